What follows belongs to an exercise in optimizing a design on an open flow for small area; a production flow would make more cautious choices. RTL that was checked went through simulation tests only; none was proved equivalent to the original. Order is by start time. A run may have started before the one above it ended, and the first run may already hold edits. The series may have gaps, and a smaller design here may also do less where the tests do not look. For runs 3 to 5 and 8, only the layout was checked, not whether the RTL still works. The flow treats the clock pin as an ideal source, which a real chip does not have. Power figures rest on the tool's default switching activity, not on a simulated workload.

===== design/flow/run.sh =====
#!/bin/bash
# synth_recipe.tcl (not shown) runs the flow's synth.tcl, then flattens the netlist and writes it again
# the make line also repeats each setting of config.mk as NAME=value (left out here)
make -C /OpenROAD-flow-scripts/flow DESIGN_CONFIG=/design/flow/config.mk WORK_HOME=/design/flow/orfs CLKGATE_MAP_FILE= SYNTH_SCRIPT=/design/flow/synth_recipe.tcl finish

===== design/flow/config.mk =====
export PLATFORM = sky130hd
export DESIGN_NAME = control_led
export DESIGN_NICKNAME = control_led
export VERILOG_FILES = /design/flow/design.v
export SDC_FILE = /design/flow/constraint.sdc
export NUM_CORES = 4
export LEC_CHECK = 0
export CAP_MARGIN = 20
export CORE_MARGIN = 2
export CORE_UTILIZATION = 40
export SLEW_MARGIN = 20

===== design/flow/constraint.sdc =====
create_clock -name core_clock -period 10.0 [get_ports {pclk}]
set_input_delay 2.0000 -clock core_clock [delete_from_list [all_inputs] [get_ports {pclk}]]
set_output_delay 2.0000 -clock core_clock [all_outputs]
set_load 0.01 [all_outputs]

===== design/flow/design.v =====
module control_led(
  input   pclk,
  input   rst,
  input   button,
  output reg  [7:0] led
);
reg [31:0] press_count, release_count, press_catch, release_catch;
reg start_case; 
reg [1:0] click;
reg [11:0] div;
always @(posedge pclk) begin
  if (rst) div <= 12'd0;
  else     div <= div - 1'b1;
end
wire clk25 = div[11];
reg last_clk_in;
wire count_en;
always @(posedge pclk) begin  
  if (rst) last_clk_in <= 1'b0;
  else last_clk_in <= clk25;
end
assign count_en = ~last_clk_in & clk25;
always @(posedge pclk) begin  
  if (rst) begin
    press_count <= 32'h0000_0000;
    release_count <= 32'h0000_0000;
  end else if (button == 1'b0) begin
    press_count <= press_count + 1'b1;
    release_count <= 32'h0000_0000;
  end else begin
    press_count <= 32'h0000_0000;
    release_count <= release_count + 1'b1;
  end
end
always @(posedge pclk) begin  
  if (rst) begin
    click <= 2'b00;
  end else if(button == 1'b0 && release_catch != 32'h0000_0000) begin
    if(release_catch < 32'd3000) begin
      click <= click + 1'b1;
    end else begin
      click <= 2'b01;
    end
  end else begin
    click <= click;
  end
end
always @(posedge pclk) begin  
	if (rst) begin
		start_case <= 1'b0;
	end else if (button == 1'b1 && press_count != 32'h0000_0000) begin
		start_case <= 1'b1;
	end else if (click == 2'b01) begin
		if (press_catch >= 32'd12000 && press_catch < 32'd30000) begin
			if (start_case == 1'b1) begin
				start_case <= 1'b0;
			end else begin
				start_case <= start_case;
			end
		end else if (press_catch >= 32'd30000) begin
			if (start_case == 1'b1) begin
				start_case <= 1'b0;
			end else begin
				start_case <= start_case;
			end
		end else begin
			start_case <= start_case;
		end
	end else if (click == 2'b10) begin
		if (start_case == 1'b1) begin
			start_case <= 1'b0;
		end else begin
			start_case <= start_case;
		end
	end else begin
		if (start_case == 1'b1) begin
			start_case <= 1'b0;
		end else begin
			start_case <= start_case;
		end
	end
end
always @(posedge pclk) begin  
  if (rst) begin
    press_catch <= 32'h0000_0000;
  end else if (button == 1'b1 && press_count != 32'h0000_0000) begin
    press_catch <= press_count;
  end else begin
    press_catch <= press_catch;
  end
end
always @(posedge pclk) begin  
  if (rst) begin
    release_catch <= 32'h0000_0000;
  end else if (button == 1'b0) begin
    release_catch <= release_count;
  end else begin
    release_catch <= release_catch;
  end
end
always @(posedge pclk) begin  
  if (rst) begin
    led <= 8'h00;
  end else if (click == 2'b01) begin
    if (press_catch < 32'd12000) begin
      led <= 8'hff;
    end else if (press_catch >= 32'd12000 && press_catch < 32'd30000) begin
      if (start_case == 1'b1) begin
        led <= 8'h01;
      end else begin
        if (led == 8'h00) begin
          led <= 8'h01;
        end else begin
          if (count_en == 1'b1) begin
            led <= {led[6:0], 1'b0};
          end else begin
            led <= led;
          end
        end
      end
    end else if (press_catch >= 32'd30000) begin
      if (start_case == 1'b1) begin
        led <= 8'h80;
      end else begin
        if (led == 8'h00) begin
          led <= 8'h80;
        end else begin
          if (count_en == 1'b1) begin
            led <= {1'b0, led[7:1]};
          end else begin
            led <= led;
          end
        end
      end
    end else begin
      led <= led;
    end
  end else if(click == 2'b10) begin
    if (start_case == 1'b1) begin
      led <= 8'h81;
    end else begin
      if (led == 8'h00) begin
        led <= 8'h81;
      end else begin
        if (count_en == 1'b1) begin
          led <= {1'b0, led[7:5], led[2:0], 1'b0};
        end else begin
          led <= led;
        end
      end
    end
  end else begin
    if (start_case == 1'b1) begin
      led <= 8'h18;
    end else begin
      if (led <= 8'h00) begin
        led <= 8'h18;
      end else begin
        if (count_en == 1'b1) begin
          led <= {led[6:4], 1'b0, 1'b0, led[3:1]};
        end else begin
          led <= led;
        end
      end
    end
  end
end
endmodule

==> run_results.csv, run 1 <==
group,metric,value,unit
cts,post_cts_buffers,0,
worst_setup_path,crit_chain,"clkdlybuf4s50_1",
floorplan,initial_core_util,0.413,
floorplan,dieArea,17500,sq um
worst_setup_path,cp_slowest_stage_delay,0.58,ns
pwr,ir_drop,0.000111,V
route,drc,0,
finish,syn2layout_area_growth,14.0,%
cts,htreeDepth,4,
place,gp_congestion,0.802,
timing,hold_violations,0,
cts,cts-buffers-inserted,17,
logic_synthesis,yosys_warnings,1,
status,status,"finished clean",
logic_synthesis,syn_avg_cell_area,8.87,sq um
logic_synthesis,synth.ff_latch_count,152,
logic_synthesis,syn-num-nets,753,
grt,grt_pass1_wl,23.4,mm
route,via_count,5050,
cts,clockRootBuffer,"clkbuf_16",
timing,relSlewSlack,0.430,
min_path,hold_path_class,"reg -> reg",
route,final_antenna_net_count,0,
place,place_hpwl,9.37,mm
timing,finalClockSkew,0.00746,ns
floorplan,pin_count,11,
route,vias_per_cell,5.19,
timing,setup_tns,0,ns
worst_setup_path,startpoint_type,"flop",
timing,finalCriticalPeriod,3.46,ns
logic_synthesis,async_reset_ff_frac,0,
finish,nets,753,
finish,postLayoutCoreUtil,0.470,
pwr,p_leak,2.87,nW
cts,cts_resized,0,
timing,finalSetupViolCount,0,
logic_synthesis,synth-edff-count,0,
cts,cts_sinks,152,
worst_setup_path,critPathKind,"reg -> out",
floorplan,core-area,16000,sq um
worst_setup_path,cpLargestDelayFamily,"buffers and inverters",
grt,grt_usage,0.163,
worst_setup_path,crit_slowest_cell,"clkdlybuf4s50_1",
timing,timing.final.crit_share,0.346,
flow_run,drv_cap,0,
timing,report.final.slew_viol_count,0,
logic_synthesis,ys_types,51,
route,wl,13.5,mm
timing,worstMarginPinSlew,0.849,ns
logic_synthesis,synthCells,744,
floorplan,die_height,132,um
finish,num_antenna_cells,0,
place,io_buffers,10,
floorplan,fp.dieW,132,um
pwr,cellPowerDensity,203,nW/um^2
worst_setup_path,critPathBufInv,1,
pwr,power,1.53,mW
worst_setup_path,cp.arrival,1.46,ns
timing,fmax,289,MHz
cts,tritoncts,"yes",
route,drt_iter0_drc,265,
grt,antenna_found_initial,0,
grt,grt_pass1_vias,4982,
worst_setup_path,end_kind,"output port",
cts,insertion_delay,0.42,ns
grt,grt_max_degree,86,
logic_synthesis,seq_area_frac_synth,0.461,
worst_setup_path,cp.required,8.00,ns
route,drt-pass1-iter-count,4,
cts,path_clk_slew,0.06,ns
worst_setup_path,worstPathMaxFanout,6,
logic_synthesis,syn_area,6600,sq um
route,wire_per_inst,13.9,um
timing,rsz0062_at_grt,"no",
cts,hold_buffers,0,
cts,clock_path_buffers,2,
finish,drive_above_1_share,0.0581,
floorplan,rows,46,
grt,overflow,0,
logic_synthesis,synth_flop_cell,"dfxtp_1",
## through the flow
stage | worst slack [ns] | area [sq um] | cells | hold WS (ns)
floorplan | 6.79 | 6600 | 744 | 0.421
global placement | 6.02 | 6870 | 941 | 0.433
detailed placement | 5.92 | 6870 | 941 | 0.445
CTS | 6.37 | 7520 | 973 | 0.459
global route | 6.48 | 7520 | 973 | 0.473
finish | 6.54 | 7520 | 973 | 0.456
## flip-flops by register name (all words and copies together) (netlist names)
| signal | count |
|---|---|
| release_catch | 32 |
| press_catch | 32 |
| last_clk_in | 1 |
| press_count | 32 |
| div | 12 |
| led | 8 |
| click | 2 |
| release_count | 32 |
| start_case | 1 |
## power breakdown
part	internal, mW	switching (mW)	leakage (nW)
registers	0.629	0.0279	1.23
logic	0.0790	0.0955	1.34
clock network	0.443	0.253	0.301
total	1.15	0.376	2.87
## final timing paths
check / startpoint / end / slack (ns) / depth (start not counted)
worst min register to register: div[0] / div[0] / 0.46 / 1
worst min-delay path: div[0] / div[0] / 0.46 / 1
worst max-delay path: led[3] / led[3] / 6.54 / 1
worst max register to register: press_catch[23] / led[5] / 7.46 / 6
## per-layer routing
layer | vias to the layer above | wire [um] | global-route usage
li1 | 2586 | - | -
met1 | 2391 | 6640 | 0.206
met2 | 60 | 6330 | 0.265
met3 | 13 | 364 | 0.0421
met4 | 0 | 211 | 0.0699
met5 | - | 0 | 0
## logic make-up after synthesis
family	Yosys count	share of synthesized area
compound gates	73	0.0715
xor+xnor	61	0.0809
fa+ha+maj	6	0.0114
buf+inv	46	0.0273
flops	152	0.461
mux	66	0.100
simple gates	340	0.248
## Yosys cell counts, types with 2 or more instances
library cell | instances | area (sq um)
nand2b_1 | 6 | 37.5
a211oi_1 | 5 | 37.5
buf_2 | 5 | 25.0
nand3b_1 | 2 | 15.0
nand4_1 | 14 | 87.6
o31ai_1 | 2 | 15.0
nor3_1 | 15 | 75.1
dfxtp_1 | 152 | 3040
or4_1 | 3 | 22.5
buf_1 | 6 | 22.5
inv_1 | 14 | 52.6
and3_1 | 11 | 68.8
a21o_1 | 3 | 22.5
a31oi_1 | 3 | 18.8
nor2_1 | 162 | 608
and2_1 | 4 | 25.0
or3_1 | 7 | 43.8
nand2_1 | 35 | 131
a32o_1 | 4 | 40.0
nor4_1 | 22 | 138
ha_1 | 6 | 75.1
xor2_1 | 32 | 280
o21ai_0 | 17 | 85.1
and4_1 | 7 | 61.3
a22o_1 | 4 | 35.0
xnor2_1 | 29 | 254
clkbuf_1 | 20 | 75.1
o21a_1 | 5 | 37.5
nand3_1 | 34 | 170
nor2b_1 | 8 | 50.1
nor4b_1 | 2 | 17.5
a21oi_1 | 21 | 105
mux2i_1 | 66 | 661
## area by class of cell
type / instances / area (sq um)
fillers: 1546 / 8480
clock buffers: 17 / 425
repair buffers: 13 / 113
clock inverters: 15 / 228
well taps: 216 / 270
inverters: 14 / 52.6
flip-flops and latches: 152 / 3040
multi-input cells: 546 / 3390
## cells in the final DEF (no fill, tap or decap), types with 4 or more instances in the layout
master and count:
nor2_1 162, dfxtp_1 152, mux2i_1 66, nand2_1 35
nand3_1 34, xor2_1 32, xnor2_1 29, nor4_1 22
a21oi_1 21, clkbuf_16 17, o21ai_0 16, nor3_1 15
inv_1 14, nand4_1 14, and3_1 11, nor2b_1 8
clkdlybuf4s50_1 8, or3_1 7, and4_1 7, ha_1 6
nand2b_1 5, a211oi_1 5, o21a_1 5, clkinvlp_4 5
bufinv_16 5, a22o_1 4, a32o_1 4, and2_1 4
clkinv_4 4
==> inputs of run 2 (changes only) <==
==> design/flow/design.v (replaced) <==
module control_led(
  input   pclk,
  input   rst,
  input   button,
  output reg  [7:0] led
);
reg [11:0] div;
always @(posedge pclk) begin
  if (rst) div <= 12'hffe;
  else     div <= div + 1'b1;
end
wire count_en = &div;
reg        lvl;
reg [14:0] cnt;
wire cnt_sat = cnt[14] & cnt[13] & cnt[12] & cnt[10] & cnt[8] & cnt[5] & cnt[4];
always @(posedge pclk) begin
  if (rst) begin
    lvl <= 1'b1;
    cnt <= 15'd0;
  end else begin
    lvl <= button;
    if (button != lvl) cnt <= 15'd1;
    else if (!cnt_sat)  cnt <= cnt + 1'b1;
  end
end
wire led_zero = (led == 8'h00);
wire just_reset = led_zero & div[1];
wire first_rel  = button & ~lvl;           
wire press_med  = (cnt >= 15'd12000);
wire rel_long   = (cnt >= 15'd3000);
reg [1:0] pcls;
reg [1:0] rcls;
reg [1:0] click;
reg start_case;
always @(posedge pclk) begin
  if (rst) begin
    pcls <= 2'd0;
    rcls <= 2'd0;
    click <= 2'd0;
  end else begin
    if (first_rel) pcls <= cnt_sat ? 2'd2 : press_med ? 2'd1 : 2'd0;
    if (!button) begin
      rcls <= (~lvl | just_reset) ? 2'd0 : rel_long ? 2'd2 : 2'd1;
      if (rcls != 2'd0) click <= rcls[0] ? click + 1'b1 : 2'd1;
    end
  end
end
wire c1short = (click == 2'b01) && (pcls == 2'd0);
always @(posedge pclk) begin
  start_case <= first_rel | (c1short & start_case);
end
wire restart = start_case | led_zero;
always @(posedge pclk) begin
  if (rst) led <= 8'h00;
  else if (click == 2'b01) begin
    if (pcls == 2'd0)       led <= 8'hff;
    else if (pcls == 2'd1) begin
      if (restart)          led <= 8'h01;
      else if (count_en)    led <= {led[6:0], 1'b0};
    end else begin
      if (restart)          led <= 8'h80;
      else if (count_en)    led <= {1'b0, led[7:1]};
    end
  end else if (click == 2'b10) begin
    if (restart)            led <= 8'h81;
    else if (count_en)      led <= {1'b0, led[7:5], led[2:0], 1'b0};
  end else begin
    if (restart)            led <= 8'h18;
    else if (count_en)      led <= {led[6:4], 2'b00, led[3:1]};
  end
end
endmodule
==> run 2 against run 1 <==
Against the previous run:
- still clean
- register-to-register slack better by 0.48 ns
- routed wire length decreased by 70%
- area after synthesis fell by 66%
- clock power down 85%
- non-clock buffer count fell by 2
- count of clock-buffer cells in the layout is 10 lower
- clock skew down 0.0031 ns
- total power decreased by 65%
- largest cell class unchanged
==> run_results.csv, run 2 <==
group,metric,value,unit
place,gp_congestion,0.818,
timing,finalSetupViolCount,0,
logic_synthesis,ys_types,45,
min_path,hold_depth,1,
cts,cts_resized,0,
pwr,power,0.531,mW
min_path,hold_path_class,"reg -> reg",
finish,largest_register,"cnt",
grt,busiest_layer,"met2",
route,wire_per_inst,11.9,um
logic_synthesis,synth_area_leaders,"dfxtp_1 38%, nor2_1 5.8%, xor2_1 5.4%",
timing,finalClockSkew,0.00438,ns
floorplan,core-area,5470,sq um
pwr,cellPowerDensity,215,nW/um^2
cts,hold_buffers,0,
logic_synthesis,syn_area,2260,sq um
flow_run,drv_cap,0,
place,place_hpwl,2.86,mm
route,final_antenna_net_count,0,
cts,tritoncts,"yes",
worst_setup_path,cp.arrival,3.60,ns
timing,finalCriticalPeriod,3.38,ns
timing,fmax,296,MHz
logic_synthesis,yosysMostFrequentCell,"dfxtp_1",
floorplan,dieArea,6280,sq um
cts,clockRootBuffer,"clkbuf_8",
route,drc,0,
timing,worst_hold_slack,0.450,ns
route,wl,4.06,mm
grt,use_met3,0.0352,
logic_synthesis,seq_area_frac_synth,0.380,
logic_synthesis,yosysTopAreaCellShare,0.380,
timing,hold_violations,0,
floorplan,fp.dieW,79.2,um
cts,cts-buffers-inserted,5,
cts,post_cts_buffers,0,
status,status,"finished clean",
timing,relSlewSlack,0.634,
cts,cts_sinks,43,
place,io_buffers,10,
worst_setup_path,startpoint_type,"input port",
pwr,p_leak,0.869,nW
grt,grt_max_degree,30,
finish,num_antenna_cells,0,
route,drt_iter0_drc,75,
floorplan,initial_core_util,0.414,
grt,antenna_found_initial,0,
grt,grt_usage,0.143,
cts,path_clk_slew,0.07,ns
pwr,ir_drop,0.0000803,V
logic_synthesis,synth-edff-count,0,
timing,rsz0062_at_grt,"no",
worst_setup_path,worstPathMaxFanout,14,
route,via_count,1773,
worst_setup_path,critPathKind,"in -> reg",
worst_setup_path,cp.required,10.22,ns
timing,fin_ws,6.62,ns
cts,insertion_delay,0.29,ns
place,place_ws,6.31,ns
worst_setup_path,end_kind,"flop",
logic_synthesis,syn-num-nets,269,
logic_synthesis,yosys_warnings,1,
logic_synthesis,synth.ff_latch_count,43,
grt,grt.met2_usage,0.216,
finish,largest_register_ffs,15,
timing,setup_tns,0,ns
floorplan,die_height,79.2,um
timing,timing.final.crit_share,0.338,
finish,final_cell_mix,"43 x dfxtp_1, 35 x nor2_1, 22 x nand2_1",
worst_setup_path,r2r_cells,6,
logic_synthesis,yosysTopAreaCell,"dfxtp_1",
finish,drive_above_1_share,0.0892,
timing,report.final.slew_viol_count,0,
grt,grt_pass1_wl,7.20,mm
finish,syn2layout_area_growth,9.12,%
logic_synthesis,synthCells,260,
cts,clock_path_buffers,2,
finish,layout_commonest_cell,"dfxtp_1",
grt,overflow,0,
logic_synthesis,synth_top_cells_by_count,"43 x dfxtp_1, 35 x nor2_1, 22 x nand2_1",
grt,grt_use_met1,0.196,
floorplan,rows,27,
finish,nets,277,
logic_synthesis,synth_flop_cell,"dfxtp_1",
route,drt-pass1-iter-count,4,
finish,reg_top3,"cnt: 15 flops, div: 12 flops, led: 8 flops",
grt,grt_pass1_vias,1523,
cts,htreeDepth,2,
logic_synthesis,async_reset_ff_frac,0,
route,vias_per_cell,5.20,
logic_synthesis,syn_avg_cell_area,8.71,sq um
timing,worstMarginPinSlew,0.549,ns
floorplan,pin_count,11,
-- run 2: cell types whose count changed after synthesis, moves of 16 or more --
cell | previous run | this run
nor4_1 | 22 | 1
nor2_1 | 162 | 35
nand3_1 | 34 | 9
mux2i_1 | 66 | 3
clkbuf_1 | 20 | 4
xor2_1 | 32 | 14
dfxtp_1 | 152 | 43
xnor2_1 | 29 | 7
-- run 2: worst max-delay path: stages --
cell             delay [ns]
clkdlybuf4s50_1        0.53
ha_1                   0.36
nand2b_1               0.31
o21bai_1               0.28
a31oi_1                0.13
-- run 2: metrics by stage --
step | util | cell area [sq um] | instances
floorplan | - | 2260 | 260
CTS | 0.451 | 2470 | 341
detailed placement | 0.436 | 2390 | 333
finish | 0.451 | 2470 | 341
global route | 0.451 | 2470 | 341
global placement | 0.436 | 2390 | 333
-- run 2: final timing paths --
path | start | slack (ns) | to
worst min-delay path | div[0] | 0.45 | div[0]
worst max-delay path | button | 6.62 | cnt[5]
worst min register to register | div[0] | 0.45 | div[0]
worst max register to register | click[0] | 7.94 | led[7]
-- run 2: cells by family (layout without fill, tap and decap cells) --
| family | after synthesis | count (layout) | synth area share |
|---|---|---|---|
| compound gates | 54 | 54 | 0.178 |
| flops | 43 | 43 | 0.380 |
| simple gates | 115 | 115 | 0.269 |
| xor+xnor | 21 | 21 | 0.0813 |
| fa+ha+maj | 6 | 6 | 0.0332 |
| buf+inv | 18 | 27 | 0.0453 |
| mux | 3 | 3 | 0.0133 |
-- run 2: layer usage --
metal | routed length [um] | share of wire | vias up
li1 | - | - | 918
met1 | 2040 | 0.50 | 813
met2 | 1830 | 0.45 | 38
met3 | 154 | 0.038 | 4
met4 | 39 | 0.0096 | 0
met5 | 0 | 0 | -
-- run 2: power by group --
part / leakage, nW / switching (mW) / internal (mW)
logic: 0.475 / 0.104 / 0.0943
clock network: 0.0422 / 0.0551 / 0.0490
registers: 0.351 / 0.0329 / 0.196
-- run 2: cell type report --
type | instances | area [sq um]
Sequential cell | 43 | 861
Clock inverter | 1 | 5.00
Inverter | 8 | 30.0
Tap cell | 72 | 90.1
Fill cell | 566 | 3000
Multi-Input combinational cell | 199 | 1300
Clock buffer | 7 | 76.3
Timing Repair Buffer | 11 | 108
==> inputs of run 3 (changes only) <==
==> design/flow/design.v (replaced) <==
module control_led(
  input   pclk,
  input   rst,
  input   button,
  output reg  [7:0] led
);
reg  [11:0] div;
wire div_low0 = ~|div[10:0];
wire count_en = div_low0 & ~div[11];
always @(posedge pclk) begin
  if (rst) div <= 12'h800;
  else     div <= {div[10:0], div[11] ^ div[10] ^ div[9] ^ div[3] ^ div_low0};
end
localparam [14:0] SEED_PRESS = 15'h7c00;
localparam [14:0] SEED_REL   = 15'h6000;
localparam [14:0] HIT_A      = 15'h7da4;   
localparam [14:0] HIT_B      = 15'h6da5;   
reg        lvl;
reg [14:0] run;
reg        flag_a, flag_b;
wire       edge_b = button ^ lvl;
always @(posedge pclk) begin
  lvl <= rst | button;
  if (edge_b) run <= button ? SEED_REL : SEED_PRESS;
  else        run <= {run[13:0], run[14] ^ run[6]};
  flag_a <= ~edge_b & (flag_a | (run == HIT_A));
  flag_b <= ~edge_b & (flag_b | (run == HIT_B));
end
wire led_zero = ~|led;
wire just_reset = led_zero & div[11];
wire first_rel  = button & ~lvl;
reg pc_short, pc_med;
reg rc_nz, rc_long;
reg [1:0] click;
reg start_case;
always @(posedge pclk) begin
  if (rst) begin
    pc_short <= 1'b1;
    rc_nz    <= 1'b0;
    click    <= 2'b00;
  end else begin
    if (first_rel) begin
      pc_short <= ~flag_a;
      pc_med   <= ~flag_b;
    end
    if (!button) begin
      rc_nz   <= lvl & ~just_reset;
      rc_long <= flag_a;
      if (rc_nz) click <= rc_long ? 2'b01 : {click[0], ~click[1]};
    end
  end
  start_case <= first_rel | (c1short & start_case);
end
wire c1      = ~click[1] & click[0];
wire c1short = c1 & pc_short;
wire x = ~click[0] | (c1 & pc_med);
wire y = click[0] & (click[1] | pc_med);
wire restart = start_case | led_zero;
always @(posedge pclk) begin
  if (rst)             led <= 8'h00;
  else if (c1short)    led <= 8'hff;
  else if (restart)    led <= {~x, 2'b00, x & ~y, x & ~y, 2'b00, y};
  else if (count_en)   led <= {x & led[6],
                               x ? led[5] : led[7],
                               x ? led[4] : led[6],
                               x ? (y & led[3]) : led[5],
                               y ? led[2] : (~x & led[4]),
                               y ? led[1] : led[3],
                               y ? led[0] : led[2],
                               ~y & led[1]};
end
endmodule
==> design/flow/flow/run.sh (new file) <==
#!/bin/bash
# Own layout flow: the standard synthesis, its combinational logic
# re-mapped for area with every register kept as the standard synthesis made
# it, then the standard ORFS layout steps (port buffers of the smallest buffer).
set -euo pipefail
W=$(pwd)
R=$W/orfs/results/$FLOW_PLATFORM/control_led/base
LIB=$FLOW_HOME/platforms/$FLOW_PLATFORM/lib/sky130_fd_sc_hd__tt_025C_1v80.lib
YOSYS=$FLOW_HOME/../tools/install/yosys/bin/yosys
[[ -x $YOSYS ]] || YOSYS=yosys

bash standard.sh synth > "$W/flow_1_synth.log" 2>&1
cp "$R/1_2_yosys.v" "$R/1_2_yosys_standard.v"

RS_LIB=$LIB RS_IN=$R/1_2_yosys_standard.v RS_OUT=$R/1_2_yosys.v RS_ABC=$W/flow/abc.scr \
  "$YOSYS" -c flow/resynth.tcl > "$W/flow_2_resynth.log" 2>&1
rm -f "$R/1_synth.odb" "$R/1_synth.sdc"

bash standard.sh "BUFFER_PORTS_ARGS=-buffer_cell sky130_fd_sc_hd__buf_1" finish \
  > "$W/flow_3_layout.log" 2>&1
==> design/flow/flow/abc.scr (new file) <==
strash
ifraig
scorr
dc2
strash
&get -n
&st
&dch -f
&nf -R 1000 -a
&put
==> design/flow/flow/resynth.tcl (new file) <==
# Re-map the combinational logic of the standard synthesis for area, keeping
# every register instance (name, cell type and connections) as it is.
set lib $::env(RS_LIB)
set in  $::env(RS_IN)
set out $::env(RS_OUT)
set scr $::env(RS_ABC)
yosys read_liberty -ignore_miss_func -ignore_miss_dir $lib
yosys read_verilog $in
yosys hierarchy -top control_led
# registers (and anything else with state) stay as cell instances
foreach p {*__df* *__edf* *__sdf* *__sedf* *__dl* *__conb*} { yosys setattr -mod -set keep_hierarchy 1 $p }
yosys flatten
yosys rename -hide w:*.*
yosys opt_clean
yosys abc -script $scr -liberty $lib -dont_use *lpflow* -dont_use *probe*
yosys opt_clean -purge
yosys splitnets
yosys opt_clean -purge
yosys hilomap -singleton -hicell sky130_fd_sc_hd__conb_1 HI -locell sky130_fd_sc_hd__conb_1 LO
yosys select control_led
yosys tee -o $out.stat stat -liberty $lib
yosys write_verilog -noattr -nohex -nodec -selected $out
==> design/flow/standard.sh (new file) <==
#!/bin/bash
# synth_recipe.tcl (not shown) runs the flow's synth.tcl, then flattens the netlist and writes it again
# the make line also repeats each setting of config.mk as NAME=value (left out here)
make -C /OpenROAD-flow-scripts/flow DESIGN_CONFIG=/design/flow/config.mk WORK_HOME=/design/flow/orfs CLKGATE_MAP_FILE= SYNTH_SCRIPT=/design/flow/synth_recipe.tcl "${@:-finish}"
removed: design/flow/run.sh
==> run 3 against run 2 <==
Against the previous run:
- via count decreased by 31%
- synthesized cell count decreased by 35%
- clock skew increased by 0.0046 ns
- largest power group unchanged
- largest cell class is now sequential cells
- die area decreased by 27%
- cell area decreased by 27%
- final cell count decreased by 30%
- register-to-register slack improved by 0.09 ns
- critical endpoint is now led[7]
==> run_results.csv, run 3 <==
group,metric,value,unit
route,drc,0,
grt,antenna_found_initial,0,
place,gp_congestion,0.880,
finish,layout_commonest_cell,"dfxtp_1",
flow_run,drv_cap,0,
route,wl,3.06,mm
worst_setup_path,rr_startpoint,"div[9]",
cts,cts_sinks,45,
place,io_buffers,10,
worst_setup_path,startpoint_type,"input port",
min_path,hold_path.startpoint,"flag_b",
finish,final_cells,238,
logic_synthesis,syn_area,1630,sq um
floorplan,core-area,3940,sq um
finish,nets,190,
route,final_antenna_net_count,0,
worst_setup_path,crit_chain,"buf_1, or2_0, o21ai_0",
logic_synthesis,yosys_warnings,1,
min_path,hold_path_class,"reg -> reg",
finish,seq_area,921,sq um
grt,grt_pass1_vias,1118,
finish,drive_above_1_share,0.0319,
floorplan,rows,23,
timing,finalCriticalPeriod,3.12,ns
route,via_count,1220,
timing,setup_tns,0,ns
finish,multiInputGateArea,683,sq um
finish,largest_register_ffs,15,
finish,num_antenna_cells,0,
worst_setup_path,r2r-end,"led[0]",
cts,hold_buffers,0,
cts,clockRootBuffer,"clkbuf_8",
grt,grt_pass1_wl,5.20,mm
cts,tritoncts,"yes",
cts,cts_resized,0,
logic_synthesis,syn-num-nets,173,
timing,fmax,320,MHz
floorplan,pin_count,11,
finish,reg_top3,"run: 15 flops, div: 12 flops, led: 8 flops",
grt,grt_max_degree,25,
timing,finalSetupViolCount,0,
finish,largest_register,"run",
worst_setup_path,worstPathMaxFanout,24,
min_path,hold_depth,2,
worst_setup_path,cp.arrival,3.26,ns
cts,htreeDepth,2,
route,drt-pass1-iter-count,4,
cts,post_cts_buffers,0,
cts,path_clk_slew,0.08,ns
worst_setup_path,crit_slowest_cell,"buf_1",
floorplan,fp.dieW,67.8,um
cts,clock_path_buffers,2,
route,drt_iter0_drc,74,
status,status,"finished clean",
floorplan,initial_core_util,0.413,
worst_setup_path,cp_slowest_stage_delay,0.73,ns
worst_setup_path,end_kind,"flop",
place,place_hpwl,2.13,mm
route,wire_per_inst,12.9,um
logic_synthesis,syn_avg_cell_area,9.57,sq um
worst_setup_path,critPathLaunch,"rst",
cts,insertion_delay,0.29,ns
worst_setup_path,critPathKind,"in -> reg",
timing,finalClockSkew,0.00898,ns
pwr,p_leak,0.699,nW
timing,report.final.slew_viol_count,0,
timing,worstMarginPinSlew,1.01,ns
finish,nFillCells,362,
cts,cts-buffers-inserted,5,
grt,overflow,0,
min_path,holdPathEnd,"flag_b",
worst_setup_path,cpLargestDelayFamily,"buffers and inverters",
worst_setup_path,regToRegSetupSlack,8.03,ns
worst_setup_path,cp.required,10.14,ns
worst_setup_path,r2r_cells,6,
pwr,cellPowerDensity,231,nW/um^2
floorplan,die_height,67.8,um
timing,relSlewSlack,0.328,
worst_setup_path,critPathBufInv,1,
finish,syn2layout_area_growth,11.2,%
timing,timing.final.crit_share,0.312,
route,vias_per_cell,5.13,
grt,grt_usage,0.154,
logic_synthesis,synthCells,170,
floorplan,dieArea,4590,sq um
timing,hold_violations,0,
place,dp.cells,230,
timing,rsz0062_at_grt,"no",
pwr,ir_drop,0.0000912,V
finish,final_cell_mix,"43 x dfxtp_1, 22 x nor2_1, 13 x nor2b_1",
run 3: final cells by class:
class | count | area share
clock buffer | 5 | 0.0381
clock inverter | 3 | 0.00692
tap | 50 | 0.0346
sequential | 45 | 0.509
multi-input combinational | 119 | 0.378
timing repair buffer | 10 | 0.0208
inverter | 6 | 0.0125
run 3: per-stage QoR:
stage          setup slack [ns]  total power, mW  instance area, sq um   util  hold WS [ns]
3_5_place_dp               6.62            0.315                  1730  0.438         0.442
6_report                   6.88            0.417                  1810  0.459         0.447
4_1_cts                    6.89            0.419                  1810  0.459         0.451
2_1_floorplan              7.00            0.286                  1630      -         0.416
3_3_place_gp               6.70            0.313                  1730  0.438         0.435
5_1_grt                    6.78            0.443                  1810  0.459         0.474
run 3: worst max path at each step:
| stage | depth (start not counted) | slack [ns] | end |
|---|---|---|---|
| floorplan | 4 | 7.00 | flag_b |
| global placement | 5 | 6.70 | led[6] |
| detailed placement | 5 | 6.62 | led[6] |
| CTS | 5 | 6.89 | led[5] |
| global route | 5 | 6.78 | led[5] |
| finish | 3 | 6.88 | led[7] |
run 3: power by group:
group	switching, mW	total [mW]	internal [mW]
Clock	0.0573	0.104	0.0471
Sequential	0.0198	0.220	0.200
Combinational	0.0566	0.0928	0.0362
Total	0.134	0.417	0.283
run 3: layer usage:
layer,routed length (um),vias up,global-route usage
li1,-,621,-
met1,1510,568,0.206
met2,1360,25,0.229
met3,142,6,0.0500
met4,48,0,0.0600
met5,0,-,0
run 3: worst min-delay path, cell delays in order (launching register included):
cell     delay (ns)
dfxtp_1        0.32
nand2_1        0.05
nand2_1        0.04
==> inputs of run 4 (changes only) <==
--- a/design/flow/flow/run.sh
+++ b/design/flow/flow/run.sh
@@ -16,5 +16,5 @@
   "$YOSYS" -c flow/resynth.tcl > "$W/flow_2_resynth.log" 2>&1
 rm -f "$R/1_synth.odb" "$R/1_synth.sdc"
 
-bash standard.sh "BUFFER_PORTS_ARGS=-buffer_cell sky130_fd_sc_hd__buf_1" finish \
+bash standard.sh "BUFFER_PORTS_ARGS=-buffer_cell sky130_fd_sc_hd__buf_1" "CTS_ARGS=-buf_list sky130_fd_sc_hd__clkbuf_8 -root_buf sky130_fd_sc_hd__clkbuf_8 -dont_use_dummy_load -repair_clock_nets" finish \
   > "$W/flow_3_layout.log" 2>&1
==> run 4 against run 3 <==
Against the previous run:
- synthesized cell count did not move
- total power fell by 1.2%
- maximum frequency increased by 0.60%
- setup slack improved by 0.019 ns
- hold slack hardly changed
- clock power fell by 5%
- cell area down 0.69%
- critical path type unchanged
- flip-flop and latch count unchanged
- critical endpoint is now led[5]
==> run_results.csv, run 4 <==
group,metric,value,unit
timing,fmax,322,MHz
finish,syn2layout_area_growth,10.4,%
cts,htreeDepth,2,
finish,largest_register,"run",
timing,relSlewSlack,0.336,
grt,overflow,0,
pwr,p_int,0.281,mW
floorplan,core-area,3940,sq um
route,vias_per_cell,5.22,
cts,path_clk_slew,0.07,ns
logic_synthesis,syn_avg_cell_area,9.57,sq um
finish,layout_commonest_cell,"dfxtp_1",
worst_setup_path,regToRegSetupSlack,7.99,ns
cts,cts_resized,0,
grt,grt_usage,0.155,
grt,grt_pass1_wl,5.22,mm
timing,finalCriticalPeriod,3.10,ns
timing,finalSetupViolCount,0,
timing,worstMarginPinSlew,0.997,ns
cts,hold_buffers,0,
route,wl,3.07,mm
floorplan,rows,23,
worst_setup_path,worstPathMaxFanout,24,
logic_synthesis,syn-num-nets,173,
pwr,p_sw_frac,0.317,
cts,cts-buffers-inserted,5,
place,io_buffers,10,
worst_setup_path,cp.required,10.16,ns
place,dp.cells,230,
pwr,clkPwrFrac,0.240,
worst_setup_path,startpoint_type,"input port",
pwr,p_leak,0.692,nW
pwr,combPwrFrac,0.226,
route,drc,0,
cts,cts_sinks,45,
place,gp_congestion,0.880,
grt,grt_max_degree,25,
timing,setup_tns,0,ns
min_path,hold_path_class,"reg -> reg",
cts,clockRootBuffer,"clkbuf_8",
floorplan,pin_count,11,
cts,clock_path_buffers,2,
route,final_antenna_net_count,0,
finish,nets,190,
floorplan,dieArea,4590,sq um
pwr,ir_drop,0.0000771,V
worst_setup_path,rr_startpoint,"div[9]",
logic_synthesis,syn_area,1630,sq um
worst_setup_path,crit_chain,"buf_1, or3_1, a21oi_1, o21ai_0, nand2_1",
timing,finalClockSkew,0.00960,ns
finish,final_cells,235,
route,wire_per_inst,13.0,um
pwr,cellPowerDensity,229,nW/um^2
route,via_count,1226,
route,drt-pass1-iter-count,4,
timing,report.final.slew_viol_count,0,
timing,rsz0062_at_grt,"no",
pwr,power_frac_seq,0.534,
floorplan,initial_core_util,0.413,
grt,grt_pass1_vias,1126,
pwr,p_switching,0.131,mW
worst_setup_path,cp_slowest_stage_delay,0.72,ns
finish,drive_above_1_share,0.0270,
finish,reg_top3,"run: 15 flops, div: 12 flops, led: 8 flops",
worst_setup_path,critPathLaunch,"rst",
route,drt_iter0_drc,80,
place,place_hpwl,2.13,mm
worst_setup_path,critPathKind,"in -> reg",
logic_synthesis,yosys_warnings,1,
floorplan,fp.dieW,67.8,um
pwr,power,0.412,mW
floorplan,die_height,67.8,um
timing,hold_violations,0,
finish,final_cell_mix,"43 x dfxtp_1, 22 x nor2_1, 13 x nor2b_1",
min_path,hold_path.startpoint,"flag_b",
finish,num_antenna_cells,0,
cts,insertion_delay,0.29,ns
grt,antenna_found_initial,0,
cts,post_cts_buffers,0,
finish,largest_register_ffs,15,
worst_setup_path,end_kind,"flop",
timing,timing.final.crit_share,0.310,
flow_run,drv_cap,0,
timing,worst_hold_slack,0.446,ns
status,status,"finished clean",
worst_setup_path,cp.arrival,3.27,ns
logic_synthesis,synthCells,170,
cts,tritoncts,"yes",
worst_setup_path,crit_slowest_cell,"buf_1",
run 4: critical path: cells and delay by family:
family          cells  cell delay, ns
compound gates      2            0.16
simple gates        2            0.38
buf+inv             1            0.72
run 4: worst paths after layout:
kind	cells after the start	endpoint
min	2	flag_b
max	5	led[5]
max reg2reg	7	led[7]
min reg2reg	2	flag_b
run 4: power by group through the flow:
stage | combinational, mW | sequential (mW) | clock [mW]
2_1_floorplan | 0.0629 | 0.223 | 0
3_3_place_gp | 0.0902 | 0.222 | 0
3_5_place_dp | 0.0913 | 0.223 | 0
4_1_cts | 0.0924 | 0.220 | 0.103
5_1_grt | 0.105 | 0.223 | 0.110
6_report | 0.0932 | 0.220 | 0.0987
run 4: layer usage:
metal | GRT usage | wire, um | up-vias
met5 | 0 | 0 | -
met4 | 0.0675 | 42 | 0
met3 | 0.0500 | 206 | 6
met2 | 0.229 | 1360 | 43
met1 | 0.206 | 1460 | 559
li1 | - | - | 618
run 4: area by class of cell:
type                       count  area (sq um)
clock buffer                   5          68.8
timing repair buffer          10          37.5
tap                           50          62.6
sequential                    45           921
fill                         362          2150
multi-input combinational    119           683
inverter                       6          22.5
run 4: through the flow:
| stage | util | cell area [sq um] | setup slack (ns) |
|---|---|---|---|
| floorplan | - | 1630 | 7.00 |
| detailed placement | 0.438 | 1730 | 6.62 |
| global placement | 0.438 | 1730 | 6.70 |
| finish | 0.455 | 1800 | 6.90 |
| CTS | 0.455 | 1800 | 6.92 |
| global route | 0.455 | 1800 | 6.79 |
==> inputs of run 5 (changes only) <==
--- a/design/flow/flow/run.sh
+++ b/design/flow/flow/run.sh
@@ -16,5 +16,5 @@
   "$YOSYS" -c flow/resynth.tcl > "$W/flow_2_resynth.log" 2>&1
 rm -f "$R/1_synth.odb" "$R/1_synth.sdc"
 
-bash standard.sh "BUFFER_PORTS_ARGS=-buffer_cell sky130_fd_sc_hd__buf_1" "CTS_ARGS=-buf_list sky130_fd_sc_hd__clkbuf_8 -root_buf sky130_fd_sc_hd__clkbuf_8 -dont_use_dummy_load -repair_clock_nets" finish \
+bash standard.sh "BUFFER_PORTS_ARGS=-buffer_cell sky130_fd_sc_hd__buf_1" "CTS_ARGS=-buf_list sky130_fd_sc_hd__clkbuf_2 sky130_fd_sc_hd__clkbuf_4 -root_buf sky130_fd_sc_hd__clkbuf_4 -dont_use_dummy_load -sink_clustering_enable -repair_clock_nets" finish \
   > "$W/flow_3_layout.log" 2>&1
--- a/design/flow/config.mk
+++ b/design/flow/config.mk
@@ -7,5 +7,5 @@
 export LEC_CHECK = 0
 export CAP_MARGIN = 20
 export CORE_MARGIN = 2
-export CORE_UTILIZATION = 40
+export CORE_UTILIZATION = 60
 export SLEW_MARGIN = 20
==> run 5 against run 4 <==
Against the previous run:
- the run now fails in clock tree synthesis
- synthesized cell count stayed put
- area after synthesis stayed put
==> run_results.csv, run 5 <==
group,metric,value,unit
status,status,"aborted with a tool error",
status,haltStage,"clock tree synthesis",
status,firstError,"[ERROR STA-0564] clock_tree_synthesis positional arguments not supported.",
place,dpl_cell_area,1700,sq um
place,place_hpwl,1.94,mm
place,dp.cells,210,
floorplan,rows,18,
logic_synthesis,syn_avg_cell_area,9.57,sq um
floorplan,initial_core_util,0.645,
logic_synthesis,syn-num-nets,173,
place,gp_congestion,0.813,
floorplan,pin_count,11,
logic_synthesis,synthCells,170,
logic_synthesis,syn_area,1630,sq um
floorplan,fp.dieW,56.1,um
floorplan,die_height,56.1,um
place,io_buffers,10,
place,place_ws,6.68,ns
logic_synthesis,yosys_warnings,1,
run 5: how the worst max path moves through the flow:
stage,start,to,cells past startpoint
3_5_place_dp,rst,led[0],3
2_1_floorplan,button,flag_b,4
3_3_place_gp,rst,led[6],5
run 5: power by group through the flow:
stage / clock [mW] / sequential [mW] / combinational [mW]
detailed placement: 0 / 0.223 / 0.0901
global placement: 0 / 0.222 / 0.0888
floorplan: 0 / 0.223 / 0.0629
==> inputs of run 6 (changes only) <==
==> design/flow/design.v (replaced) <==
module control_led(
  input   pclk,
  input   rst,
  input   button,
  output reg  [7:0] led
);
localparam [11:0] DIV_INV = 12'haaa;
reg  [11:0] div_q;
wire [11:0] div = div_q ^ DIV_INV;
wire div_low0 = ~|div[10:0];
wire count_en = div_low0 & ~div[11];
always @(posedge pclk) begin
  if (rst) div_q <= 12'h800 ^ DIV_INV;
  else     div_q <= {div[10:0], div[11] ^ div[10] ^ div[9] ^ div[3] ^ div_low0} ^ DIV_INV;
end
localparam [14:0] SEED_PRESS = 15'h7c00;
localparam [14:0] SEED_REL   = 15'h6000;
localparam [14:0] HIT_A      = 15'h7da4;   
localparam [14:0] HIT_B      = 15'h6da5;   
reg        lvl;
localparam [14:0] RUN_INV = 15'h5555;
reg [14:0] run_q;
wire [14:0] run = run_q ^ RUN_INV;
reg        flag_a, flag_b;
wire       edge_b = button ^ lvl;
always @(posedge pclk) begin
  lvl <= rst | button;
  if (edge_b) run_q <= (button ? SEED_REL : SEED_PRESS) ^ RUN_INV;
  else        run_q <= {run[13:0], run[14] ^ run[6]} ^ RUN_INV;
  flag_a <= ~edge_b & (flag_a | (run == HIT_A));
  flag_b <= ~edge_b & (flag_b | (run == HIT_B));
end
wire led_zero = ~|led;
wire just_reset = led_zero & div[11];
wire first_rel  = button & ~lvl;
reg pc_short, pc_med;
reg rc_nz, rc_long;
reg [1:0] click;
reg start_case;
always @(posedge pclk) begin
  if (rst) begin
    pc_short <= 1'b1;
    rc_nz    <= 1'b0;
    click    <= 2'b00;
  end else begin
    if (first_rel) begin
      pc_short <= ~flag_a;
      pc_med   <= ~flag_b;
    end
    if (!button) begin
      rc_nz   <= lvl & ~just_reset;
      rc_long <= flag_a;
      if (rc_nz) click <= rc_long ? 2'b01 : {click[0], ~click[1]};
    end
  end
  start_case <= first_rel | (c1short & start_case);
end
wire c1      = ~click[1] & click[0];
wire c1short = c1 & pc_short;
wire x = ~click[0] | (c1 & pc_med);
wire y = click[0] & (click[1] | pc_med);
wire restart = start_case | led_zero;
wire U  = ~rst & c1short;
wire V  = ~rst & ~c1short & ~restart;
wire P  = ~rst & ~c1short & restart;
wire Vn = V & ~count_en;
wire Ve = V & count_en;
wire Ex = Ve & x, Exn = Ve & ~x, Ey = Ve & y, Eyn = Ve & ~y;
wire Pm = P & x & ~y;
always @(posedge pclk) begin
  led[7] <= U | (P & ~x) | (Ex & led[6]) | (Vn & led[7]);
  led[6] <= U | (Ex & led[5]) | (Exn & led[7]) | (Vn & led[6]);
  led[5] <= U | (Ex & led[4]) | (Exn & led[6]) | (Vn & led[5]);
  led[4] <= U | Pm | (Ex & y & led[3]) | (Exn & led[5]) | (Vn & led[4]);
  led[3] <= U | Pm | (Ey & led[2]) | (Ve & ~x & ~y & led[4]) | (Vn & led[3]);
  led[2] <= U | (Ey & led[1]) | (Eyn & led[3]) | (Vn & led[2]);
  led[1] <= U | (Ey & led[0]) | (Eyn & led[2]) | (Vn & led[1]);
  led[0] <= U | (P & y) | (Eyn & led[1]) | (Vn & led[0]);
end
endmodule
--- a/design/flow/flow/run.sh
+++ b/design/flow/flow/run.sh
@@ -16,5 +16,5 @@
   "$YOSYS" -c flow/resynth.tcl > "$W/flow_2_resynth.log" 2>&1
 rm -f "$R/1_synth.odb" "$R/1_synth.sdc"
 
-bash standard.sh "BUFFER_PORTS_ARGS=-buffer_cell sky130_fd_sc_hd__buf_1" "CTS_ARGS=-buf_list sky130_fd_sc_hd__clkbuf_2 sky130_fd_sc_hd__clkbuf_4 -root_buf sky130_fd_sc_hd__clkbuf_4 -dont_use_dummy_load -sink_clustering_enable -repair_clock_nets" finish \
+bash standard.sh "BUFFER_PORTS_ARGS=-buffer_cell sky130_fd_sc_hd__buf_1" "CTS_ARGS=-buf_list {sky130_fd_sc_hd__clkbuf_4 sky130_fd_sc_hd__clkbuf_8} -root_buf sky130_fd_sc_hd__clkbuf_4 -dont_use_dummy_load -sink_clustering_enable -repair_clock_nets" finish \
   > "$W/flow_3_layout.log" 2>&1
--- a/design/flow/config.mk
+++ b/design/flow/config.mk
@@ -7,5 +7,5 @@
 export LEC_CHECK = 0
 export CAP_MARGIN = 20
 export CORE_MARGIN = 2
-export CORE_UTILIZATION = 60
+export CORE_UTILIZATION = 40
 export SLEW_MARGIN = 20
==> run 6 against run 5 <==
Against the previous run:
- now clean on timing, DRC and antenna
- synthesized cell count shrank 2.4%
- area after synthesis shrank 3.7%
==> run_results.csv, run 6 <==
group,metric,value,unit
pwr,cellPowerDensity,207,nW/um^2
worst_setup_path,cp.required,8.00,ns
timing,fmax,339,MHz
floorplan,core-area,3720,sq um
worst_setup_path,crit_chain,"buf_1",
worst_setup_path,crit_slowest_cell,"dfxtp_1",
cts,insertion_delay,0.34,ns
worst_setup_path,cp_slowest_stage_delay,0.44,ns
route,final_antenna_net_count,0,
cts,cts_resized,0,
timing,rsz0062_at_grt,"no",
worst_setup_path,cpLargestDelayFamily,"flip-flops",
worst_setup_path,startpoint_type,"flop",
worst_setup_path,critPathBufInv,1,
worst_setup_path,cp.arrival,0.95,ns
logic_synthesis,syn_avg_cell_area,9.44,sq um
logic_synthesis,syn-num-nets,169,
pwr,p_leak,0.639,nW
place,place_hpwl,2.12,mm
timing,hold_violations,0,
route,drt-pass1-iter-count,5,
finish,largest_register,"run_q",
logic_synthesis,syn_area,1570,sq um
finish,final_cells,229,
floorplan,die_height,66.6,um
cts,post_cts_buffers,0,
timing,finalClockSkew,0.0165,ns
status,status,"finished clean",
place,dp.cells,224,
cts,clock_path_buffers,2,
flow_run,drv_cap,0,
timing,setup_tns,0,ns
logic_synthesis,yosys_warnings,1,
place,gp_congestion,0.797,
floorplan,initial_core_util,0.422,
finish,nets,186,
grt,overflow,0,
finish,postLayoutCoreUtil,0.458,
grt,grt_usage,0.150,
route,wire_per_inst,12.4,um
cts,clockRootBuffer,"clkbuf_4",
finish,syn2layout_area_growth,8.63,%
floorplan,pin_count,11,
route,via_count,1193,
worst_setup_path,end_kind,"output port",
place,io_buffers,10,
route,drt_iter0_drc,56,
route,wl,2.83,mm
finish,final_cell_mix,"43 x dfxtp_1, 25 x nor2_1, 17 x nand2_1",
grt,grt_max_degree,24,
grt,grt_pass1_wl,4.95,mm
worst_setup_path,worstPathMaxFanout,5,
worst_setup_path,critPathKind,"reg -> out",
timing,timing.final.crit_share,0.295,
cts,htreeDepth,2,
floorplan,rows,22,
route,vias_per_cell,5.21,
pwr,ir_drop,0.0000852,V
min_path,hold_path_class,"reg -> reg",
cts,cts_sinks,45,
finish,largest_register_ffs,15,
timing,finalSetupViolCount,0,
finish,reg_top3,"run_q: 15 flops, div_q: 12 flops, led: 8 flops",
logic_synthesis,synthCells,166,
grt,grt_pass1_vias,1164,
pwr,power,0.351,mW
timing,report.final.slew_viol_count,0,
timing,relSlewSlack,0.465,
timing,finalCriticalPeriod,2.95,ns
grt,antenna_found_initial,0,
cts,cts-buffers-inserted,5,
cts,tritoncts,"yes",
cts,hold_buffers,0,
floorplan,fp.dieW,66.6,um
route,drc,0,
floorplan,dieArea,4430,sq um
finish,layout_commonest_cell,"dfxtp_1",
finish,drive_above_1_share,0.0276,
finish,num_antenna_cells,0,
timing,worstMarginPinSlew,0.802,ns
cts,path_clk_slew,0.12,ns
-- run 6: final timing paths --
kind              from       end  slack [ns]  cells past startpoint
max             led[6]    led[6]        7.05                      1
min           div_q[2]  div_q[3]        0.40                      1
max reg2reg  div_q[10]    led[7]        7.86                      6
min reg2reg   div_q[2]  div_q[3]        0.40                      1
-- run 6: power breakdown --
group / switching (mW) / leakage, nW / internal, mW
Sequential: 0.0166 / 0.368 / 0.197
Clock: 0.0494 / 0.0230 / 0.0236
Combinational: 0.0395 / 0.247 / 0.0254
-- run 6: layer usage --
metal  GRT usage  up-vias  share of wire
met4      0.0842        0          0.012
met2       0.239       15           0.48
met3      0.0405        4          0.031
met1       0.182      570           0.48
met5           0        -              0
li1            -      604              -
-- run 6: cell type report --
cell class	count	area, sq um
fillers	371	2010
flip-flops and latches	45	921
clock buffers	5	37.5
inverters	5	18.8
multi-input cells	116	627
repair buffers	10	37.5
well taps	48	60.1
-- run 6: metrics by stage --
stage | area [sq um] | hold WS [ns] | worst slack [ns]
final | 1700 | 0.396 | 7.05
after global routing | 1700 | 0.416 | 6.97
after CTS | 1700 | 0.400 | 7.04
after detailed placement | 1660 | 0.375 | 6.79
after global placement | 1660 | 0.365 | 6.87
after floorplan | 1570 | 0.353 | 7.32
==> inputs of run 7 (changes only) <==
==> design/flow/flow/run.sh (replaced) <==
#!/bin/bash
# Own layout flow: the standard synthesis, its combinational logic
# re-mapped for area with every register kept as the standard synthesis made
# it (several ABC runs with different seeds, the smallest kept), then the
# standard ORFS layout steps, with the smallest buffer on the ports and a
# clock tree of small clock buffers.
set -euo pipefail
W=$(pwd)
R=$W/orfs/results/$FLOW_PLATFORM/control_led/base
LIB=$FLOW_HOME/platforms/$FLOW_PLATFORM/lib/sky130_fd_sc_hd__tt_025C_1v80.lib
YOSYS=$FLOW_HOME/../tools/install/yosys/bin/yosys
[[ -x $YOSYS ]] || YOSYS=yosys

bash standard.sh synth > "$W/flow_1_synth.log" 2>&1
cp "$R/1_2_yosys.v" "$R/1_2_yosys_standard.v"

mkdir -p "$W/resynth"
for s in 1 2 3 4; do
  printf 'strash\n&get -n\n&deepsyn -T 90 -S %s\n&st\n&dch -f\n&nf -R 1000\n&put\n' "$s" > "$W/resynth/abc_$s.scr"
  RS_LIB=$LIB RS_IN=$R/1_2_yosys_standard.v RS_OUT=$W/resynth/net_$s.v RS_ABC=$W/resynth/abc_$s.scr \
    "$YOSYS" -c flow/resynth.tcl > "$W/flow_2_resynth_$s.log" 2>&1 &
done
wait
best=""; best_area=""
for s in 1 2 3 4; do
  a=$(awk '/Chip area for module/ {print $NF}' "$W/resynth/net_$s.v.stat")
  echo "seed $s area $a" >> "$W/flow_2_resynth_pick.log"
  if [[ -z $best ]] || awk -v a="$a" -v b="$best_area" 'BEGIN{exit !(a<b)}'; then best=$s; best_area=$a; fi
done
echo "picked seed $best" >> "$W/flow_2_resynth_pick.log"
cp "$W/resynth/net_$best.v" "$R/1_2_yosys.v"
rm -f "$R/1_synth.odb" "$R/1_synth.sdc"

bash standard.sh "BUFFER_PORTS_ARGS=-buffer_cell sky130_fd_sc_hd__buf_1" \
  "CTS_ARGS=-buf_list {sky130_fd_sc_hd__clkbuf_4 sky130_fd_sc_hd__clkbuf_8} -root_buf sky130_fd_sc_hd__clkbuf_4 -dont_use_dummy_load -sink_clustering_enable -repair_clock_nets" \
  finish > "$W/flow_3_layout.log" 2>&1
removed: design/flow/flow/abc.scr
==> run 7 against run 6 <==
Against the previous run:
- still clean
- utilization decreased by 0.96 points
- register-to-register slack improved by 0.24 ns
- cell area decreased by 4.3%
- first-iteration DRC count increased by 100%
- flip-flop and latch count unchanged
- final cell count decreased by 5.7%
- maximum frequency decreased by 9.2%
- combinational power decreased by 43%
- count of clock-buffer cells in the layout unchanged
- sequential power decreased by 4%
- hold slack got worse by 0.0042 ns
==> run_results.csv, run 7 <==
group,metric,value,unit
finish,final_cell_mix,"43 x dfxtp_1, 25 x nand2_1, 21 x nor2_1",
cts,hold_buffers,0,
finish,reg_top3,"run_q: 15 flops, div_q: 12 flops, led: 8 flops",
pwr,p_leak,0.597,nW
floorplan,initial_core_util,0.411,
place,io_buffers,10,
cts,clockRootBuffer,"clkbuf_4",
min_path,hold_path.startpoint,"run_q[5]",
timing,relSlewSlack,0.453,
worst_setup_path,cp.arrival,3.52,ns
worst_setup_path,end_kind,"flop",
timing,worstMarginPinSlew,0.812,ns
pwr,cellPowerDensity,193,nW/um^2
timing,rsz0062_at_grt,"no",
timing,timing.final.crit_share,0.325,
route,wire_per_inst,12.2,um
timing,finalCriticalPeriod,3.25,ns
pwr,ir_drop,0.0000902,V
min_path,hold_depth,1,
finish,layout_commonest_cell,"dfxtp_1",
grt,grt_pass1_wl,4.66,mm
floorplan,fp.dieW,65.1,um
floorplan,core-area,3630,sq um
finish,largest_register,"run_q",
timing,setup_tns,0,ns
floorplan,die_height,65.1,um
status,status,"finished clean",
route,wl,2.64,mm
worst_setup_path,startpoint_type,"input port",
floorplan,pin_count,11,
route,drt_iter0_drc,113,
grt,grt_max_degree,19,
route,final_antenna_net_count,0,
grt,antenna_found_initial,0,
finish,largest_register_ffs,15,
route,drc,0,
cts,insertion_delay,0.34,ns
finish,postLayoutCoreUtil,0.448,
cts,cts_sinks,45,
worst_setup_path,cp.required,10.27,ns
timing,finalSetupViolCount,0,
place,gp_congestion,0.828,
min_path,hold_path_class,"reg -> reg",
route,via_count,1114,
floorplan,dieArea,4240,sq um
worst_setup_path,critPathKind,"in -> reg",
place,place_hpwl,1.98,mm
cts,cts-buffers-inserted,5,
grt,overflow,0,
logic_synthesis,yosys_warnings,1,
logic_synthesis,syn_avg_cell_area,9.76,sq um
worst_setup_path,r2r_cells,7,
route,vias_per_cell,5.16,
logic_synthesis,synthCells,153,
timing,report.final.slew_viol_count,0,
cts,tritoncts,"yes",
cts,path_clk_slew,0.12,ns
worst_setup_path,rr_startpoint,"div_q[10]",
timing,hold_violations,0,
cts,post_cts_buffers,0,
logic_synthesis,syn-num-nets,156,
cts,clock_path_buffers,2,
finish,syn2layout_area_growth,9.05,%
logic_synthesis,syn_area,1490,sq um
finish,drive_above_1_share,0.0298,
worst_setup_path,worstPathMaxFanout,18,
flow_run,drv_cap,0,
timing,finalClockSkew,0.0172,ns
route,drt-pass1-iter-count,4,
floorplan,rows,22,
finish,num_antenna_cells,0,
cts,htreeDepth,2,
timing,fmax,308,MHz
finish,nets,173,
grt,grt_pass1_vias,1079,
worst_setup_path,critPathLaunch,"rst",
cts,cts_resized,0,
grt,grt_usage,0.142,
[run 7: layout make-up]
class / count / area, sq um
Timing Repair Buffer: 10 / 37.5
Sequential cell: 45 / 921
Multi-Input combinational cell: 100 / 543
Inverter: 8 / 30.0
Clock buffer: 5 / 37.5
Fill cell: 362 / 2000
Tap cell: 48 / 60.1
[run 7: through the flow]
step	area [sq um]	hold slack, ns	instances	setup slack, ns	power [mW]
6_report	1630	0.392	216	6.75	0.315
3_3_place_gp	1590	0.362	211	6.50	0.245
3_5_place_dp	1590	0.365	211	6.40	0.246
2_1_floorplan	1490	0.353	153	7.03	0.232
5_1_grt	1630	0.417	216	6.53	0.332
4_1_cts	1630	0.394	216	6.77	0.318
[run 7: routing by layer]
layer | vias up | share of wire | wire length, um | GRT usage
li1 | 569 | - | - | -
met5 | - | 0 | 0 | 0
met4 | 0 | 0.017 | 46 | 0.0521
met2 | 25 | 0.46 | 1220 | 0.228
met1 | 513 | 0.47 | 1250 | 0.179
met3 | 7 | 0.047 | 123 | 0.0479
[run 7: final timing paths]
| kind | end | slack (ns) |
|---|---|---|
| max reg2reg | led[3] | 8.10 |
| max | led[3] | 6.75 |
| min | run_q[6] | 0.39 |
| min reg2reg | run_q[6] | 0.39 |
[run 7: critical path, cell delays in order]
cell and delay (ns):
buf_1 0.30, nor2_1 0.22, a21boi_0 0.68, a221oi_1 0.21, o21ai_0 0.11
[run 7: where the power goes]
part / switching [mW] / internal (mW)
clock: 0.0490 / 0.0236
sequential: 0.0120 / 0.193
combinational: 0.0222 / 0.0149
total: 0.0832 / 0.232
==> inputs of run 8 (changes only) <==
--- a/design/flow/design.v
+++ b/design/flow/design.v
@@ -17,6 +17,8 @@
 localparam [14:0] SEED_REL   = 15'h6000;
 localparam [14:0] HIT_A      = 15'h7da4;   
 localparam [14:0] HIT_B      = 15'h6da5;   
+localparam [14:0] MASK_A     = 15'h4fde;
+localparam [14:0] MASK_B     = 15'h6ffd;
 reg        lvl;
 localparam [14:0] RUN_INV = 15'h5555;
 reg [14:0] run_q;
@@ -27,8 +29,8 @@
   lvl <= rst | button;
   if (edge_b) run_q <= (button ? SEED_REL : SEED_PRESS) ^ RUN_INV;
   else        run_q <= {run[13:0], run[14] ^ run[6]} ^ RUN_INV;
-  flag_a <= ~edge_b & (flag_a | (run == HIT_A));
-  flag_b <= ~edge_b & (flag_b | (run == HIT_B));
+  flag_a <= ~edge_b & (flag_a | ((run & MASK_A) == (HIT_A & MASK_A)));
+  flag_b <= ~edge_b & (flag_b | ((run & MASK_B) == (HIT_B & MASK_B)));
 end
 wire led_zero = ~|led;
 wire just_reset = led_zero & div[11];
--- a/design/flow/flow/run.sh
+++ b/design/flow/flow/run.sh
@@ -15,14 +15,15 @@
 cp "$R/1_2_yosys.v" "$R/1_2_yosys_standard.v"
 
 mkdir -p "$W/resynth"
-for s in 1 2 3 4; do
+for s in 1 2 3 4 5 6 7 8; do
   printf 'strash\n&get -n\n&deepsyn -T 90 -S %s\n&st\n&dch -f\n&nf -R 1000\n&put\n' "$s" > "$W/resynth/abc_$s.scr"
   RS_LIB=$LIB RS_IN=$R/1_2_yosys_standard.v RS_OUT=$W/resynth/net_$s.v RS_ABC=$W/resynth/abc_$s.scr \
     "$YOSYS" -c flow/resynth.tcl > "$W/flow_2_resynth_$s.log" 2>&1 &
+  if (( s % 4 == 0 )); then wait; fi
 done
 wait
 best=""; best_area=""
-for s in 1 2 3 4; do
+for s in 1 2 3 4 5 6 7 8; do
   a=$(awk '/Chip area for module/ {print $NF}' "$W/resynth/net_$s.v.stat")
   echo "seed $s area $a" >> "$W/flow_2_resynth_pick.log"
   if [[ -z $best ]] || awk -v a="$a" -v b="$best_area" 'BEGIN{exit !(a<b)}'; then best=$s; best_area=$a; fi
==> run 8 against run 7 <==
Against the previous run:
- still clean
- final cell count did not move
- sequential share of layout area barely moved
- total power up 2.4%
- flip-flop and latch count stayed put
- area after synthesis barely moved
- clock power fell by 1%
- setup slack got worse by 0.33 ns
- cell area hardly changed
- sequential power is essentially flat
- maximum frequency is 9.2% lower
- utilization about the same
- largest cell class unchanged
==> run_results.csv, run 8 <==
group,metric,value,unit
status,status,"finished clean",
cts,clock_path_buffers,2,
logic_synthesis,synthCells,153,
route,wl,2.65,mm
place,io_buffers,10,
route,final_antenna_net_count,0,
timing,setup_tns,0,ns
finish,layout_commonest_cell,"dfxtp_1",
route,drc,0,
route,drt-pass1-iter-count,4,
timing,fmax,279,MHz
floorplan,die_height,65.1,um
cts,path_clk_slew,0.11,ns
finish,syn2layout_area_growth,9.04,%
worst_setup_path,worstPathMaxFanout,22,
floorplan,pin_count,11,
min_path,hold_path_class,"reg -> reg",
place,dp.cells,211,
timing,hold_violations,0,
worst_setup_path,r2r_cells,9,
min_path,hold_path.startpoint,"run_q[12]",
logic_synthesis,syn_avg_cell_area,9.77,sq um
logic_synthesis,yosys_warnings,1,
cts,cts-buffers-inserted,5,
worst_setup_path,r2r-end,"led[0]",
grt,overflow,0,
worst_setup_path,rr_startpoint,"div_q[1]",
finish,postLayoutCoreUtil,0.449,
timing,worstMarginPinSlew,0.921,ns
grt,grt_pass1_vias,1044,
pwr,p_leak,0.613,nW
place,place_ws,6.05,ns
pwr,cellPowerDensity,198,nW/um^2
route,drt_iter0_drc,46,
timing,finalSetupViolCount,0,
timing,finalClockSkew,0.0187,ns
cts,tritoncts,"yes",
worst_setup_path,regToRegSetupSlack,7.66,ns
cts,cts_sinks,45,
finish,drive_above_1_share,0.0298,
worst_setup_path,startpoint_type,"input port",
floorplan,fp.dieW,65.1,um
finish,nets,173,
grt,grt_max_degree,23,
timing,fin_ws,6.42,ns
grt,grt_usage,0.148,
cts,clockRootBuffer,"clkbuf_4",
finish,largest_register,"run_q",
cts,htreeDepth,2,
worst_setup_path,critPathKind,"in -> reg",
logic_synthesis,syn_area,1500,sq um
grt,antenna_found_initial,0,
timing,finalCriticalPeriod,3.58,ns
timing,timing.final.crit_share,0.358,
route,via_count,1110,
finish,num_antenna_cells,0,
worst_setup_path,end_kind,"flop",
cts,insertion_delay,0.34,ns
timing,rsz0062_at_grt,"no",
pwr,ir_drop,0.0000620,V
finish,final_cell_mix,"43 x dfxtp_1, 27 x nor2_1, 23 x nand2_1",
cts,cts_resized,0,
floorplan,initial_core_util,0.412,
place,place_hpwl,1.88,mm
place,gp_congestion,0.757,
logic_synthesis,syn-num-nets,156,
timing,relSlewSlack,0.385,
floorplan,core-area,3630,sq um
floorplan,rows,22,
cts,post_cts_buffers,0,
finish,final_cells,216,
flow_run,drv_cap,0,
route,wire_per_inst,12.3,um
min_path,holdPathEnd,"run_q[13]",
worst_setup_path,cp.required,10.24,ns
finish,nFillCells,376,
finish,largest_register_ffs,15,
timing,report.final.slew_viol_count,0,
finish,reg_top3,"run_q: 15 flops, div_q: 12 flops, led: 8 flops",
floorplan,dieArea,4240,sq um
route,vias_per_cell,5.14,
cts,hold_buffers,0,
worst_setup_path,cp.arrival,3.82,ns
grt,grt_pass1_wl,4.75,mm
min_path,hold_depth,1,
==> run 8: layout make-up <==
class                      instances  area, sq um  area share
tap                               48         60.1      0.0368
sequential                        45          921       0.565
clock buffer                       5         37.5      0.0230
timing repair buffer              10         37.5      0.0230
multi-input combinational        104          559       0.343
inverter                           4         15.0     0.00921
==> run 8: worst max path at each step <==
stage / from / to / slack (ns) / depth (start not counted)
final: rst / led[0] / 6.42 / 6
after global routing: rst / led[0] / 6.25 / 6
after CTS: rst / led[0] / 6.44 / 6
after detailed placement: rst / led[0] / 6.05 / 6
after global placement: rst / led[0] / 6.16 / 6
after floorplan: rst / led[0] / 6.64 / 5
==> run 8: report_power, final <==
group | total [mW] | switching [mW] | internal [mW]
Sequential | 0.208 | 0.0134 | 0.195
Clock | 0.0719 | 0.0483 | 0.0236
Combinational | 0.0423 | 0.0244 | 0.0179
==> run 8: stage by stage <==
stage	total power [mW]	hold slack (ns)	cell area, sq um
after floorplan	0.239	0.343	1500
after global placement	0.253	0.351	1590
after detailed placement	0.255	0.352	1590
after CTS	0.327	0.377	1630
after global routing	0.343	0.397	1630
final	0.322	0.374	1630
==> run 8: metal layers <==
layer  vias to the layer above  track usage  part of all wire
met3                         5       0.0565             0.051
met1                       516        0.186              0.51
met5                         -            0                 0
met2                        25        0.227              0.43
li1                        564            -                 -
met4                         0       0.0625             0.019
==> run 8: worst max-delay path: stages <==
cell and delay [ns]:
buf_1 0.32, or3_1 0.51, or2_0 0.27, nor2_1 0.23, nor2_1 0.12, a221o_1 0.36
==> inputs of run 9 (changes only) <==
--- a/design/flow/design.v
+++ b/design/flow/design.v
@@ -23,20 +23,21 @@
 localparam [14:0] RUN_INV = 15'h5555;
 reg [14:0] run_q;
 wire [14:0] run = run_q ^ RUN_INV;
-reg        flag_a, flag_b;
+reg        flag_a;
 wire       edge_b = button ^ lvl;
+wire       hit_b  = ((run & MASK_B) == (HIT_B & MASK_B));
 always @(posedge pclk) begin
   lvl <= rst | button;
   if (edge_b) run_q <= (button ? SEED_REL : SEED_PRESS) ^ RUN_INV;
   else        run_q <= {run[13:0], run[14] ^ run[6]} ^ RUN_INV;
   flag_a <= ~edge_b & (flag_a | ((run & MASK_A) == (HIT_A & MASK_A)));
-  flag_b <= ~edge_b & (flag_b | ((run & MASK_B) == (HIT_B & MASK_B)));
 end
 wire led_zero = ~|led;
 wire just_reset = led_zero & div[11];
 wire first_rel  = button & ~lvl;
 reg pc_short, pc_med;
-reg rc_nz, rc_long;
+reg rc_nz;
+reg flag_b;
 reg [1:0] click;
 reg start_case;
 always @(posedge pclk) begin
@@ -47,15 +48,15 @@
   end else begin
     if (first_rel) begin
       pc_short <= ~flag_a;
-      pc_med   <= ~flag_b;
+      pc_med   <= rc_nz | ~flag_b;
     end
     if (!button) begin
       rc_nz   <= lvl & ~just_reset;
-      rc_long <= flag_a;
-      if (rc_nz) click <= rc_long ? 2'b01 : {click[0], ~click[1]};
+      if (rc_nz) click <= flag_b ? 2'b01 : {click[0], ~click[1]};
     end
   end
   start_case <= first_rel | (c1short & start_case);
+  if (!button) flag_b <= lvl ? (flag_a & ~just_reset) : (~rc_nz & (flag_b | hit_b));
 end
 wire c1      = ~click[1] & click[0];
 wire c1short = c1 & pc_short;
==> run 9 against run 8 <==
Against the previous run:
- global-route usage is essentially flat
- largest cell class unchanged
- final cell count rose by 0.93%
- still clean on timing, DRC and antenna
- clock power fell by 0.6%
- critical path depth shrank 2
- first-iteration DRC count decreased by 11%
- total power decreased by 0.43%
- largest power group unchanged
- via count rose by 5.9%
- critical endpoint is now led[5]
- utilization hardly changed
- flip-flop and latch count fell by 1
- combinational power up 5.0%
==> run_results.csv, run 9 <==
group,metric,value,unit
status,status,"finished clean",
worst_setup_path,cp.arrival,3.47,ns
logic_synthesis,syn_area,1500,sq um
cts,hold_buffers,0,
grt,grt_max_degree,25,
route,wire_per_inst,12.6,um
cts,cts_sinks,44,
pwr,p_int,0.233,mW
place,place_hpwl,2.02,mm
timing,worstMarginPinSlew,0.877,ns
pwr,power_frac_seq,0.639,
route,drt-pass1-iter-count,4,
logic_synthesis,syn_avg_cell_area,9.65,sq um
floorplan,die_height,65.2,um
pwr,p_leak,0.617,nW
flow_run,drv_cap,0,
worst_setup_path,cpLargestDelayFamily,"buffers and inverters",
worst_setup_path,end_kind,"flop",
timing,finalCriticalPeriod,3.24,ns
cts,post_cts_buffers,0,
worst_setup_path,cp.required,10.22,ns
cts,path_clk_slew,0.11,ns
timing,hold_violations,0,
cts,insertion_delay,0.34,ns
floorplan,core-area,3630,sq um
floorplan,pin_count,11,
pwr,clkPwrFrac,0.223,
worst_setup_path,startpoint_type,"input port",
finish,largest_register,"run_q",
pwr,cellPowerDensity,197,nW/um^2
timing,timing.final.crit_share,0.324,
finish,final_cells,218,
worst_setup_path,worstPathMaxFanout,24,
worst_setup_path,critPathKind,"in -> reg",
worst_setup_path,cp_slowest_stage_delay,0.64,ns
route,via_count,1175,
finish,syn2layout_area_growth,9.03,%
logic_synthesis,synthCells,155,
worst_setup_path,critPathLaunch,"rst",
worst_setup_path,crit_chain,"buf_1, nor3_1, a221oi_1, nand2_1",
cts,cts_resized,0,
pwr,p_switching,0.0880,mW
timing,report.final.slew_viol_count,0,
finish,layout_commonest_cell,"dfxtp_1",
route,final_antenna_net_count,0,
finish,postLayoutCoreUtil,0.449,
cts,clock_path_buffers,2,
timing,rsz0062_at_grt,"no",
cts,cts-buffers-inserted,5,
place,gp_congestion,0.825,
grt,antenna_found_initial,0,
grt,grt_usage,0.147,
timing,setup_tns,0,ns
finish,nFillCells,369,
logic_synthesis,yosys_warnings,1,
cts,clockRootBuffer,"clkbuf_4",
place,dp.cells,213,
timing,relSlewSlack,0.416,
floorplan,fp.dieW,65.2,um
finish,largest_register_ffs,15,
finish,reg_top3,"run_q: 15 flops, div_q: 12 flops, led: 8 flops",
pwr,ir_drop,0.0000958,V
route,vias_per_cell,5.39,
grt,grt_pass1_vias,1121,
worst_setup_path,critPathBufInv,1,
pwr,p_sw_frac,0.274,
grt,overflow,0,
worst_setup_path,rr_startpoint,"div_q[10]",
finish,drive_above_1_share,0.0294,
finish,final_cell_mix,"42 x dfxtp_1, 25 x nor2_1, 24 x nand2_1",
floorplan,initial_core_util,0.412,
timing,fmax,308,MHz
cts,htreeDepth,2,
logic_synthesis,syn-num-nets,158,
grt,grt_pass1_wl,4.79,mm
route,drc,0,
finish,num_antenna_cells,0,
floorplan,dieArea,4250,sq um
pwr,combPwrFrac,0.138,
cts,tritoncts,"yes",
min_path,hold_path.startpoint,"run_q[12]",
min_path,hold_path_class,"reg -> reg",
worst_setup_path,crit_slowest_cell,"buf_1",
floorplan,rows,22,
place,io_buffers,10,
finish,nets,175,
timing,finalSetupViolCount,0,
route,drt_iter0_drc,41,
timing,finalClockSkew,0.0160,ns
route,wl,2.74,mm
run 9: changes by cell type in the layout (fill, tap and decap cells not counted), moves of 2 or more:
cell and delta:
a21oi_1 +2, and3_1 +2, clkinv_1 +2, nor2_1 -2
nor2b_1 -2, nor3b_1 -2, nor4_1 +2
run 9: worst register-to-register path, cell delays in order (launching register included):
cell and delay (ns):
dfxtp_1 0.39, xor2_1 0.23, xor2_1 0.11, a41oi_1 0.25, and4b_1 0.27, nor3_1 0.61
a221oi_1 0.23, nand2_1 0.10
run 9: final timing paths:
path | depth (start not counted) | slack (ns) | to
setup / recovery | 4 | 6.76 | led[5]
hold / removal | 1 | 0.37 | run_q[13]
setup reg to reg | 7 | 7.75 | led[5]
hold reg to reg | 1 | 0.37 | run_q[13]
run 9: routing by layer:
layer  vias up  track usage  routed length (um)
li1        575            -                   -
met1       571        0.160                1210
met2        22        0.254                1360
met3         7       0.0582                 125
met4         0       0.0625                  51
met5         -            0                   0
run 9: through the flow:
step | total power [mW] | cell area [sq um] | setup slack, ns | hold WS, ns
2_1_floorplan | 0.237 | 1500 | 7.18 | 0.343
3_3_place_gp | 0.252 | 1590 | 6.48 | 0.349
3_5_place_dp | 0.254 | 1590 | 6.41 | 0.348
4_1_cts | 0.325 | 1630 | 6.78 | 0.375
5_1_grt | 0.339 | 1630 | 6.58 | 0.392
6_report | 0.321 | 1630 | 6.76 | 0.372
run 9: cell type report:
type                            count  area, sq um  share of cell area
Timing Repair Buffer               10         37.5              0.0230
Clock buffer                        5         37.5              0.0230
Sequential cell                    44          901               0.552
Tap cell                           48         60.1              0.0368
Inverter                            6         22.5              0.0138
Multi-Input combinational cell    105          573               0.351
run 9: power groups by stage:
stage          registers [mW]  clock network [mW]  logic, mW
2_1_floorplan           0.208                   0     0.0284
3_3_place_gp            0.208                   0     0.0439
3_5_place_dp            0.209                   0     0.0447
4_1_cts                 0.205              0.0756     0.0449
5_1_grt                 0.207              0.0813     0.0502
6_report                0.205              0.0715     0.0444
==> inputs of run 10 (changes only) <==
--- a/design/flow/flow/run.sh
+++ b/design/flow/flow/run.sh
@@ -15,15 +15,15 @@
 cp "$R/1_2_yosys.v" "$R/1_2_yosys_standard.v"
 
 mkdir -p "$W/resynth"
-for s in 1 2 3 4 5 6 7 8; do
-  printf 'strash\n&get -n\n&deepsyn -T 90 -S %s\n&st\n&dch -f\n&nf -R 1000\n&put\n' "$s" > "$W/resynth/abc_$s.scr"
+for s in $(seq 1 16); do
+  printf 'strash\n&get -n\n&deepsyn -T 60 -S %s\n&st\n&dch -f\n&nf -R 1000\n&put\n' "$s" > "$W/resynth/abc_$s.scr"
   RS_LIB=$LIB RS_IN=$R/1_2_yosys_standard.v RS_OUT=$W/resynth/net_$s.v RS_ABC=$W/resynth/abc_$s.scr \
     "$YOSYS" -c flow/resynth.tcl > "$W/flow_2_resynth_$s.log" 2>&1 &
   if (( s % 4 == 0 )); then wait; fi
 done
 wait
 best=""; best_area=""
-for s in 1 2 3 4 5 6 7 8; do
+for s in $(seq 1 16); do
   a=$(awk '/Chip area for module/ {print $NF}' "$W/resynth/net_$s.v.stat")
   echo "seed $s area $a" >> "$W/flow_2_resynth_pick.log"
   if [[ -z $best ]] || awk -v a="$a" -v b="$best_area" 'BEGIN{exit !(a<b)}'; then best=$s; best_area=$a; fi
@@ -34,4 +34,4 @@
 
 bash standard.sh "BUFFER_PORTS_ARGS=-buffer_cell sky130_fd_sc_hd__buf_1" \
   "CTS_ARGS=-buf_list {sky130_fd_sc_hd__clkbuf_4 sky130_fd_sc_hd__clkbuf_8} -root_buf sky130_fd_sc_hd__clkbuf_4 -dont_use_dummy_load -sink_clustering_enable -repair_clock_nets" \
-  finish > "$W/flow_3_layout.log" 2>&1
+  "POST_CTS_TCL=$W/flow/fix_clock.tcl" finish > "$W/flow_3_layout.log" 2>&1
==> design/flow/flow/fix_clock.tcl (new file) <==
set block [ord::get_db_block]
set big [[ord::get_db] findMaster sky130_fd_sc_hd__clkbuf_8]
set n_up 0
foreach inst [$block getInsts] {
  if {![string match "clkbuf_*" [$inst getName]]} { continue }
  if {[[$inst getMaster] getName] ne "sky130_fd_sc_hd__clkbuf_4"} { continue }
  set net [[$inst findITerm X] getNet]
  if {$net eq "NULL"} { continue }
  set sinks 0
  foreach it [$net getITerms] { if {[$it getInst] != $inst} { incr sinks } }
  if {$sinks >= 12} { $inst swapMaster $big; incr n_up }
}
puts "fix_clock: upsized $n_up clock buffers"
if {$n_up > 0} {
  detailed_placement
  check_placement -verbose
  estimate_parasitics -placement
}
==> run 10 against run 9 <==
Against the previous run:
- still clean on timing, DRC and antenna
- clock skew increased by 0.0076 ns
- register-to-register slack improved by 0.16 ns
- total power decreased by 1.3%
- area after synthesis decreased by 0.75%
- global-route usage decreased by 0.38 points
- via count decreased by 3.5%
- first-iteration DRC count increased by 66%
- setup slack improved by 0.076 ns
- highest routed layer unchanged
==> run_results.csv, run 10 <==
group,metric,value,unit
route,via_count,1134,
timing,report.final.slew_viol_count,0,
pwr,ir_drop,0.0000889,V
timing,finalCriticalPeriod,3.17,ns
route,drt_iter0_drc,68,
worst_setup_path,cp.required,10.24,ns
place,gp_congestion,0.873,
grt,antenna_found_initial,0,
worst_setup_path,worstPathMaxFanout,22,
finish,syn2layout_area_growth,9.52,%
min_path,hold_path_class,"reg -> reg",
worst_setup_path,regToRegSetupSlack,7.91,ns
grt,grt_max_degree,23,
timing,setup_tns,0,ns
floorplan,rows,22,
pwr,p_leak,0.617,nW
finish,largest_register,"run_q",
route,final_antenna_net_count,0,
cts,insertion_delay,0.35,ns
cts,path_clk_slew,0.10,ns
grt,overflow,0,
finish,largest_register_ffs,15,
timing,finalClockSkew,0.0236,ns
worst_setup_path,r2r-end,"led[7]",
cts,tritoncts,"yes",
floorplan,die_height,64.9,um
finish,reg_top3,"run_q: 15 flops, div_q: 12 flops, led: 8 flops",
worst_setup_path,startpoint_type,"input port",
worst_setup_path,rr_startpoint,"div_q[0]",
worst_setup_path,critPathKind,"in -> reg",
cts,cts_sinks,44,
status,status,"finished clean",
timing,relSlewSlack,0.461,
logic_synthesis,syn_avg_cell_area,9.58,sq um
finish,nets,175,
grt,grt_pass1_wl,4.57,mm
timing,hold_violations,0,
route,wire_per_inst,12.1,um
finish,num_antenna_cells,0,
timing,finalSetupViolCount,0,
route,wl,2.64,mm
logic_synthesis,synthCells,155,
floorplan,dieArea,4220,sq um
worst_setup_path,end_kind,"flop",
finish,final_cell_mix,"42 x dfxtp_1, 24 x nor2_1, 24 x nand2_1",
place,dp.cells,213,
timing,fin_ws,6.83,ns
floorplan,initial_core_util,0.412,
logic_synthesis,syn-num-nets,158,
floorplan,pin_count,11,
min_path,holdPathEnd,"run_q[13]",
floorplan,fp.dieW,64.9,um
grt,grt_pass1_vias,1032,
floorplan,core-area,3610,sq um
route,drt-pass1-iter-count,4,
place,place_hpwl,1.91,mm
min_path,hold_depth,1,
logic_synthesis,yosys_warnings,1,
logic_synthesis,syn_area,1490,sq um
finish,layout_commonest_cell,"dfxtp_1",
pwr,cellPowerDensity,195,nW/um^2
min_path,hold_path.startpoint,"run_q[12]",
route,drc,0,
worst_setup_path,r2r_cells,8,
place,place_ws,6.43,ns
timing,rsz0062_at_grt,"no",
route,vias_per_cell,5.20,
finish,drive_above_1_share,0.0294,
worst_setup_path,cp.arrival,3.41,ns
timing,worstMarginPinSlew,0.803,ns
grt,grt_usage,0.144,
flow_run,drv_cap,0,
finish,final_cells,218,
timing,worst_hold_slack,0.381,ns
timing,timing.final.crit_share,0.317,
place,io_buffers,10,
timing,fmax,316,MHz
run 10: final cells by class:
class / instances / area (sq um)
Fill cell: 351 / 1980
Sequential cell: 44 / 901
Multi-Input combinational cell: 106 / 566
Tap cell: 48 / 60.1
Clock buffer: 5 / 43.8
Timing Repair Buffer: 10 / 37.5
Inverter: 5 / 18.8
run 10: worst max-delay path by stage:
stage,start,end,slack [ns]
2_1_floorplan,rst,led[3],7.18
3_3_place_gp,rst,led[4],6.50
3_5_place_dp,rst,led[3],6.43
5_1_grt,rst,led[4],6.61
6_report,rst,led[3],6.83
run 10: per-stage QoR:
step | cell area [sq um] | power, mW | utilization
global route | 1630 | 0.334 | 0.451
global placement | 1580 | 0.242 | 0.439
finish | 1630 | 0.317 | 0.451
floorplan | 1490 | 0.228 | -
detailed placement | 1580 | 0.242 | 0.439
run 10: worst max-delay path, stage by stage:
cell      delay [ns]
buf_1           0.58
nor3_1          0.29
o21bai_1        0.25
a221oi_1        0.22
nand2_1         0.07
run 10: metal layers:
metal  share of wire  GRT usage
met1            0.49      0.182
met4           0.028     0.0878
met3           0.042     0.0451
met2            0.44      0.211
met5               0          0
run 10: power by group:
part | internal, mW | switching [mW]
combinational | 0.0147 | 0.0218
sequential | 0.189 | 0.0120
clock | 0.0278 | 0.0513

static timing again, ports no longer ideal:
No port has a modelled driver above. Below, the same layouts with a new extraction and two added sets of constraints. Step 1 (the two cells are an assumption about what drives the block):
set clk [get_ports {pclk}]
set_driving_cell -lib_cell sky130_fd_sc_hd__clkbuf_16 $clk
set_driving_cell -lib_cell sky130_fd_sc_hd__buf_2 [delete_from_list [all_inputs] $clk]
Step 2 moves the port delays by t, midway between the first and last clock arrival at a register: inputs arrive t later, outputs are due t later. That takes back most of the time a late clock gives input paths. Slacks: ideal ports / drivers / drivers and shift; pairs: ideal ports / drivers.
run	t (ns)	setup WS [ns]	hold WS [ns]	worst setup path at the end	clock arrival spread, ns
run 1	0.462	6.542 / 6.497 / 6.168	0.456 / 0.456 / 0.456	input to register	0.008 / 0.007
run 2	0.312	6.617 / 6.624 / 6.311	0.450 / 0.450 / 0.450	input to register	0.005 / 0.005
run 3	0.315	6.878 / 6.876 / 6.562	0.447 / 0.447 / 0.447	input to register	0.009 / 0.009
run 4	0.311	6.897 / 6.895 / 6.584	0.446 / 0.446 / 0.446	input to register	0.010 / 0.010
run 6	0.354	7.049 / 7.026 / 6.832	0.396 / 0.396 / 0.396	input to register	0.018 / 0.017
run 7	0.352	6.749 / 6.749 / 6.397	0.392 / 0.392 / 0.392	input to register	0.018 / 0.018
run 8	0.357	6.420 / 6.423 / 6.066	0.374 / 0.374 / 0.374	input to register	0.019 / 0.019
run 9	0.357	6.758 / 6.751 / 6.394	0.372 / 0.372 / 0.372	input to register	0.016 / 0.016
run 10	0.360	6.834 / 6.832 / 6.472	0.381 / 0.381 / 0.381	input to register	0.023 / 0.024
After both steps setup and hold are still met in every run listed. The setup slack of run 1, which loses most, moves by -0.045 ns with the drivers and by -0.374 ns with both steps.
